What follows belongs to an exercise in optimizing a design on an open flow for small area and a short achievable clock period; a production flow would make more cautious choices. RTL that was checked went through simulation tests only; none was proved equivalent to the original. Order is by start time. A run may have started before the one above it ended, and the first run may already hold edits. The series may have gaps, and a smaller design here may also do less where the tests do not look. Function not checked in runs 1 and 2: the RTL went through the layout flow alone. No activity file was given, so power comes from the tool's default toggle rates.

$ cat run.sh
#!/bin/bash
# synth_recipe.tcl (not shown) runs the flow's synth.tcl, then flattens the netlist and writes it again
# the make line also repeats each setting of config.mk as NAME=value (left out here)
make -C /OpenROAD-flow-scripts/flow DESIGN_CONFIG=/design/flow/config.mk WORK_HOME=/design/flow/orfs CLKGATE_MAP_FILE= SYNTH_SCRIPT=/design/flow/synth_recipe.tcl finish
$ cat config.mk
export PLATFORM = sky130hd
export DESIGN_NAME = top
export DESIGN_NICKNAME = top
export VERILOG_FILES = /design/flow/design.v
export SDC_FILE = /design/flow/constraint.sdc
export NUM_CORES = 4
export LEC_CHECK = 0
export CAP_MARGIN = 30
export CORE_MARGIN = 2
export CORE_UTILIZATION = 40
export SLEW_MARGIN = 20
$ cat constraint.sdc
create_clock -name core_clock -period 12.0 [get_ports {clk}]
set_input_delay 2.4000 -clock core_clock [delete_from_list [all_inputs] [get_ports {clk}]]
set_output_delay 2.4000 -clock core_clock [all_outputs]
set_load 0.01 [all_outputs]
$ cat design.v
module IFU(
    input wire clk,
    input wire rst,
    input wire mret_taken,  
    input wire [31:0] mret_target,  
    input wire ecall_taken,
    input wire [31:0] ecall_target,
    input wire branch_taken,
    input wire [31:0] branch_target,
    output reg [31:0] pc,
    output reg [31:0] snpc,  
    input wire [31:0] inst_in,  
    output reg [31:0] inst  
);
    reg [31:0] dnpc;  
    always @(*) begin
        snpc = pc + 32'd4;
    end
    always @(*) begin
        dnpc = mret_taken ? mret_target :   
                    ecall_taken ? ecall_target : 
                    branch_taken ? branch_target : 
                    snpc;
    end
    always @(*) begin
        inst = inst_in;
    end
    always @(posedge clk) begin
        if (!rst) begin
            pc <= 32'h80000000;
        end 
        else begin
            pc <= dnpc;
        end
    end
endmodule
module IDU(
    input wire [31:0] inst,
    input wire [31:0] pc,
    input wire rst,
    output wire [4:0] rs1_addr,
    output wire [4:0] rs2_addr,
    output wire [4:0] rd_addr,
    output reg [31:0] imm,
    output reg [3:0] alu_op,
    output reg mem_read,
    output reg mem_write,
    output reg reg_write,
    output reg alu_src,
    output reg mem_to_reg,
    output reg branch,
    output reg jal_en,
    output reg jalr_en,
    output reg ebreak_en,  
    output reg ecall_en,   
    output reg mret_en,    
    output wire [2:0] funct3,
    output reg auipc_flag,
    output reg is_csr_op
);
    wire [6:0] opcode;
    wire [6:0] funct7;
    assign opcode = inst[6:0];
    assign funct3 = inst[14:12];
    assign funct7 = inst[31:25];
    assign rs1_addr = inst[19:15] & 5'hF;  
    assign rs2_addr = inst[24:20] & 5'hF;
    assign rd_addr = inst[11:7] & 5'hF;
    always @(*) begin
        alu_op = 4'b0000;
        mem_read = 1'b0;
        mem_write = 1'b0;
        reg_write = 1'b0;
        alu_src = 1'b0;
        auipc_flag = 1'b0;
        ecall_en = 1'b0;
        ebreak_en = 1'b0;  
        mret_en = 1'b0;
        mem_to_reg = 1'b0;
        branch = 1'b0;
        jal_en = 1'b0;
        jalr_en = 1'b0;
        imm = 32'h0;
        is_csr_op = 1'b0;
        case (opcode)
            7'b0110011: begin  
                reg_write = 1'b1;
                alu_src = 1'b0;
                case (funct3)
                    3'b000: alu_op = (funct7 == 7'b0000000) ? 4'b0000 : 4'b0001;  
                    3'b001: alu_op = 4'b0010;  
                    3'b010: alu_op = 4'b0011;  
                    3'b011: alu_op = 4'b0100;  
                    3'b100: alu_op = 4'b0101;  
                    3'b101: alu_op = (funct7 == 7'b0000000) ? 4'b0110 : 4'b0111;  
                    3'b110: alu_op = 4'b1000;  
                    3'b111: alu_op = 4'b1001;  
                    default: begin
                end
                endcase
            end
            7'b0010011: begin  
                reg_write = 1'b1;
                alu_src = 1'b1;
                imm = {{20{inst[31]}}, inst[31:20]};
                case (funct3)
                    3'b000: alu_op = 4'b0000;  
                    3'b001: alu_op = 4'b0010;  
                    3'b010: alu_op = 4'b0011;  
                    3'b011: alu_op = (imm == 32'h0) ? 4'b1011 : 4'b0100;  
                    3'b100: alu_op = 4'b0101;  
                    3'b101: alu_op = (funct7 == 7'b0000000) ? 4'b0110 : 4'b0111;  
                    3'b110: alu_op = 4'b1000;  
                    3'b111: alu_op = 4'b1001;  
                    default: begin
                end
                endcase
            end
            7'b0000011: begin  
                reg_write = 1'b1;
                alu_src = 1'b1;
                mem_read = 1'b1;
                mem_to_reg = 1'b1;
                alu_op = 4'b0000;  
                imm = {{20{inst[31]}}, inst[31:20]};
            end
            7'b0100011: begin  
                alu_src = 1'b1;
                mem_write = 1'b1;
                alu_op = 4'b0000;  
                imm = {{20{inst[31]}}, inst[31:25], inst[11:7]};
            end
            7'b1100011: begin  
                branch = 1'b1;
                alu_src = 1'b0;
                case (funct3)
                    3'b000: alu_op = 4'b1010;  
                    3'b001: alu_op = 4'b1011;  
                    3'b100: alu_op = 4'b1100;  
                    3'b101: alu_op = 4'b1101;  
                    3'b110: alu_op = 4'b1110;  
                    3'b111: alu_op = 4'b1111;  
                default: begin
                end
                endcase
                imm = {{20{inst[31]}}, inst[7], inst[30:25], inst[11:8], 1'b0};
            end
            7'b1101111: begin  
                reg_write = 1'b1;
                jal_en = 1'b1;
                alu_src = 1'b1;
                alu_op = 4'b0000;
                imm = {{12{inst[31]}}, inst[19:12], inst[20], inst[30:21], 1'b0};
            end
            7'b1100111: begin  
                reg_write = 1'b1;
                jalr_en = 1'b1;
                alu_src = 1'b1;
                alu_op = 4'b0000;
                imm = {{20{inst[31]}}, inst[31:20]};
            end
            7'b0110111: begin  
                reg_write = 1'b1;
                alu_op = 4'b1010;  
                alu_src = 1'b1;
                imm = {inst[31:12], 12'b0};
            end
            7'b0010111: begin  
                reg_write = 1'b1;
                alu_op = 4'b0000;
                auipc_flag = 1'b1;  
                alu_src = 1'b1;
                imm = {inst[31:12], 12'b0};
            end
            7'b1110011: begin  
                if (funct3 == 3'b000) begin
                    case (inst[31:20])
                        12'b000000000000: begin  
                            ecall_en = 1'b1;  
                        end
                        12'b000000000001: begin  
                            ebreak_en = 1'b1;  
                        end
                        12'b001100000010: begin  
                            mret_en = 1'b1;  
                        end
                        default: begin
                        end
                    endcase
                end
                else if (funct3 == 3'b001) begin  
                    reg_write = 1'b1;
                    is_csr_op = 1'b1;
                    alu_op = 4'b1100;  
                    imm = {{20{1'b0}}, inst[31:20]};
                end 
                else if (funct3 == 3'b010) begin  
                    reg_write = 1'b1;
                    is_csr_op = (rs1_addr != 5'h0) ? 1'b1 : 1'b0;  
                    alu_op = 4'b1100;  
                    imm = {{20{1'b0}}, inst[31:20]};
                end 
                else begin
                end
            end
            default: begin
                if(!rst)begin
                end
            end
        endcase
    end
endmodule
module REG(
    input wire clk,
    input wire rst,
    input wire [4:0] rs1_addr,
    input wire [4:0] rs2_addr,
    input wire [4:0] rd_addr,
    input wire [31:0] rd_data,
    input wire rd_wen,   
    output reg [31:0] rs1_data,
    output reg [31:0] rs2_data
);
  reg [31:0] registers [0:31];
  integer i;
  always @(*) begin
      if (!rst) begin
          rs1_data = 32'h0;
          rs2_data = 32'h0;
      end else begin
          rs1_data = (rs1_addr == 5'h0) ? 32'h0 : registers[rs1_addr];
          rs2_data = (rs2_addr == 5'h0) ? 32'h0 : registers[rs2_addr];
      end
  end
  always @(posedge clk) begin
      if (!rst) begin
          for (i = 0; i < 16; i = i + 1) begin
              registers[i] <= 32'h0;
          end
      end else if (rd_wen && rd_addr != 5'h0) begin
          registers[rd_addr] <= rd_data;
      end
  end
endmodule
module EXU(
    input wire clk,
    input wire rst,
    input wire [3:0] alu_op,
    input wire ebreak_en,  
    input wire ecall_en,   
    input wire mret_en,    
    input wire [31:0] rs1_data,
    input wire [31:0] rs2_data,
    input wire [31:0] imm,
    input wire alu_src,
    input wire is_csr_op,
    input wire [31:0] pc,
    input wire branch,
    input wire jal_en,
    input wire jalr_en,
    input wire auipc_flag,
    output reg [31:0] alu_result,
    output reg ecall_taken,          
    output reg [31:0] ecall_target,   
    output reg mret_taken,        
    output reg [31:0] mret_target,  
    output wire branch_taken,
    output wire [31:0] branch_target
);
    wire [31:0] operand_a;
    wire [31:0] operand_b;
    wire [31:0] csr_read_data;
    reg [31:0] mstatus;
    reg [31:0] mepc;
    reg [31:0] mcause;
    reg [31:0] mtvec;
    assign csr_read_data = (imm == 32'h300) ? mstatus :
                          (imm == 32'h341) ? mepc :
                          (imm == 32'h342) ? mcause :
                          (imm == 32'h305) ? mtvec : 32'h0;
    assign operand_a = (jal_en | auipc_flag ) ? pc : rs1_data;
    assign operand_b = alu_src ? imm : rs2_data;   
    assign branch_target = (jal_en | jalr_en) ? 
                        (alu_op == 4'b0000 && alu_src && jal_en) ? (pc + imm) :     
                        (rs1_data + imm) & 32'hFFFFFFFE :                 
                        (pc + imm);        
    reg branch_cond;
    always @(*) begin
        case (alu_op)
            4'b1010: branch_cond = (rs1_data == rs2_data);      
            4'b1011: branch_cond = (rs1_data != rs2_data);      
            4'b1100: branch_cond = ($signed(rs1_data) < $signed(rs2_data));  
            4'b1101: branch_cond = ($signed(rs1_data) >= $signed(rs2_data));  
            4'b1110: branch_cond = (rs1_data < rs2_data);       
            4'b1111: branch_cond = (rs1_data >= rs2_data);      
            default: branch_cond = 1'b0;
        endcase
    end
    assign branch_taken = (branch && branch_cond) || (jal_en | jalr_en);
    always @(*) begin
        case (alu_op)
            4'b0000: alu_result = operand_a + operand_b;   
            4'b0001: alu_result = operand_a - operand_b;       
            4'b0010: alu_result = operand_a << operand_b[4:0];  
            4'b0011: alu_result = {31'b0, $signed(operand_a) < $signed(operand_b)};  
            4'b0100: alu_result = {31'b0, operand_a < operand_b};  
            4'b0101: alu_result = operand_a ^ operand_b;       
            4'b0110: alu_result = operand_a >> operand_b[4:0];  
            4'b0111: alu_result = $signed(operand_a) >>> operand_b[4:0];  
            4'b1000: alu_result = operand_a | operand_b;       
            4'b1001: alu_result = operand_a & operand_b;       
            4'b1010: alu_result = operand_b;                   
            4'b1011: alu_result = {31'b0, operand_a == 0};  
            4'b1100: alu_result = csr_read_data;
            default: alu_result = 32'h0;
        endcase
    end
    always @(*) begin
        mret_taken = 1'b0;
        mret_target = 32'h0;
        if (mret_en) begin
            mret_taken = 1'b1;
            mret_target = mepc;   
        end
    end
    always @(*) begin
        ecall_taken = 1'b0;
        ecall_target = 32'h0;
        if (ecall_en) begin
            ecall_taken = 1'b1;
            ecall_target = mtvec;  
        end
    end
    always @(posedge clk) begin
        if (!rst) begin
            mstatus <= 32'h1800;
            mepc <= 32'h0;
            mcause <= 32'h0;
            mtvec <= 32'h80000004;   
        end
        else if (ecall_en) begin
            mepc <= pc;             
            mcause <= 32'd11;       
        end
        else if (is_csr_op) begin
            case (imm)
                32'h300: mstatus <= rs1_data;  
                32'h341: mepc <= rs1_data;     
                32'h342: mcause <= rs1_data;   
                32'h305: mtvec <= rs1_data;    
                default: ;  
            endcase
        end
    end
endmodule
module LSU(
    input wire mem_read,
    input wire mem_write,
    input wire [2:0] funct3, 
    input wire [31:0] addr,
    input wire [31:0] store_data,
    output reg [31:0] load_data,
    input wire [31:0] ram_rdata,    
    output wire ram_re,
    output reg [1:0] ram_size,      
    output wire ram_we,
    output wire [31:0] ram_addr,
    output wire [31:0] ram_wdata
);
    assign ram_re = mem_read;
    assign ram_we = mem_write;
    assign ram_addr = addr;
    assign ram_wdata = store_data;
    reg [31:0] temp_data;
    always @(*) begin
        temp_data = ram_rdata;
        ram_size = 2'd2;
        if (mem_read) begin
            case (funct3)
                3'b000: begin   
                    ram_size = 2'd0;
                    load_data = {{24{temp_data[7]}}, temp_data[7:0]};
                end
                3'b100: begin   
                    ram_size = 2'd0;
                    load_data = temp_data;
                end
                3'b001: begin   
                    ram_size = 2'd1;
                    load_data = {{16{temp_data[15]}}, temp_data[15:0]};
                end
                3'b101: begin   
                    ram_size = 2'd1;
                    load_data = temp_data;
                end
                3'b010: begin   
                    load_data = temp_data;
                end
                default: load_data = temp_data;  
            endcase
        end 
        else if (mem_write) begin
            load_data = 32'h0;  
            case (funct3) 
                3'b000: ram_size = 2'd0;  
                3'b001: ram_size = 2'd1;  
                3'b010: ram_size = 2'd2;  
                default: ram_size = 2'd2;  
            endcase
        end
        else begin
            load_data = 32'h0;
        end
    end
endmodule
module WBU(
    input wire [31:0] alu_result,
    input wire [31:0] load_data,
    input wire [31:0] snpc,      
    input wire mem_to_reg,
    input wire jal_en,
    input wire jalr_en,
    output reg [31:0] wb_data
);
    always @(*) begin
        if (jal_en || jalr_en) begin
            wb_data = snpc;      
        end else if (mem_to_reg) begin
            wb_data = load_data;  
        end else begin
            wb_data = alu_result;  
        end
    end
endmodule
module top(
    input wire clk,
    input wire rst,
    output wire [31:0] pc,
    input  wire [31:0] inst,
    output wire ram_we,
    output wire ram_re,
    output wire [1:0] ram_size,
    output wire [31:0] ram_addr,
    output wire [31:0] ram_wdata,
    input  wire [31:0] ram_rdata,
    output wire ebreak
);
    wire [31:0] inst_out;
    wire [31:0] snpc;   
    wire [4:0] rs1_addr, rs2_addr, rd_addr;
    wire [31:0] rs1_data, rs2_data, wb_data;
    wire reg_write;
    wire [31:0] imm;
    wire [3:0] alu_op;
    wire mem_read, mem_write, alu_src, mem_to_reg, branch, jal_en, jalr_en, ebreak_en, ecall_en, mret_en, auipc_flag, is_csr_op;
    wire [31:0] alu_result;
    wire branch_taken;
    wire [31:0] branch_target;
    wire ecall_taken;
    wire [31:0] ecall_target;
    wire mret_taken;
    wire [31:0] mret_target;
    wire [31:0] load_data;
    wire [2:0] funct3;
    IFU ifu(
        .clk(clk),
        .rst(rst),
        .mret_taken(mret_taken),
        .mret_target(mret_target),
        .ecall_taken(ecall_taken),
        .ecall_target(ecall_target),
        .branch_taken(branch_taken),
        .branch_target(branch_target),
        .pc(pc),
        .snpc(snpc),
        .inst_in(inst),
        .inst(inst_out)
    );
    IDU idu(
        .pc(pc),
        .rst(rst),
        .inst(inst_out),
        .rs1_addr(rs1_addr),
        .rs2_addr(rs2_addr),
        .rd_addr(rd_addr),
        .imm(imm),
        .alu_op(alu_op),
        .ebreak_en(ebreak_en),
        .ecall_en(ecall_en),
        .mret_en(mret_en),
        .mem_read(mem_read),
        .mem_write(mem_write),
        .reg_write(reg_write),
        .alu_src(alu_src),
        .mem_to_reg(mem_to_reg),
        .funct3(funct3),
        .branch(branch),
        .jal_en(jal_en),
        .jalr_en(jalr_en),
        .auipc_flag(auipc_flag),
        .is_csr_op(is_csr_op)
    );
    REG reg_file(
        .clk(clk),
        .rst(rst),
        .rs1_addr(rs1_addr),
        .rs2_addr(rs2_addr),
        .rd_addr(rd_addr),
        .rd_data(wb_data),
        .rd_wen(reg_write),
        .rs1_data(rs1_data),
        .rs2_data(rs2_data)
    );
    EXU exu(
        .clk(clk),
        .rst(rst),
        .alu_op(alu_op),
        .rs1_data(rs1_data),
        .rs2_data(rs2_data),
        .imm(imm),
        .alu_src(alu_src),
        .pc(pc),
        .branch(branch),
        .jal_en(jal_en),
        .jalr_en(jalr_en),
        .ebreak_en(ebreak_en),
        .ecall_en(ecall_en),
        .mret_en(mret_en),
        .mret_taken(mret_taken),
        .mret_target(mret_target),
        .ecall_taken(ecall_taken),
        .ecall_target(ecall_target),
        .auipc_flag(auipc_flag),
        .is_csr_op(is_csr_op),
        .alu_result(alu_result),
        .branch_taken(branch_taken),
        .branch_target(branch_target)
    );
    LSU lsu(
        .mem_read(mem_read),
        .mem_write(mem_write),
        .addr(alu_result),
        .funct3(funct3),
        .store_data(rs2_data),
        .load_data(load_data),
        .ram_rdata(ram_rdata),
        .ram_re(ram_re),
        .ram_size(ram_size),
        .ram_we(ram_we),
        .ram_addr(ram_addr),
        .ram_wdata(ram_wdata)
    );
    WBU wbu(
        .alu_result(alu_result),
        .load_data(load_data),
        .snpc(snpc),            
        .mem_to_reg(mem_to_reg),
        .jal_en(jal_en),
        .jalr_en(jalr_en),
        .wb_data(wb_data)
    );
    assign ebreak = ebreak_en;
endmodule
==> impl_metrics.csv, run 1 <==
group,metric,value,unit
logic_synthesis,synth_cell_types,124,
power,p_leak,22.50,nW
setup_path,r2r_slack,4.49,ns
detailed_routing,via_per_inst,7.151,
timing,slew_headroom,0.1782,
detailed_routing,wl_per_cell,43.44,µm
floorplanning,start_util,0.4020,
floorplanning,row_count,132,
cts,cts_sinks,672,
timing,whs,0.4580,ns
run,drv_cap,0,
cts,clock_latency,0.68,ns
logic_synthesis,seq_area_frac_synth,0.3573,
timing,post-route-min-period,11.64,ns
setup_path,cp_max_fo,15,
timing,clock.fmax,0.08590,GHz
floorplanning,dieHeight,364.5,µm
global_routing,grt_use_total,0.4849,
timing,maxSlewViolCount,0,
global_routing,first_global_vias,49417,
detailed_routing,drc,0,
global_routing,antenna_found_initial,39,
cts,cts_buffer_depth,3,
place,dp_hpwl,245.4,mm
logic_synthesis,yosys-top-cells-count,"nor2_1 (618), edfxtp_1 (512), nand2_1 (507)",
cts,tritoncts,"built",
detailed_routing,drt_iter0_markers,9170,
cts,hold_buffers,0,
setup_path,crit_chain,"clkdlybuf4s50_1 -> nor2_1 -> o211ai_1 -> a21o_1 -> buf_4 -> mux2i_1 -> inv_1 -> ha_1 -> buf_4 -> nand4_1 -> nor3_1 -> o2111ai_1 -> a31oi_1 -> xnor2_1 -> nor2_1 -> a211oi_1 -> nand4_1 -> or2_1 -> clkdlybuf4s50_1",
timing,tns,0,ns
run_status,status,"no timing/DRC/antenna violations",
timing,rsz0062_at_grt,"no",
floorplanning,core_area,0.1293,mm²
detailed_routing,detail-route-antenna-nets,0,
timing,finalHoldViolations,0,
cts,postCtsSetupBuffers,0,
setup_path,crit_type,"input pin to primary output",
cells_and_area,drive_gt1_frac,0.1898,
setup_path,end_kind,"primary output",
setup_path,cp-start-kind,"input pin",
timing,fin_crit_sh,0.9701,
cts,cts_max_level,3,
logic_synthesis,netlist_top_cells_area,"edfxtp_1 (30%), mux4_2 (9.5%), dfxtp_1 (6.2%)",
timing,worst_slew_pin_slew,1.233,ns
place,place.gp.congestion,1.144,
global_routing,grt_max_degree,66,
logic_synthesis,synth_edf_count,512,
setup_path,worst_ep_arrival_time,9.24,ns
cts,cts_root_buffer,"clkbuf_16",
logic_synthesis,netlist_area,0.05199,mm²
hold_path,hold_path.class,"flip-flop to flip-flop",
cells_and_area,fillers,12468,
cts,cts_buffers,69,
floorplanning,dieArea,0.1329,mm²
setup_path,cp.buffers_inverters,5,
place,numPortBuffers,166,
logic_synthesis,yosysMostFrequentCell,"nor2_1",
logic_synthesis,synth-seq-cells,672,
global_routing,overflow,0,
floorplanning,die_w,364.5,µm
logic_synthesis,synth_top_cell_by_area,"edfxtp_1",
logic_synthesis,synth.avg_cell_area,9.582,µm²
timing,setup_viol,0,
setup_path,critPathMaxStageDelay,0.93,ns
cells_and_area,area_delta_synth_final,15.18,%
cts,cts.repair.resized,0,
detailed_routing,route.vias.total,53869,
setup_path,cp.required,9.60,ns
cts,clk_pin_slew,0.07,ns
floorplanning,ios,167,
logic_synthesis,synth_warnings,6,
detailed_routing,drt-pass1-iter-count,8,
cells_and_area,nets,5983,
setup_path,cpLargestDelayFamily,"buffers and inverters",
logic_synthesis,async_flop_share,0,
logic_synthesis,yosys_most_used_dff,"edfxtp_1",
setup_path,slowest_stage,"clkdlybuf4s50_1",
power,vdd_drop_max,0.1291,mV
detailed_routing,wirelength,327.2,mm
global_routing,grt_pass1_wl,437.8,mm
logic_synthesis,synth_top_area_frac,0.2957,
power,p_per_area,118.7,mW/mm²
logic_synthesis,syn-instance-count,5426,
timing,final.setup_skew,0.03869,ns
## cells in the final DEF (no fill, tap or decap), drive strengths merged, types with 35 or more instances in the layout
cell type and instances:
nor3 145, a22oi 98, nand3 186, nor2 630
a211oi 87, o22ai 41, dfxtp 160, xor2 38
o21ai 242, nand2b 35, nand4 73, and3 42
o22a 50, inv 176, a221o 35, and2 37
nand2 510, mux4 227, clkdlybuf4s50 158, o211ai 111
mux2 43, buf 457, nor2b 72, ha 200
a31oi 44, a21oi 428, edfxtp 512, mux2i 154
a21o 62, clkbuf 93, xnor2 65
## logic make-up (layout without fill, tap and decap cells)
group	count (synthesis)	count (layout)	synth area share
muxes	424	424	0.1413
adders and majority gates	204	204	0.04967
and+or+nand+nor	1874	1874	0.1708
other	1	58	0.00007213
DFF	672	672	0.3573
AOI/OAI and AO/OA	1542	1542	0.2076
xor gates and xnor gates	103	103	0.01750
buffers and inverters	606	914	0.05569
## per-layer routing
metal	share of wire	vias up	global-route usage	wire [µm]
met5	0.00050	-	0	164
met4	0.10	24	0.3942	33300
met3	0.13	1219	0.1606	41020
met2	0.42	4620	0.7142	138500
met1	0.35	26772	0.5769	114300
li1	-	21234	-	-
## worst register-to-register path, cell delays in order (launching register included)
cell       delay, ns
edfxtp_1        0.38
mux4_2          0.49
mux4_2          0.58
nand2_1         0.23
buf_4           0.22
ha_1            0.27
a211oi_1        0.26
nand2_1         0.09
o311ai_0        0.74
a31oi_1         0.41
nor3_2          0.77
mux2i_1         0.27
mux2i_1         0.09
o2bb2ai_1       0.81
nand2b_2        0.81
buf_4           0.32
o211ai_1        0.12
o21ai_0         0.26
a31oi_1         0.23
## through the flow
| step | power [W] | setup WS [ns] | utilization | cells | instance area, µm² |
|---|---|---|---|---|---|
| after detailed placement | 0.004812 | 0.6493 | 0.4443 | 7372 | 57450 |
| after CTS | 0.006968 | 0.6342 | 0.4615 | 7495 | 59680 |
| final | 0.007108 | 0.3585 | 0.4631 | 7533 | 59880 |
| after global placement | 0.004811 | 0.5566 | 0.4427 | 7356 | 57250 |
| after global routing | 0.007197 | 0.1492 | 0.4626 | 7507 | 59820 |
| after floorplan | 0.003750 | 1.971 | - | 5457 | 52110 |
## sequential cells by signal (all words and copies together) (netlist names)
signal and flops:
exu.mstatus 32, reg_file.registers 512, exu.mcause 32, ifu.pc 32, exu.mtvec 32, exu.mepc 32
## path summary, 6_finish.rpt
path / from / end / depth (start not counted)
setup / recovery: inst[6] / ram_addr[25] / 19
hold / removal: exu.mcause[26] / exu.mcause[26] / 2
setup reg to reg: reg_file.registers[7][7] / ifu.pc[23] / 18
hold reg to reg: exu.mcause[26] / exu.mcause[26] / 2
## cell type report
| class | instances | area [µm²] | share of cell area |
|---|---|---|---|
| clock inverter | 34 | 327.8 | 0.005474 |
| sequential | 672 | 18580 | 0.3102 |
| inverter | 172 | 648.1 | 0.01082 |
| tap | 1742 | 2180 | 0.03640 |
| antenna | 26 | 65.06 | 0.001087 |
| timing repair buffer | 619 | 5205 | 0.08692 |
| multi-input combinational | 4179 | 30970 | 0.5172 |
| clock buffer | 89 | 1907 | 0.03184 |
## power by group
group          internal, W  switching, W
Combinational     0.000699       0.00160
Clock              0.00122      0.000985
Sequential         0.00256     0.0000434
==> run 2, diff against run 1 <==
==> design.v (replaced) <==
module top(
    input  wire        clk,
    input  wire        rst,       
    output wire [31:0] pc,
    input  wire [31:0] inst,
    output wire        ram_we,
    output wire        ram_re,
    output wire [1:0]  ram_size,
    output wire [31:0] ram_addr,
    output wire [31:0] ram_wdata,
    input  wire [31:0] ram_rdata,
    output wire        ebreak
);
    wire b2 = inst[2], b3 = inst[3], b4 = inst[4], b5 = inst[5], b6 = inst[6];
    wire [2:0] f3 = inst[14:12];
    wire [3:0] rs1a = inst[18:15];
    wire [3:0] rs2a = inst[23:20];
    wire [3:0] rda  = inst[10:7];
    wire is_load   = ~b6 & ~b5 & ~b4;
    wire is_store  = ~b6 &  b5 & ~b4;
    wire is_op     = b5;                 
    wire is_lui    = ~b6 &  b5 &  b4 &  b2;
    wire is_branch =  b6 & ~b4 & ~b2;
    wire is_jal    =  b6 &  b3;
    wire is_jalr   =  b6 & ~b3 &  b2;
    wire is_sys    =  b6 &  b4;
    wire sys0      = is_sys & ~f3[0] & ~f3[1];
    wire is_ecall  = sys0 & ~inst[20] & ~inst[21];
    wire is_mret   = sys0 & inst[21];
    wire is_ebreak = sys0 & inst[20];
    wire csr_wen   = is_sys & (f3[0] | (f3[1] & (rs1a != 4'd0)));
    wire rd_wen = (rda != 4'd0) &
                  ((~b6 & (b4 | ~b5)) | (b6 & b2) | (is_sys & (f3[0] | f3[1])));
    wire [31:0] imm_i = {{20{inst[31]}}, inst[31:20]};
    wire [31:0] imm_m = {{20{inst[31]}}, inst[31:25], (b5 & ~b2) ? inst[11:7] : inst[24:20]};
    wire [31:0] imm_b = {{20{inst[31]}}, inst[7], inst[30:25], inst[11:8], 1'b0};
    wire [31:0] imm_j = {{12{inst[31]}}, inst[19:12], inst[20], inst[30:21], 1'b0};
    wire [31:0] imm_u = {inst[31:12], 12'b0};
    reg [31:0] pc_r;
    reg [31:0] mstatus, mepc, mcause, mtvec;
    assign pc = pc_r;
    wire [31:0] wb_data;
    wire [31:0] wd = rst ? wb_data : 32'd0;
    wire [31:0] rfv [0:15];
    assign rfv[0] = 32'd0;
    genvar gi;
    generate
        for (gi = 1; gi < 16; gi = gi + 1) begin : g_rf
            reg [31:0] r;
            always @(posedge clk)
                if (~rst | (rd_wen & (rda == gi))) r <= wd;
            assign rfv[gi] = r;
        end
    endgenerate
    wire [31:0] rs1 = rfv[rs1a];
    wire [31:0] rs2 = rfv[rs2a];
    wire [31:0] agu = rs1 + imm_m;
    assign ram_addr  = agu;
    assign ram_wdata = rs2;
    assign ram_re    = is_load;
    assign ram_we    = is_store;
    assign ram_size  = f3[1:0];
    assign ebreak    = is_ebreak;
    wire [31:0] opb = is_op ? rs2 : imm_i;
    wire sub = b6 | (~f3[2] & f3[1]) | (is_op & inst[30] & ~f3[2] & ~f3[1] & ~f3[0]);
    wire [31:0] opbx = opb ^ {32{sub}};
    wire [33:0] sum34 = {1'b0, rs1, 1'b1} + {1'b0, opbx, sub};
    wire [31:0] sum = sum34[32:1];
    wire cout = sum34[33];
    wire ltu = ~cout;
    wire lt  = (rs1[31] ^ opb[31]) ? rs1[31] : sum[31];
    wire eq  = (rs1 == opb);
    wire sltu_r = ltu | (~is_op & eq & (inst[31:20] == 12'd0));
    wire [4:0] shamt = opb[4:0];
    wire [31:0] rs1_rev;
    wire [31:0] shr_rev;
    generate
        for (gi = 0; gi < 32; gi = gi + 1) begin : g_rev
            assign rs1_rev[gi] = rs1[31-gi];
            assign shr_rev[gi] = shr[31-gi];
        end
    endgenerate
    wire [31:0] shin = f3[2] ? rs1 : rs1_rev;
    wire fill = f3[2] & inst[30] & rs1[31];
    wire [63:0] shx = {{32{fill}}, shin} >> shamt;
    wire [31:0] shr = shx[31:0];
    reg [31:0] alu;
    always @(*) begin
        case (f3)
            3'b000: alu = sum;
            3'b001: alu = shr_rev;
            3'b010: alu = {31'd0, lt};
            3'b011: alu = {31'd0, sltu_r};
            3'b100: alu = rs1 ^ opb;
            3'b101: alu = shr;
            3'b110: alu = rs1 | opb;
            default: alu = rs1 & opb;
        endcase
    end
    wire [11:0] csra = inst[31:20];
    wire sel_mstatus = csra == 12'h300;
    wire sel_mepc    = csra == 12'h341;
    wire sel_mcause  = csra == 12'h342;
    wire sel_mtvec   = csra == 12'h305;
    wire [31:0] csr_rdata = ({32{sel_mstatus}} & mstatus) | ({32{sel_mepc}} & mepc) |
                            ({32{sel_mcause}} & mcause) | ({32{sel_mtvec}} & mtvec);
    always @(posedge clk) begin
        if (~rst) begin
            mstatus <= 32'h1800;
            mepc    <= 32'h0;
            mcause  <= 32'h0;
            mtvec   <= 32'h80000004;
        end else if (is_ecall) begin
            mepc   <= pc_r;
            mcause <= 32'd11;
        end else if (csr_wen) begin
            if (sel_mstatus) mstatus <= rs1;
            if (sel_mepc)    mepc    <= rs1;
            if (sel_mcause)  mcause  <= rs1;
            if (sel_mtvec)   mtvec   <= rs1;
        end
    end
    wire [31:0] pc4   = {pc_r[31:2] + 30'd1, pc_r[1:0]};
    wire [31:0] pcimm = b6 ? (b3 ? imm_j : imm_b) : imm_u;
    wire [31:0] pcadd = (is_lui ? 32'd0 : pc_r) + pcimm;
    wire cond  = (f3[2] ? (f3[1] ? ltu : lt) : eq) ^ f3[0];
    wire taken = is_jal | (is_branch & cond);
    wire [31:0] npc = is_mret  ? mepc :
                      is_ecall ? mtvec :
                      is_jalr  ? {agu[31:1], 1'b0} :
                      taken    ? pcadd : pc4;
    always @(posedge clk)
        if (~rst) pc_r <= 32'h80000000;
        else      pc_r <= npc;
    wire [31:0] ld = {(f3[2] | f3[1]) ? ram_rdata[31:16] : {16{f3[0] ? ram_rdata[15] : ram_rdata[7]}},
                      (f3[2] | f3[1] | f3[0]) ? ram_rdata[15:8] : {8{ram_rdata[7]}},
                      ram_rdata[7:0]};
    assign wb_data = b6 ? (b2 ? pc4 : csr_rdata) :
                     ~b4 ? ld :
                     b2 ? pcadd : alu;
endmodule
==> run 2 against run 1 <==
  * Die area fell by 19%
  * Non-clock buffer count fell by 210
  * Critical endpoint is now ram_addr[31]
  * Utilization rose by 0.45 points
  * Still clean
  * Wire length fell by 32%
  * Highest routed layer unchanged
==> impl_metrics.csv, run 2 <==
group,metric,value,unit
logic_synthesis,netlist_top_cells_area,"edfxtp_1 (34%), dfxtp_1 (7.7%), ha_1 (4.7%)",
cells_and_area,multi_input_area,0.02251,mm²
power,intPower,0.004839,W
logic_synthesis,synth_top_cell_by_area,"edfxtp_1",
timing,finalHoldViolations,0,
detailed_routing,met2_length,86.49,mm
timing,maxSlewViolCount,0,
cts,cts_buffers,74,
logic_synthesis,synth_edf_count,480,
power,clockPowerShare,0.305,
cells_and_area,final_cells,5873,
cts,cts.repair.resized,0,
logic_synthesis,syn-instance-count,4260,
global_routing,grt_pass1_wl,304.4,mm
setup_path,slowest_stage,"nand2b_1",
place,numPortBuffers,164,
floorplanning,dieArea,0.1071,mm²
detailed_routing,drt_iter0_markers,8378,
logic_synthesis,netlist_area,0.04180,mm²
detailed_routing,detail-route-antenna-nets,0,
setup_path,critPathLaunch,"inst[16]",
cells_and_area,largest_reg_flops,480,
logic_synthesis,synth_warnings,1,
cts,cts_sinks,640,
power,power_frac_comb,0.342,
floorplanning,row_count,118,
timing,setup_viol,0,
timing,clock.fmax,0.09044,GHz
detailed_routing,wl_per_cell,38.04,µm
floorplanning,die_w,327.3,µm
timing,final.setup_skew,0.06113,ns
floorplanning,start_util,0.4033,
cts,cts_root_buffer,"clkbuf_16",
cts,tritoncts,"built",
setup_path,cp-start-kind,"input pin",
floorplanning,dieHeight,327.3,µm
power,total_power,0.007782,W
place,dp_hpwl,159.1,mm
logic_synthesis,synth-seq-cells,640,
place,place.gp.congestion,1.120,
floorplanning,core_area,0.1036,mm²
logic_synthesis,yosys_most_used_dff,"edfxtp_1",
logic_synthesis,synth_top_area_frac,0.3448,
setup_path,worst_ep_arrival_time,8.66,ns
global_routing,antenna_found_initial,20,
setup_path,r2r_start,"g_rf[4].r[4]",
global_routing,overflow,0,
power,p_per_area,160.6,mW/mm²
hold_path,hp-start,"mepc[11]",
cts,cts_max_level,3,
cts,clk_pin_slew,0.06,ns
timing,tns,0,ns
setup_path,crit_type,"input pin to primary output",
global_routing,first_global_vias,37954,
floorplanning,ios,167,
cts,postCtsSetupBuffers,0,
cells_and_area,fin_util,0.4676,
cells_and_area,nets,4643,
detailed_routing,route.met3.wl,36.72,mm
detailed_routing,drt-pass1-iter-count,8,
logic_synthesis,synth_cell_types,115,
timing,rsz0062_at_grt,"no",
detailed_routing,route.vias.total,42042,
detailed_routing,routed.top_layer,"met5",
cts,hold_buffers,0,
power,swShare,0.3782,
logic_synthesis,async_flop_share,0,
setup_path,cp_max_fo,39,
setup_path,end_kind,"primary output",
logic_synthesis,yosys-top-cells-count,"edfxtp_1 (480), nor2_1 (371), nand2_1 (275)",
timing,worst_slew_pin_slew,1.273,ns
detailed_routing,m1WireLength,82.29,mm
power,p_leak,18.05,nW
global_routing,grt_use_total,0.4030,
setup_path,crit_chain,"buf_4 -> buf_4 -> nand2b_1 -> o22ai_1 -> nor4_4 -> inv_1 -> ha_1 -> or3_1 -> a2111oi_0 -> a22o_1 -> o21ai_0 -> a2111oi_0 -> nor2_1 -> a21oi_1 -> o21ai_0 -> a21oi_1 -> xnor2_1 -> clkdlybuf4s50_1",
timing,fin_crit_sh,0.9214,
cells_and_area,area_delta_synth_final,15.93,%
logic_synthesis,yosysMostFrequentCell,"edfxtp_1",
setup_path,critPathMaxStageDelay,0.74,ns
cells_and_area,final_cell_mix,"edfxtp_1 (480), nor2_1 (360), nand2_1 (274), a22oi_1 (245), buf_4 (238)",
power,seqPwrFrac,0.352,
detailed_routing,via_per_inst,7.159,
detailed_routing,drc,0,
run_status,status,"no timing/DRC/antenna violations",
cts,cts_buffer_depth,3,
cells_and_area,layout_commonest_cell,"edfxtp_1",
cells_and_area,drive_gt1_frac,0.1293,
detailed_routing,wirelength,223.4,mm
cells_and_area,fillers,9786,
power,vdd_drop_max,0.1264,mV
run,drv_cap,0,
timing,slew_headroom,0.1514,
global_routing,grt_max_degree,54,
place,dp_cells,5714,
power,switchingPower,0.002944,W
cells_and_area,regArea,0.01762,mm²
setup_path,cp.required,9.60,ns
logic_synthesis,synth.avg_cell_area,9.813,µm²
hold_path,hold_path.class,"flip-flop to flip-flop",
logic_synthesis,seq_area_frac_synth,0.4214,
cts,clock_latency,0.66,ns
timing,post-route-min-period,11.06,ns
cells_and_area,regMostFlops,"g_rf.r",
==> run 2: cell count changes after synthesis, sizes merged, moves of 103 or more <==
cell,delta
a21oi,-218
a22oi,+147
mux4,-194
nand2,-234
nor2,-256
nor3,-103
==> run 2: path summary, 6_finish.rpt <==
kind	endpoint	cells past startpoint	slack (ns)
setup reg to reg	g_rf[3].r[20]	20	5.27
setup / recovery	ram_addr[31]	18	0.94
hold reg to reg	pc_r[11]	2	0.48
hold / removal	pc_r[11]	2	0.48
==> run 2: power groups by stage <==
stage / clock (W) / combinational, W / sequential (W)
after detailed placement: 0 / 0.00249 / 0.00278
after global routing: 0.00246 / 0.00270 / 0.00275
after global placement: 0 / 0.00249 / 0.00278
final: 0.00237 / 0.00266 / 0.00274
after floorplan: 0 / 0.00134 / 0.00273
after CTS: 0.00237 / 0.00251 / 0.00273
==> run 2: layer usage <==
| metal | global-route usage | vias up |
|---|---|---|
| li1 | - | 16889 |
| met1 | 0.5390 | 20217 |
| met2 | 0.5480 | 4058 |
| met3 | 0.1489 | 866 |
| met4 | 0.2474 | 12 |
| met5 | 0 | - |
==> run 2: area by class of cell <==
class,count,share of cell area
Timing Repair Buffer,409,0.07196
Antenna cell,15,0.0007746
Multi-Input combinational cell,3143,0.4646
Clock inverter,49,0.01208
Inverter,149,0.01154
Sequential cell,640,0.3635
Clock buffer,88,0.03994
Tap cell,1380,0.03563
==> run 2: kinds of logic (layout without fill, tap and decap cells) <==
logic type               after synthesis  in the layout  synth area share
AO/OA/AOI/OAI                       1454           1454            0.2507
AND/OR/NAND/NOR                     1189           1189            0.1414
flip-flops                           640            640            0.4214
buffers and inverters                477            695           0.04894
multiplexers                         194            194           0.05866
adder cells (fa/ha/maj)              160            160           0.04825
XOR/XNOR                             146            146           0.03059
other                                  0             15                 0
==> run 2: metrics by stage <==
stage,area [µm²],setup WS (ns),hold WS [ns]
global placement,45710,1.266,0.4585
floorplan,41800,3.304,0.4395
CTS,48350,1.328,0.4783
global route,48430,0.7356,0.4928
detailed placement,45830,1.346,0.4696
finish,48460,0.9429,0.4813
==> run 2: critical path: cells and delay by family <==
family | cells | cell delay [ns]
and+or+nand+nor | 4 | 1.99
xor gates and xnor gates | 1 | 0.19
buffers and inverters | 4 | 1.52
adders and majority gates | 1 | 0.32
AOI/OAI and AO/OA | 8 | 2.18
==> run 3, diff against run 2 <==
==> design.v (replaced) <==
module top(
    input  wire        clk,
    input  wire        rst,       
    output wire [31:0] pc,
    input  wire [31:0] inst,
    output wire        ram_we,
    output wire        ram_re,
    output wire [1:0]  ram_size,
    output wire [31:0] ram_addr,
    output wire [31:0] ram_wdata,
    input  wire [31:0] ram_rdata,
    output wire        ebreak
);
    wire b2 = inst[2], b3 = inst[3], b4 = inst[4], b5 = inst[5], b6 = inst[6];
    wire [2:0] f3 = inst[14:12];
    wire [3:0] rs1a = inst[18:15];
    wire [3:0] rs2a = inst[23:20];
    wire [3:0] rda  = inst[10:7];
    wire is_load   = ~b6 & ~b5 & ~b4;
    wire is_store  = ~b6 &  b5 & ~b4;
    wire is_lui    = ~b6 &  b5 &  b4 &  b2;
    wire is_branch =  b6 & ~b4 & ~b2;
    wire is_jal    =  b6 &  b3;
    wire is_jalr   =  b6 & ~b3 &  b2;
    wire is_sys    =  b6 &  b4;
    wire sys0      = is_sys & ~f3[0] & ~f3[1];
    wire is_ecall  = sys0 & ~inst[20] & ~inst[21];
    wire is_mret   = sys0 & inst[21];
    wire is_ebreak = sys0 & inst[20];
    wire csr_wen   = is_sys & (f3[0] | (f3[1] & (rs1a != 4'd0)));
    wire rd_wen = (rda != 4'd0) &
                  ((~b6 & (b4 | ~b5)) | (b6 & b2) | (is_sys & (f3[0] | f3[1])));
    reg [31:0] pc_r;
    reg [31:0] mstatus, mepc, mcause, mtvec;
    assign pc = pc_r;
    wire [31:0] wb_data;
    wire [31:0] wd = rst ? wb_data : 32'd0;
    wire [511:0] rf_all;
    assign rf_all[31:0] = 32'd0;
    genvar gi;
    generate
        for (gi = 1; gi < 16; gi = gi + 1) begin : g_rf
            reg [31:0] r;
            always @(posedge clk)
                if (~rst | (rd_wen & (rda == gi))) r <= wd;
            assign rf_all[gi*32 +: 32] = r;
        end
    endgenerate
    wire [31:0] rs1, rs2;
    wire [15:0] oh2;
    generate
        for (gi = 0; gi < 16; gi = gi + 1) begin : g_dec
            assign oh2[gi] = (rs2a == gi);
        end
    endgenerate
    rf_read_mux u_rd1(.rf(rf_all), .sel(rs1a), .q(rs1));
    rf_read u_rd2(.rf(rf_all), .oh(oh2), .q(rs2));
    wire [11:0] imm_m = {inst[31:25], (b5 & ~b2) ? inst[11:7] : inst[24:20]};
    agu_add u_agu(.a(rs1), .imm(imm_m), .s(ram_addr));
    assign ram_wdata = rs2;
    assign ram_re    = is_load;
    assign ram_we    = is_store;
    assign ram_size  = f3[1:0];
    assign ebreak    = is_ebreak;
    wire [31:0] alu;
    wire lt, ltu, eq;
    alu u_alu(.a(rs1), .rs2(rs2), .inst(inst), .y(alu), .lt(lt), .ltu(ltu), .eq(eq));
    wire [11:0] csra = inst[31:20];
    wire sel_mstatus = csra == 12'h300;
    wire sel_mepc    = csra == 12'h341;
    wire sel_mcause  = csra == 12'h342;
    wire sel_mtvec   = csra == 12'h305;
    wire [31:0] csr_rdata = ({32{sel_mstatus}} & mstatus) | ({32{sel_mepc}} & mepc) |
                            ({32{sel_mcause}} & mcause) | ({32{sel_mtvec}} & mtvec);
    always @(posedge clk) begin
        if (~rst) begin
            mstatus <= 32'h1800;
            mepc    <= 32'h0;
            mcause  <= 32'h0;
            mtvec   <= 32'h80000004;
        end else if (is_ecall) begin
            mepc   <= pc_r;
            mcause <= 32'd11;
        end else if (csr_wen) begin
            if (sel_mstatus) mstatus <= rs1;
            if (sel_mepc)    mepc    <= rs1;
            if (sel_mcause)  mcause  <= rs1;
            if (sel_mtvec)   mtvec   <= rs1;
        end
    end
    wire [31:0] pc4, pcadd;
    pc_add u_pca(.pc(pc_r), .inst(inst), .pc4(pc4), .pcadd(pcadd));
    wire cond  = (f3[2] ? (f3[1] ? ltu : lt) : eq) ^ f3[0];
    wire taken = is_jal | (is_branch & cond);
    wire [31:0] npc = is_mret  ? mepc :
                      is_ecall ? mtvec :
                      is_jalr  ? {ram_addr[31:1], 1'b0} :
                      taken    ? pcadd : pc4;
    always @(posedge clk)
        if (~rst) pc_r <= 32'h80000000;
        else      pc_r <= npc;
    wire [31:0] ld = {(f3[2] | f3[1]) ? ram_rdata[31:16] : {16{f3[0] ? ram_rdata[15] : ram_rdata[7]}},
                      (f3[2] | f3[1] | f3[0]) ? ram_rdata[15:8] : {8{ram_rdata[7]}},
                      ram_rdata[7:0]};
    assign wb_data = b6 ? (b2 ? pc4 : csr_rdata) :
                     ~b4 ? ld :
                     b2 ? pcadd : alu;
endmodule
module rf_read_mux(
    input  wire [511:0] rf,
    input  wire [3:0]   sel,
    output wire [31:0]  q
);
    assign q = rf[sel*32 +: 32];
endmodule
module rf_read(
    input  wire [511:0] rf,
    input  wire [15:0]  oh,
    output reg  [31:0]  q
);
    integer k;
    always @(*) begin
        q = 32'd0;
        for (k = 1; k < 16; k = k + 1)
            q = q | ({32{oh[k]}} & rf[k*32 +: 32]);
    end
endmodule
module pc_add(
    input  wire [31:0] pc,
    input  wire [31:0] inst,
    output wire [31:0] pc4,
    output wire [31:0] pcadd
);
    wire b2 = inst[2], b3 = inst[3], b4 = inst[4], b5 = inst[5], b6 = inst[6];
    wire [31:0] imm_b = {{20{inst[31]}}, inst[7], inst[30:25], inst[11:8], 1'b0};
    wire [31:0] imm_j = {{12{inst[31]}}, inst[19:12], inst[20], inst[30:21], 1'b0};
    wire [31:0] imm_u = {inst[31:12], 12'b0};
    wire is_lui = ~b6 & b5 & b4 & b2;
    wire [31:0] pcimm = b6 ? (b3 ? imm_j : imm_b) : imm_u;
    assign pcadd = (is_lui ? 32'd0 : pc) + pcimm;
    assign pc4 = {pc[31:2] + 30'd1, pc[1:0]};
endmodule
module alu(
    input  wire [31:0] a,
    input  wire [31:0] rs2,
    input  wire [31:0] inst,
    output reg  [31:0] y,
    output wire        lt,
    output wire        ltu,
    output wire        eq
);
    wire [2:0] f3 = inst[14:12];
    wire is_op = inst[5];
    wire b6 = inst[6];
    wire [31:0] imm_i = {{20{inst[31]}}, inst[31:20]};
    wire [31:0] opb = is_op ? rs2 : imm_i;
    wire sub = b6 | (~f3[2] & f3[1]) | (is_op & inst[30] & ~f3[2] & ~f3[1] & ~f3[0]);
    wire [31:0] bx = opb ^ {32{sub}};
    wire [31:0] p = a ^ bx;
    wire [31:0] g = a & bx;
    wire [31:0] G [0:5];
    wire [31:0] P [0:5];
    assign G[0] = {g[31:1], g[0] | (p[0] & sub)};
    assign P[0] = p;
    genvar l, i;
    generate
        for (l = 0; l < 5; l = l + 1) begin : lv
            for (i = 0; i < 32; i = i + 1) begin : b
                if (i & (1 << l)) begin : x
                    localparam integer j = (i & ~((1 << l) - 1)) - 1;   
                    assign G[l+1][i] = G[l][i] | (P[l][i] & G[l][j]);
                    assign P[l+1][i] = P[l][i] & P[l][j];
                end else begin : y
                    assign G[l+1][i] = G[l][i];
                    assign P[l+1][i] = P[l][i];
                end
            end
        end
    endgenerate
    wire [32:0] c = {G[5], sub};
    wire [31:0] sum = p ^ c[31:0];
    assign ltu = ~c[32];
    assign lt  = (a[31] ^ opb[31]) ? a[31] : sum[31];
    assign eq  = &p;
    wire sltu_r = ltu | (~is_op & eq & (inst[31:20] == 12'd0));
    wire [4:0] shamt = opb[4:0];
    wire [31:0] a_rev, shr_rev, shr;
    genvar gi;
    generate
        for (gi = 0; gi < 32; gi = gi + 1) begin : g_rev
            assign a_rev[gi]   = a[31-gi];
            assign shr_rev[gi] = shr[31-gi];
        end
    endgenerate
    wire [31:0] shin = f3[2] ? a : a_rev;
    wire fill = f3[2] & inst[30] & a[31];
    wire [63:0] shx = {{32{fill}}, shin} >> shamt;
    assign shr = shx[31:0];
    always @(*) begin
        case (f3)
            3'b000: y = sum;
            3'b001: y = shr_rev;
            3'b010: y = {31'd0, lt};
            3'b011: y = {31'd0, sltu_r};
            3'b100: y = p;
            3'b101: y = shr;
            3'b110: y = p | g;
            default: y = g;
        endcase
    end
endmodule
module agu_add(
    input  wire [31:0] a,
    input  wire [11:0] imm,
    output wire [31:0] s
);
    wire [11:0] g0 = a[11:0] & imm;
    wire [11:0] p0 = a[11:0] ^ imm;
    wire [11:0] g1, p1, g2, p2, g3, p3, g4;
    genvar i;
    generate
        for (i = 0; i < 12; i = i + 1) begin : l1
            if (i >= 1) begin : x
                assign g1[i] = g0[i] | (p0[i] & g0[i-1]);
                assign p1[i] = p0[i] & p0[i-1];
            end else begin : y
                assign g1[i] = g0[i];
                assign p1[i] = p0[i];
            end
        end
        for (i = 0; i < 12; i = i + 1) begin : l2
            if (i >= 2) begin : x
                assign g2[i] = g1[i] | (p1[i] & g1[i-2]);
                assign p2[i] = p1[i] & p1[i-2];
            end else begin : y
                assign g2[i] = g1[i];
                assign p2[i] = p1[i];
            end
        end
        for (i = 0; i < 12; i = i + 1) begin : l3
            if (i >= 4) begin : x
                assign g3[i] = g2[i] | (p2[i] & g2[i-4]);
                assign p3[i] = p2[i] & p2[i-4];
            end else begin : y
                assign g3[i] = g2[i];
                assign p3[i] = p2[i];
            end
        end
        for (i = 0; i < 12; i = i + 1) begin : l4
            if (i >= 8) begin : x
                assign g4[i] = g3[i] | (p3[i] & g3[i-8]);
            end else begin : y
                assign g4[i] = g3[i];
            end
        end
    endgenerate
    assign s[0] = p0[0];
    assign s[11:1] = p0[11:1] ^ g4[10:0];
    wire c12 = g4[11];
    wire sg = imm[11];
    wire [19:0] ah = a[31:12];
    wire [19:0] all1, all0;    
    assign all1[0] = 1'b1;
    assign all0[0] = 1'b1;
    generate
        for (i = 1; i < 20; i = i + 1) begin : hp
            assign all1[i] = &ah[i-1:0];
            assign all0[i] = ~|ah[i-1:0];
        end
    endgenerate
    wire [19:0] inc = ah ^ all1;
    wire [19:0] dec = ah ^ all0;
    assign s[31:12] = (sg == c12) ? ah : (c12 ? inc : dec);
endmodule
--- a/config.mk
+++ b/config.mk
@@ -7,5 +7,9 @@
 export LEC_CHECK = 0
 export CAP_MARGIN = 30
 export CORE_MARGIN = 2
-export CORE_UTILIZATION = 40
+export CORE_UTILIZATION = 60
+export CTS_BUF_LIST = sky130_fd_sc_hd__clkbuf_8
+export SETUP_SLACK_MARGIN = 4
 export SLEW_MARGIN = 20
+export SYNTH_HIERARCHICAL = 1
+export SYNTH_MINIMUM_KEEP_SIZE = 0
==> run 3 against run 2 <==
  * Via count fell by 8.4%
  * First-iteration DRC count shrank 11%
  * Register-to-register slack gained 0.78 ns
  * Clock skew down 0.010 ns
  * Global-route usage is 8.2 points higher
  * Synthesized cell count is 9.9% lower
  * Utilization is 24 points higher
  * Critical path depth is 2 higher
  * Cell area is 2.1% lower
  * Sequential power down 1%
  * Flip-flop and latch count unchanged
  * Clock-buffer cell count increased by 19
  * Critical path type unchanged
  * Largest power group unchanged
  * Highest routed layer unchanged
==> impl_metrics.csv, run 3 <==
group,metric,value,unit
floorplanning,dieHeight,263.6,µm
detailed_routing,m1WireLength,57.25,mm
setup_path,cp_max_fo,6,
timing,post-route-min-period,8.281,ns
logic_synthesis,synth_warnings,9,
detailed_routing,detail-route-antenna-nets,0,
setup_path,cp.required,9.60,ns
cells_and_area,regMostFlops,"g_rf.r",
timing,final.setup_skew,0.05112,ns
logic_synthesis,synth.avg_cell_area,10.54,µm²
timing,finalHoldViolations,0,
floorplanning,core_area,0.06692,mm²
setup_path,worst_r2r_path_depth,18,
place,place.gp.congestion,1.055,
cells_and_area,drive_gt1_frac,0.1970,
setup_path,r2r_start,"g_rf[4].r[1]",
setup_path,end_kind,"primary output",
setup_path,crit_type,"input pin to primary output",
global_routing,antenna_found_initial,14,
detailed_routing,via_per_inst,7.648,
hold_path,hp-start,"mcause[12]",
cts,cts_buffer_depth,3,
global_routing,grt_use_total,0.4852,
timing,rsz0062_at_grt,"yes",
run,drv_cap,0,
detailed_routing,drt-pass1-iter-count,10,
detailed_routing,wl_per_cell,34.43,µm
floorplanning,start_util,0.6043,
timing,maxSlewViolCount,0,
cts,hold_buffers,0,
cells_and_area,nets,4253,
timing,slew_headroom,0.2947,
timing,fin_crit_sh,0.6901,
place,numPortBuffers,164,
global_routing,grt_max_degree,67,
cts,cts_max_level,3,
cells_and_area,final_cell_mix,"edfxtp_1 (480), nand2_1 (366), a21oi_1 (363), a22oi_1 (210), buf_4 (199)",
run_status,status,"no timing/DRC/antenna violations",
setup_path,slowest_stage,"mux4_2",
cells_and_area,fin_util,0.7091,
hold_path,hold_path.class,"flip-flop to flip-flop",
power,p_per_area,147.1,mW/mm²
detailed_routing,wirelength,173.4,mm
floorplanning,die_w,263.6,µm
hold_path,worstHoldEndpoint,"mcause[12]",
setup_path,crit-reg2reg-capture,"g_rf[14].r[22]",
setup_path,cp-start-kind,"input pin",
detailed_routing,route.met3.wl,30.85,mm
floorplanning,row_count,95,
setup_path,critPathMaxStageDelay,0.42,ns
setup_path,r2r_slack,6.05,ns
global_routing,first_global_vias,36689,
logic_synthesis,syn-instance-count,3838,
cells_and_area,final_cells,5037,
cells_and_area,largest_reg_flops,480,
logic_synthesis,netlist_area,0.04044,mm²
place,dp_cells,4732,
cells_and_area,area_delta_synth_final,17.34,%
cells_and_area,fillers,4626,
floorplanning,dieArea,0.06949,mm²
timing,clock.fmax,0.1208,GHz
detailed_routing,met2_length,72.39,mm
detailed_routing,drc,0,
power,vdd_drop_max,0.1357,mV
detailed_routing,routed.top_layer,"met5",
global_routing,overflow,0,
cells_and_area,layout_commonest_cell,"edfxtp_1",
power,p_leak,17.40,nW
global_routing,grt_pass1_wl,246.8,mm
cts,tritoncts,"built",
detailed_routing,drt_iter0_markers,7453,
setup_path,worst_ep_arrival_time,5.88,ns
timing,tns,0,ns
cts,clk_pin_slew,0.06,ns
cts,clock_latency,0.76,ns
place,dp_hpwl,112.4,mm
cts,cts_sinks,640,
cts,cts_root_buffer,"clkbuf_8",
setup_path,crit_top_cell,"buf_4",
timing,worst_slew_pin_slew,1.052,ns
hold_path,whs_path_depth,2,
cts,cts_buffers,101,
power,total_power,0.006978,W
setup_path,crit_chain,"clkbuf_16 -> buf_4 -> buf_6 -> buf_4 -> mux4_2 -> a22oi_2 -> nand2_2 -> buf_12 -> ha_4 -> o211ai_1 -> o211ai_1 -> buf_4 -> buf_4 -> buf_6 -> a31o_4 -> buf_6 -> nand4b_1 -> nand2_1 -> xor2_2 -> buf_2",
floorplanning,ios,167,
timing,setup_viol,0,
detailed_routing,route.vias.total,38522,
## run 3: cell type report
type	count	area (µm²)	share of cell area
Clock inverter	81	625.6	0.01318
Inverter	106	397.9	0.008385
Clock buffer	107	1473	0.03103
Antenna cell	6	15.01	0.0003164
Sequential cell	640	17620	0.3712
Multi-Input combinational cell	2820	22390	0.4717
Tap cell	873	1092	0.02302
Timing Repair Buffer	404	3847	0.08108
## run 3: worst max-delay path by stage
stage,start,to,slack [ns],depth (start not counted)
2_1_floorplan,inst[21],pc_r[11],3.93,26
3_3_place_gp,inst[23],pc_r[18],1.43,25
3_5_place_dp,inst[23],pc_r[29],1.13,25
4_1_cts,inst[15],ram_addr[30],3.74,15
5_1_grt,inst[15],ram_addr[27],3.67,14
6_report,inst[15],ram_addr[14],3.72,20
## run 3: stage by stage
stage               hold WS [ns]  worst slack, ns  area, µm²
finish                    0.4576            3.719      47450
global route              0.4706            3.668      47440
global placement          0.4421            1.427      43150
detailed placement        0.4490            1.134      43250
CTS                       0.4570            3.744      46520
floorplan                 0.4360            3.930      40580
## run 3: where the power goes
group / total, W / leakage (nW) / internal (W) / switching [W]
registers: 0.00270 / 6.24 / 0.00258 / 0.000117
clock network: 0.00197 / 1.18 / 0.00101 / 0.000953
logic: 0.00231 / 9.98 / 0.000872 / 0.00144
## run 3: what timing repair did
item                       4_1_cts  5_1_grt
gates cloned                    11        2
pin swaps                       45       44
buffers inserted                48       43
resized for setup              246      102
setup endpoints to repair      575      339
## run 3: worst max-delay path: cells and delay by family
kind	cells	cell delay [ns]
fa+ha+maj	1	0.28
xor+xnor	1	0.30
compound gates	4	0.72
mux	1	0.42
buf+inv	10	1.41
simple gates	3	0.31
## run 3: routing by layer
layer,GRT usage,up-vias
met2,0.6984,3968
met1,0.6222,18165
met4,0.2934,14
met5,0,-
met3,0.1839,911
li1,-,15464
==> run 4, diff against run 3 <==
==> flow/run.sh (new file) <==
#!/bin/bash
# The standard layout, except that the port buffers inserted before global
# placement are the smallest buffer; timing repair resizes those that need it.
set -euo pipefail
export BUFFER_PORTS_ARGS="-buffer_cell sky130_fd_sc_hd__buf_1"
bash standard.sh > standard_flow.log 2>&1
==> standard.sh (new file) <==
#!/bin/bash
# synth_recipe.tcl (not shown) runs the flow's synth.tcl, then flattens the netlist and writes it again
# the make line also repeats each setting of config.mk as NAME=value (left out here)
make -C /OpenROAD-flow-scripts/flow DESIGN_CONFIG=/design/flow/config.mk WORK_HOME=/design/flow/orfs CLKGATE_MAP_FILE= SYNTH_SCRIPT=/design/flow/synth_recipe.tcl "${@:-finish}"
--- a/config.mk
+++ b/config.mk
@@ -9,6 +9,8 @@
 export CORE_MARGIN = 2
 export CORE_UTILIZATION = 60
 export CTS_BUF_LIST = sky130_fd_sc_hd__clkbuf_8
+export CTS_CLUSTER_DIAMETER = 50
+export CTS_CLUSTER_SIZE = 20
 export SETUP_SLACK_MARGIN = 4
 export SLEW_MARGIN = 20
 export SYNTH_HIERARCHICAL = 1
removed: run.sh
==> run 4 against run 3 <==
  * Still clean
  * Sequential share of layout area grew 1.1 points
  * Global-route usage grew 0.10 points
  * Via count shrank 0.79%
  * Worst setup slack lost 0.015 ns
  * Critical endpoint is now ram_addr[29]
==> impl_metrics.csv, run 4 <==
group,metric,value,unit
timing,slew_headroom,0.2763,
timing,maxSlewViolCount,0,
timing,post-route-min-period,8.295,ns
detailed_routing,detail-route-antenna-nets,0,
logic_synthesis,netlist_area,0.04044,mm²
timing,layout_setup_ws,3.705,ns
floorplanning,row_count,95,
cts,cts_buffers,67,
power,p_leak,16.65,nW
cts,clk_pin_slew,0.08,ns
place,numPortBuffers,164,
logic_synthesis,syn-instance-count,3838,
cells_and_area,final_cell_mix,"edfxtp_1 (480), nand2_1 (369), a21oi_1 (364), a22oi_1 (215), buf_4 (191)",
setup_path,cp-start-kind,"input pin",
detailed_routing,drt-pass1-iter-count,13,
global_routing,grt_max_degree,96,
global_routing,grt_use_total,0.4862,
place,post-place-ws,1.854,ns
global_routing,first_global_vias,36508,
floorplanning,core_area,0.06692,mm²
setup_path,cp_max_fo,12,
cts,cts_root_buffer,"clkbuf_8",
cts,cts_sinks,640,
timing,worst_slew_pin_slew,1.083,ns
cts,tritoncts,"built",
setup_path,end_kind,"primary output",
cells_and_area,drive_gt1_frac,0.1912,
logic_synthesis,synth_warnings,9,
floorplanning,dieArea,0.06949,mm²
setup_path,cp.required,9.60,ns
detailed_routing,drt_iter0_markers,7413,
global_routing,antenna_found_initial,14,
timing,tns,0,ns
run_status,status,"no timing/DRC/antenna violations",
cells_and_area,largest_reg_flops,480,
cts,clock_latency,0.75,ns
floorplanning,dieHeight,263.6,µm
power,p_per_area,142.6,mW/mm²
power,total_power,0.006568,W
detailed_routing,wirelength,174.1,mm
hold_path,hold_path.class,"flip-flop to flip-flop",
floorplanning,die_w,263.6,µm
cells_and_area,area_delta_synth_final,13.90,%
cells_and_area,fillers,4927,
floorplanning,ios,167,
floorplanning,start_util,0.6043,
logic_synthesis,synth.avg_cell_area,10.54,µm²
cts,cts_max_level,3,
setup_path,worst_ep_arrival_time,5.90,ns
run,drv_cap,0,
timing,fin_crit_sh,0.6913,
detailed_routing,via_per_inst,7.680,
setup_path,r2r_slack,6.02,ns
detailed_routing,route.vias.total,38218,
cells_and_area,fin_util,0.6883,
detailed_routing,drc,0,
detailed_routing,wl_per_cell,34.99,µm
cells_and_area,layout_commonest_cell,"edfxtp_1",
power,vdd_drop_max,0.1500,mV
setup_path,crit_type,"input pin to primary output",
cts,cts_buffer_depth,3,
timing,final.setup_skew,0.07026,ns
global_routing,overflow,0,
timing,finalHoldViolations,0,
timing,whs,0.4598,ns
cells_and_area,regMostFlops,"g_rf.r",
place,dp_hpwl,112.0,mm
cells_and_area,nets,4221,
timing,rsz0062_at_grt,"yes",
timing,clock.fmax,0.1206,GHz
timing,setup_viol,0,
global_routing,grt_pass1_wl,246.7,mm
place,place.gp.congestion,1.040,
[run 4: worst max-delay path, stage by stage]
cell and delay (ns):
clkbuf_2 0.29, buf_12 0.26, nor2b_4 0.19, mux2_2 0.36
ha_4 0.17, fa_2 0.37, a211oi_2 0.25, o211ai_1 0.12
buf_4 0.18, a31o_4 0.30, and4bb_4 0.46, a32oi_2 0.10
xnor2_2 0.22, buf_2 0.17
[run 4: layout make-up]
class                      instances  area [µm²]  share of cell area
clock buffer                      67       922.1             0.02002
antenna                            8       20.02           0.0004346
tap                              873        1092             0.02372
inverter                         106       397.9            0.008638
multi-input combinational       2820       22290              0.4839
sequential                       640       17620              0.3825
clock inverter                    56       638.1             0.01385
timing repair buffer             406        3082             0.06691
[run 4: what timing repair did]
action / in CTS / in global routing
setup endpoints to repair: 452 / 295
pin swaps: 44 / 28
cloned: 12 / 4
setup buffers: 48 / 34
hold buffers: 0 / 0
resized for setup: 161 / 69
[run 4: power breakdown]
part	switching [W]	internal (W)
logic	0.00144	0.000797
clock network	0.000934	0.000702
registers	0.000114	0.00258
total	0.00249	0.00408
[run 4: final timing paths]
path / start / to / depth (start not counted)
worst min-delay path: mcause[24] / mcause[24] / 2
worst max-delay path: inst[5] / ram_addr[29] / 14
worst max register to register: g_rf[3].r[0] / g_rf[12].r[22] / 20
worst min register to register: mcause[24] / mcause[24] / 2
[run 4: routing by layer]
metal	vias to the layer above	GRT usage	wire length, µm
met1	18081	0.6289	58490
met2	3848	0.6986	72500
met4	16	0.3012	13140
li1	15400	-	-
met3	873	0.1734	29880
met5	-	0.001386	118
[run 4: per-stage QoR]
stage / cell area (µm²) / cells
final: 46060 / 4976
after global placement: 42240 / 4734
after floorplan: 40580 / 3869
after CTS: 45300 / 4926
after detailed placement: 42370 / 4743
after global routing: 46040 / 4970
==> run 5, diff against run 4 <==
--- a/design.v
+++ b/design.v
@@ -34,7 +34,7 @@
     reg [31:0] mstatus, mepc, mcause, mtvec;
     assign pc = pc_r;
     wire [31:0] wb_data;
-    wire [31:0] wd = rst ? wb_data : 32'd0;
+    wire [31:0] wd = wb_data;    
     wire [511:0] rf_all;
     assign rf_all[31:0] = 32'd0;
     genvar gi;
@@ -62,16 +62,15 @@
     assign ram_we    = is_store;
     assign ram_size  = f3[1:0];
     assign ebreak    = is_ebreak;
-    wire [31:0] alu;
-    wire lt, ltu, eq;
-    alu u_alu(.a(rs1), .rs2(rs2), .inst(inst), .y(alu), .lt(lt), .ltu(ltu), .eq(eq));
+    wire [31:0] a_sum, a_shr, a_p, a_g;
+    wire lt, ltu, eq, sltu_r;
+    alu u_alu(.a(rs1), .rs2(rs2), .inst(inst), .sum(a_sum), .shr(a_shr), .p(a_p), .g(a_g),
+              .lt(lt), .ltu(ltu), .sltu_r(sltu_r), .eq(eq));
     wire [11:0] csra = inst[31:20];
     wire sel_mstatus = csra == 12'h300;
     wire sel_mepc    = csra == 12'h341;
     wire sel_mcause  = csra == 12'h342;
     wire sel_mtvec   = csra == 12'h305;
-    wire [31:0] csr_rdata = ({32{sel_mstatus}} & mstatus) | ({32{sel_mepc}} & mepc) |
-                            ({32{sel_mcause}} & mcause) | ({32{sel_mtvec}} & mtvec);
     always @(posedge clk) begin
         if (~rst) begin
             mstatus <= 32'h1800;
@@ -102,9 +101,15 @@
     wire [31:0] ld = {(f3[2] | f3[1]) ? ram_rdata[31:16] : {16{f3[0] ? ram_rdata[15] : ram_rdata[7]}},
                       (f3[2] | f3[1] | f3[0]) ? ram_rdata[15:8] : {8{ram_rdata[7]}},
                       ram_rdata[7:0]};
-    assign wb_data = b6 ? (b2 ? pc4 : csr_rdata) :
-                     ~b4 ? ld :
-                     b2 ? pcadd : alu;
+    wire is_alu = ~b6 & b4 & ~b2;
+    wire [7:0] f3d = 8'd1 << f3;
+    wire is_csr = b6 & ~b2;
+    wire [14:0] wsel = {15{rst}} & {is_csr & sel_mtvec, is_csr & sel_mcause, is_csr & sel_mepc,
+                                    is_csr & sel_mstatus, ~b6 & ~b4, ~b6 & b4 & b2, b6 & b2,
+                                    {8{is_alu}} & f3d};
+    wb_sel u_wb(.sel(wsel), .sum(a_sum), .shr(a_shr), .p(a_p), .g(a_g), .lt(lt), .sltu_r(sltu_r),
+                .pc4(pc4), .pcadd(pcadd), .ld(ld), .mstatus(mstatus), .mepc(mepc),
+                .mcause(mcause), .mtvec(mtvec), .y(wb_data));
 endmodule
 module rf_read_mux(
     input  wire [511:0] rf,
@@ -144,9 +149,13 @@
     input  wire [31:0] a,
     input  wire [31:0] rs2,
     input  wire [31:0] inst,
-    output reg  [31:0] y,
+    output wire [31:0] sum,
+    output wire [31:0] shr,
+    output wire [31:0] p,
+    output wire [31:0] g,
     output wire        lt,
     output wire        ltu,
+    output wire        sltu_r,
     output wire        eq
 );
     wire [2:0] f3 = inst[14:12];
@@ -156,8 +165,8 @@
     wire [31:0] opb = is_op ? rs2 : imm_i;
     wire sub = b6 | (~f3[2] & f3[1]) | (is_op & inst[30] & ~f3[2] & ~f3[1] & ~f3[0]);
     wire [31:0] bx = opb ^ {32{sub}};
-    wire [31:0] p = a ^ bx;
-    wire [31:0] g = a & bx;
+    assign p = a ^ bx;
+    assign g = a & bx;
     wire [31:0] G [0:5];
     wire [31:0] P [0:5];
     assign G[0] = {g[31:1], g[0] | (p[0] & sub)};
@@ -178,36 +187,54 @@
         end
     endgenerate
     wire [32:0] c = {G[5], sub};
-    wire [31:0] sum = p ^ c[31:0];
+    assign sum = p ^ c[31:0];
     assign ltu = ~c[32];
     assign lt  = (a[31] ^ opb[31]) ? a[31] : sum[31];
     assign eq  = &p;
-    wire sltu_r = ltu | (~is_op & eq & (inst[31:20] == 12'd0));
+    assign sltu_r = ltu | (~is_op & eq & (inst[31:20] == 12'd0));
     wire [4:0] shamt = opb[4:0];
-    wire [31:0] a_rev, shr_rev, shr;
-    genvar gi;
-    generate
-        for (gi = 0; gi < 32; gi = gi + 1) begin : g_rev
-            assign a_rev[gi]   = a[31-gi];
-            assign shr_rev[gi] = shr[31-gi];
+    wire [31:0] a_rev;
+    generate
+        for (i = 0; i < 32; i = i + 1) begin : g_rev
+            assign a_rev[i] = a[31-i];
         end
     endgenerate
     wire [31:0] shin = f3[2] ? a : a_rev;
     wire fill = f3[2] & inst[30] & a[31];
     wire [63:0] shx = {{32{fill}}, shin} >> shamt;
     assign shr = shx[31:0];
-    always @(*) begin
-        case (f3)
-            3'b000: y = sum;
-            3'b001: y = shr_rev;
-            3'b010: y = {31'd0, lt};
-            3'b011: y = {31'd0, sltu_r};
-            3'b100: y = p;
-            3'b101: y = shr;
-            3'b110: y = p | g;
-            default: y = g;
-        endcase
-    end
+endmodule
+module wb_sel(
+    input  wire [14:0] sel,
+    input  wire [31:0] sum,
+    input  wire [31:0] shr,
+    input  wire [31:0] p,
+    input  wire [31:0] g,
+    input  wire        lt,
+    input  wire        sltu_r,
+    input  wire [31:0] pc4,
+    input  wire [31:0] pcadd,
+    input  wire [31:0] ld,
+    input  wire [31:0] mstatus,
+    input  wire [31:0] mepc,
+    input  wire [31:0] mcause,
+    input  wire [31:0] mtvec,
+    output wire [31:0] y
+);
+    wire [31:0] shl;
+    genvar i;
+    generate
+        for (i = 0; i < 32; i = i + 1) begin : g_rev
+            assign shl[i] = shr[31-i];
+        end
+    endgenerate
+    assign y = ({32{sel[0]}} & sum) | ({32{sel[1]}} & shl) |
+               {31'd0, (sel[2] & lt) | (sel[3] & sltu_r)} |
+               ({32{sel[4]}} & p) | ({32{sel[5]}} & shr) |
+               ({32{sel[6]}} & (p | g)) | ({32{sel[7]}} & g) |
+               ({32{sel[8]}} & pc4) | ({32{sel[9]}} & pcadd) | ({32{sel[10]}} & ld) |
+               ({32{sel[11]}} & mstatus) | ({32{sel[12]}} & mepc) |
+               ({32{sel[13]}} & mcause) | ({32{sel[14]}} & mtvec);
 endmodule
 module agu_add(
     input  wire [31:0] a,
@@ -220,7 +247,10 @@
     genvar i;
     generate
         for (i = 0; i < 12; i = i + 1) begin : l1
-            if (i >= 1) begin : x
+            if (i == 1) begin : z
+                assign g1[i] = g0[i] | ((p0[i] & a[0]) & imm[0]);
+                assign p1[i] = p0[i] & p0[i-1];
+            end else if (i >= 1) begin : x
                 assign g1[i] = g0[i] | (p0[i] & g0[i-1]);
                 assign p1[i] = p0[i] & p0[i-1];
             end else begin : y
--- a/config.mk
+++ b/config.mk
@@ -7,7 +7,7 @@
 export LEC_CHECK = 0
 export CAP_MARGIN = 30
 export CORE_MARGIN = 2
-export CORE_UTILIZATION = 60
+export CORE_UTILIZATION = 50
 export CTS_BUF_LIST = sky130_fd_sc_hd__clkbuf_8
 export CTS_CLUSTER_DIAMETER = 50
 export CTS_CLUSTER_SIZE = 20
==> run 5 against run 4 <==
  * Combinational power fell by 9.8%
  * Maximum frequency rose by 0.43%
  * Critical path depth rose by 4
  * Non-clock buffer count fell by 4
  * Largest power group unchanged
  * Utilization fell by 11 points
  * Synthesized cell count fell by 9.6%
  * Total power fell by 2.9%
  * Die area rose by 16%
  * Still clean on timing, DRC and antenna
  * Clock-buffer cell count rose by 6
  * Wire length fell by 5.9%
  * Synthesized area fell by 2.9%
  * Sequential power barely moved
  * Critical path type unchanged
==> impl_metrics.csv, run 5 <==
group,metric,value,unit
run_status,status,"no timing/DRC/antenna violations",
cts,cts_sinks,640,
power,vdd_drop_max,0.1129,mV
setup_path,cp.buffers_inverters,9,
setup_path,end_kind,"primary output",
cts,hold_buffers,0,
setup_path,worst_r2r_path_depth,15,
setup_path,crit-reg2reg-capture,"g_rf[10].r[27]",
detailed_routing,drc,0,
place,post-place-ws,1.787,ns
cells_and_area,area_delta_synth_final,14.86,%
setup_path,cp_max_fo,5,
timing,maxSlewViolCount,0,
cells_and_area,fillers,6566,
global_routing,grt_max_degree,69,
floorplanning,die_w,284.2,µm
timing,final.setup_skew,0.09747,ns
detailed_routing,wirelength,163.8,mm
cells_and_area,final_cell_mix,"edfxtp_1 (480), a22oi_1 (241), mux2i_1 (228), nand2_1 (210), a21oi_1 (193)",
setup_path,crit_top_cell,"buf_6",
timing,slew_headroom,0.3132,
setup_path,critPathMaxStageDelay,0.50,ns
setup_path,crit_chain,"clkbuf_16 -> buf_12 -> buf_6 -> buf_16 -> buf_6 -> mux4_2 -> a22oi_2 -> nand2_1 -> buf_12 -> or4_4 -> nor4b_4 -> nand3b_1 -> buf_4 -> nor3_4 -> buf_6 -> a32oi_4 -> xnor2_2 -> buf_2",
setup_path,r2r_start,"g_rf[4].r[4]",
floorplanning,dieHeight,284.2,µm
cells_and_area,regMostFlops,"g_rf.r",
hold_path,worstHoldEndpoint,"mcause[18]",
setup_path,slowest_stage,"mux4_2",
cells_and_area,regArea,0.01762,mm²
place,place_area,0.04110,mm²
place,place.gp.congestion,1.005,
timing,post-route-min-period,8.260,ns
place,dp_hpwl,105.3,mm
floorplanning,ios,167,
global_routing,grt_use_total,0.3933,
detailed_routing,detail-route-antenna-nets,0,
run,drv_cap,0,
cells_and_area,nets,3831,
cells_and_area,drive_gt1_frac,0.2046,
floorplanning,core_area,0.07759,mm²
detailed_routing,route.vias.total,34370,
setup_path,worst_ep_arrival_time,5.86,ns
detailed_routing,wl_per_cell,34.19,µm
timing,worst_slew_pin_slew,1.028,ns
cts,cts_buffer_depth,3,
cells_and_area,largest_reg_flops,480,
cts,tritoncts,"built",
cells_and_area,fin_area,0.04509,mm²
floorplanning,start_util,0.5060,
floorplanning,dieArea,0.08078,mm²
hold_path,hold_path.class,"flip-flop to flip-flop",
global_routing,overflow,0,
hold_path,hp-start,"mcause[18]",
logic_synthesis,synth_warnings,9,
timing,finalHoldViolations,0,
setup_path,cp.required,9.60,ns
power,p_leak,16.89,nW
setup_path,crit_type,"input pin to primary output",
cts,clock_latency,0.75,ns
detailed_routing,drt-pass1-iter-count,9,
place,dp_cells,4523,
power,total_power,0.006380,W
timing,setup_viol,0,
cts,cts_max_level,3,
cells_and_area,layout_commonest_cell,"edfxtp_1",
floorplanning,row_count,102,
hold_path,whs_path_depth,2,
global_routing,grt_pass1_wl,231.6,mm
timing,clock.fmax,0.1211,GHz
detailed_routing,via_per_inst,7.175,
cells_and_area,final_cells,4790,
logic_synthesis,syn-instance-count,3469,
place,numPortBuffers,164,
cts,cts_root_buffer,"clkbuf_8",
global_routing,antenna_found_initial,5,
cells_and_area,multi_input_area,0.02119,mm²
timing,layout_setup_ws,3.740,ns
logic_synthesis,synth.avg_cell_area,11.32,µm²
setup_path,cp-start-kind,"input pin",
logic_synthesis,netlist_area,0.03926,mm²
timing,fin_crit_sh,0.6883,
detailed_routing,drt_iter0_markers,5217,
global_routing,first_global_vias,32994,
cts,cts_buffers,72,
setup_path,r2r_slack,6.41,ns
timing,tns,0,ns
cts,clk_pin_slew,0.05,ns
setup_path,cpLargestDelayFamily,"buffers and inverters",
timing,rsz0062_at_grt,"yes",
power,p_per_area,141.5,mW/mm²
==> run 5: cell types whose count changed in the layout (fill, tap and decap cells not counted), moves of 46 or more <==
cell / change
nand2_1: -159
mux2i_1: +120
a21oi_1: -171
inv_1: -56
a22o_1: +52
nand4_1: +46
==> run 5: what timing repair did <==
action | CTS | global route
setup endpoints to repair | 499 | 323
buffers inserted | 77 | 33
cloned | 10 | 2
gates resized for setup | 169 | 66
pin swaps | 54 | 47
==> run 5: final cells by class <==
| cell class | instances | share of cell area |
|---|---|---|
| inverters | 44 | 0.003746 |
| clock inverters | 60 | 0.01326 |
| multi-input cells | 2524 | 0.4700 |
| repair buffers | 402 | 0.07084 |
| well taps | 1040 | 0.02886 |
| clock buffers | 73 | 0.02228 |
| diodes | 7 | 0.0003885 |
| flip-flops and latches | 640 | 0.3907 |
==> run 5: tightest hold or removal path: cells and delay by family, from the launching register on <==
kind	cells	cell delay (ns)
simple gates	1	0.05
flops	1	0.30
compound gates	1	0.05
==> run 5: how the worst max path moves through the flow <==
stage	start	slack [ns]	to	depth (start not counted)
finish	inst[15]	3.74	ram_addr[23]	18
CTS	inst[15]	3.80	ram_addr[23]	15
detailed placement	inst[20]	1.79	pc_r[26]	22
global placement	inst[20]	1.95	pc_r[27]	21
floorplan	inst[15]	4.10	ram_addr[27]	12
global route	inst[15]	3.69	ram_addr[23]	18
==> run 5: layer usage <==
layer / GRT usage / share of wire
met5: 0 / 0.000092
met4: 0.2109 / 0.058
met3: 0.09374 / 0.13
met2: 0.6038 / 0.45
met1: 0.5166 / 0.37
==> run 5: where the power goes <==
group | switching [W] | internal [W]
clock | 0.000957 | 0.000701
combinational | 0.00130 | 0.000722
sequential | 0.000110 | 0.00259
total | 0.00236 | 0.00402
==> run 5: stage by stage <==
stage | utilization | hold WS, ns
final | 0.5811 | 0.4507
after global placement | 0.5278 | 0.4375
after floorplan | - | 0.4319
after CTS | 0.5725 | 0.4515
after detailed placement | 0.5297 | 0.4447
after global routing | 0.5811 | 0.4648
==> run 6, diff against run 5 <==
--- a/design.v
+++ b/design.v
@@ -241,64 +241,133 @@
     input  wire [11:0] imm,
     output wire [31:0] s
 );
-    wire [11:0] g0 = a[11:0] & imm;
-    wire [11:0] p0 = a[11:0] ^ imm;
-    wire [11:0] g1, p1, g2, p2, g3, p3, g4;
     genvar i;
+    wire [11:0] gn, tn, hs;           
+    wire [11:0] g1, t1;               
+    wire [11:0] g2n, t2n;             
+    wire [11:0] g3, t3;               
+    wire [11:0] g4n;                  
     generate
-        for (i = 0; i < 12; i = i + 1) begin : l1
-            if (i == 1) begin : z
-                assign g1[i] = g0[i] | ((p0[i] & a[0]) & imm[0]);
-                assign p1[i] = p0[i] & p0[i-1];
-            end else if (i >= 1) begin : x
-                assign g1[i] = g0[i] | (p0[i] & g0[i-1]);
-                assign p1[i] = p0[i] & p0[i-1];
+        for (i = 0; i < 12; i = i + 1) begin : lo0
+            hm_nand2 u_g(.a(a[i]), .b(imm[i]), .y(gn[i]));
+            hm_nor2  u_t(.a(a[i]), .b(imm[i]), .y(tn[i]));
+            hm_xor2  u_h(.a(a[i]), .b(imm[i]), .y(hs[i]));
+        end
+        for (i = 0; i < 12; i = i + 1) begin : lo1
+            if (i >= 1) begin : x
+                hm_oai21 u_g(.a1(tn[i]), .a2(gn[i-1]), .b1(gn[i]), .y(g1[i]));
+                hm_nor2  u_t(.a(tn[i]), .b(tn[i-1]), .y(t1[i]));
             end else begin : y
-                assign g1[i] = g0[i];
-                assign p1[i] = p0[i];
+                hm_inv u_g(.a(gn[i]), .y(g1[i]));
+                hm_inv u_t(.a(tn[i]), .y(t1[i]));
             end
         end
-        for (i = 0; i < 12; i = i + 1) begin : l2
+        for (i = 0; i < 12; i = i + 1) begin : lo2
             if (i >= 2) begin : x
-                assign g2[i] = g1[i] | (p1[i] & g1[i-2]);
-                assign p2[i] = p1[i] & p1[i-2];
+                hm_aoi21 u_g(.a1(t1[i]), .a2(g1[i-2]), .b1(g1[i]), .y(g2n[i]));
+                hm_nand2 u_t(.a(t1[i]), .b(t1[i-2]), .y(t2n[i]));
             end else begin : y
-                assign g2[i] = g1[i];
-                assign p2[i] = p1[i];
+                hm_inv u_g(.a(g1[i]), .y(g2n[i]));
+                hm_inv u_t(.a(t1[i]), .y(t2n[i]));
             end
         end
-        for (i = 0; i < 12; i = i + 1) begin : l3
+        for (i = 0; i < 12; i = i + 1) begin : lo3
             if (i >= 4) begin : x
-                assign g3[i] = g2[i] | (p2[i] & g2[i-4]);
-                assign p3[i] = p2[i] & p2[i-4];
+                hm_oai21 u_g(.a1(t2n[i]), .a2(g2n[i-4]), .b1(g2n[i]), .y(g3[i]));
+                hm_nor2  u_t(.a(t2n[i]), .b(t2n[i-4]), .y(t3[i]));
             end else begin : y
-                assign g3[i] = g2[i];
-                assign p3[i] = p2[i];
+                hm_inv u_g(.a(g2n[i]), .y(g3[i]));
+                hm_inv u_t(.a(t2n[i]), .y(t3[i]));
             end
         end
-        for (i = 0; i < 12; i = i + 1) begin : l4
+        for (i = 0; i < 12; i = i + 1) begin : lo4
             if (i >= 8) begin : x
-                assign g4[i] = g3[i] | (p3[i] & g3[i-8]);
+                hm_aoi21 u_g(.a1(t3[i]), .a2(g3[i-8]), .b1(g3[i]), .y(g4n[i]));
             end else begin : y
-                assign g4[i] = g3[i];
+                hm_inv u_g(.a(g3[i]), .y(g4n[i]));
             end
         end
     endgenerate
-    assign s[0] = p0[0];
-    assign s[11:1] = p0[11:1] ^ g4[10:0];
-    wire c12 = g4[11];
+    assign s[0] = hs[0];
+    generate
+        for (i = 1; i < 12; i = i + 1) begin : los
+            hm_xnor2 u_s(.a(hs[i]), .b(g4n[i-1]), .y(s[i]));
+        end
+    endgenerate
+    wire c12n = g4n[11];
     wire sg = imm[11];
     wire [19:0] ah = a[31:12];
-    wire [19:0] all1, all0;    
-    assign all1[0] = 1'b1;
-    assign all0[0] = 1'b1;
+    wire [19:0] a1n, z1, a2, z2n, a3n, z3, a4, z4n, a5n, z5;
+    generate
+        for (i = 0; i < 20; i = i + 1) begin : hp1
+            if (i >= 1) begin : x
+                hm_nand2 u_a(.a(ah[i]), .b(ah[i-1]), .y(a1n[i]));
+                hm_nor2  u_z(.a(ah[i]), .b(ah[i-1]), .y(z1[i]));
+            end else begin : y
+                hm_inv u_a(.a(ah[i]), .y(a1n[i]));
+                hm_inv u_z(.a(ah[i]), .y(z1[i]));
+            end
+        end
+        for (i = 0; i < 20; i = i + 1) begin : hp2
+            if (i >= 2) begin : x
+                hm_nor2  u_a(.a(a1n[i]), .b(a1n[i-2]), .y(a2[i]));
+                hm_nand2 u_z(.a(z1[i]), .b(z1[i-2]), .y(z2n[i]));
+            end else begin : y
+                hm_inv u_a(.a(a1n[i]), .y(a2[i]));
+                hm_inv u_z(.a(z1[i]), .y(z2n[i]));
+            end
+        end
+        for (i = 0; i < 20; i = i + 1) begin : hp3
+            if (i >= 4) begin : x
+                hm_nand2 u_a(.a(a2[i]), .b(a2[i-4]), .y(a3n[i]));
+                hm_nor2  u_z(.a(z2n[i]), .b(z2n[i-4]), .y(z3[i]));
+            end else begin : y
+                hm_inv u_a(.a(a2[i]), .y(a3n[i]));
+                hm_inv u_z(.a(z2n[i]), .y(z3[i]));
+            end
+        end
+        for (i = 0; i < 20; i = i + 1) begin : hp4
+            if (i >= 8) begin : x
+                hm_nor2  u_a(.a(a3n[i]), .b(a3n[i-8]), .y(a4[i]));
+                hm_nand2 u_z(.a(z3[i]), .b(z3[i-8]), .y(z4n[i]));
+            end else begin : y
+                hm_inv u_a(.a(a3n[i]), .y(a4[i]));
+                hm_inv u_z(.a(z3[i]), .y(z4n[i]));
+            end
+        end
+        for (i = 0; i < 20; i = i + 1) begin : hp5
+            if (i >= 16) begin : x
+                hm_nand2 u_a(.a(a4[i]), .b(a4[i-16]), .y(a5n[i]));
+                hm_nor2  u_z(.a(z4n[i]), .b(z4n[i-16]), .y(z5[i]));
+            end else begin : y
+                hm_inv u_a(.a(a4[i]), .y(a5n[i]));
+                hm_inv u_z(.a(z4n[i]), .y(z5[i]));
+            end
+        end
+    endgenerate
+    wire sgn;
+    hm_inv u_sgn(.a(sg), .y(sgn));
+    wire [19:0] f1, f0n, x1, x0;
     generate
-        for (i = 1; i < 20; i = i + 1) begin : hp
-            assign all1[i] = &ah[i-1:0];
-            assign all0[i] = ~|ah[i-1:0];
+        for (i = 0; i < 20; i = i + 1) begin : hs_
+            if (i >= 1) begin : x
+                hm_nor2  u_f1(.a(sg), .b(a5n[i-1]), .y(f1[i]));
+                hm_nand2 u_f0(.a(sg), .b(z5[i-1]), .y(f0n[i]));
+            end else begin : y
+                assign f1[i] = sgn;
+                hm_inv u_f0(.a(sg), .y(f0n[i]));
+            end
+            hm_xor2  u_x1(.a(ah[i]), .b(f1[i]), .y(x1[i]));
+            hm_xnor2 u_x0(.a(ah[i]), .b(f0n[i]), .y(x0[i]));
+            hm_mux2  u_m(.a0(x1[i]), .a1(x0[i]), .s(c12n), .y(s[12+i]));
         end
     endgenerate
-    wire [19:0] inc = ah ^ all1;
-    wire [19:0] dec = ah ^ all0;
-    assign s[31:12] = (sg == c12) ? ah : (c12 ? inc : dec);
 endmodule
+module hm_inv  (input wire a, output wire y); assign y = ~a; endmodule
+module hm_nand2(input wire a, input wire b, output wire y); assign y = ~(a & b); endmodule
+module hm_nor2 (input wire a, input wire b, output wire y); assign y = ~(a | b); endmodule
+module hm_xor2 (input wire a, input wire b, output wire y); assign y = a ^ b; endmodule
+module hm_xnor2(input wire a, input wire b, output wire y); assign y = ~(a ^ b); endmodule
+module hm_oai21(input wire a1, input wire a2, input wire b1, output wire y); assign y = ~((a1 | a2) & b1); endmodule
+module hm_aoi21(input wire a1, input wire a2, input wire b1, output wire y); assign y = ~((a1 & a2) | b1); endmodule
+module hm_mux2 (input wire a0, input wire a1, input wire s, output wire y); assign y = s ? a1 : a0; endmodule
--- a/config.mk
+++ b/config.mk
@@ -11,7 +11,7 @@
 export CTS_BUF_LIST = sky130_fd_sc_hd__clkbuf_8
 export CTS_CLUSTER_DIAMETER = 50
 export CTS_CLUSTER_SIZE = 20
-export SETUP_SLACK_MARGIN = 4
+export SETUP_SLACK_MARGIN = 4.5
 export SLEW_MARGIN = 20
 export SYNTH_HIERARCHICAL = 1
 export SYNTH_MINIMUM_KEEP_SIZE = 0
==> run 6 against run 5 <==
  * Critical endpoint is now ram_addr[29]
  * Flip-flop and latch count unchanged
  * First-iteration DRC count down 3.6%
  * Worst setup slack better by 0.66 ns
  * Register-to-register slack better by 0.30 ns
  * Largest cell class unchanged
  * Die area up 1.8%
  * Via count up 4.8%
  * Cell count up 6.6%
  * Maximum frequency up 8.7%
  * Synthesized cell count up 6.3%
==> impl_metrics.csv, run 6 <==
group,metric,value,unit
cts,cts_max_level,3,
timing,fin_crit_sh,0.6331,
run_status,status,"no timing/DRC/antenna violations",
detailed_routing,via_per_inst,7.053,
global_routing,grt_pass1_wl,241.1,mm
timing,final.setup_skew,0.07378,ns
cts,cts_buffer_depth,3,
timing,finalHoldViolations,0,
setup_path,cp.required,9.60,ns
logic_synthesis,synth_warnings,9,
floorplanning,start_util,0.5053,
timing,layout_setup_ws,4.403,ns
cells_and_area,layout_commonest_cell,"edfxtp_1",
timing,worst_slew_pin_slew,1.028,ns
timing,setup_viol,0,
place,numPortBuffers,164,
place,post-place-ws,1.891,ns
setup_path,crit_chain,"clkbuf_16 -> buf_12 -> mux4_2 -> a22oi_2 -> nand2_4 -> nor2_4 -> nor2_2 -> a21oi_2 -> o21ai_2 -> a21oi_4 -> buf_12 -> buf_6 -> buf_16 -> mux2_4 -> buf_2",
detailed_routing,wirelength,173.5,mm
cells_and_area,regMostFlops,"g_rf.r",
global_routing,overflow,0,
timing,maxSlewViolCount,0,
hold_path,hold_path.class,"flip-flop to flip-flop",
timing,slew_headroom,0.3130,
cts,cts_root_buffer,"clkbuf_8",
floorplanning,die_w,286.8,µm
place,place.gp.congestion,0.9800,
detailed_routing,route.vias.total,36006,
cells_and_area,area_delta_synth_final,17.69,%
logic_synthesis,netlist_area,0.03998,mm²
global_routing,first_global_vias,34469,
cts,cts_buffers,73,
place,dp_cells,4759,
place,dp_hpwl,107.8,mm
cts,clock_latency,0.74,ns
global_routing,grt_use_total,0.4070,
cts,tritoncts,"built",
logic_synthesis,syn-instance-count,3689,
floorplanning,dieHeight,286.8,µm
cts,cts_sinks,640,
setup_path,cp_max_fo,22,
floorplanning,core_area,0.07913,mm²
cells_and_area,nets,4133,
setup_path,crit_type,"input pin to primary output",
setup_path,worst_ep_arrival_time,5.20,ns
cells_and_area,final_cells,5105,
timing,clock.fmax,0.1316,GHz
cells_and_area,final_cell_mix,"edfxtp_1 (480), nand2_1 (299), a22oi_1 (232), mux2i_1 (223), buf_4 (221)",
setup_path,slowest_stage,"mux4_2",
detailed_routing,detail-route-antenna-nets,0,
setup_path,end_kind,"primary output",
detailed_routing,drt_iter0_markers,5030,
global_routing,grt_max_degree,69,
power,vdd_drop_max,0.1172,mV
timing,tns,0,ns
cts,hold_buffers,0,
detailed_routing,drc,0,
timing,post-route-min-period,7.597,ns
cells_and_area,drive_gt1_frac,0.2240,
timing,rsz0062_at_grt,"yes",
cells_and_area,largest_reg_flops,480,
setup_path,critPathMaxStageDelay,0.36,ns
global_routing,antenna_found_initial,3,
detailed_routing,drt-pass1-iter-count,6,
logic_synthesis,synth.avg_cell_area,10.84,µm²
run,drv_cap,0,
setup_path,cp-start-kind,"input pin",
power,p_leak,17.90,nW
detailed_routing,wl_per_cell,33.98,µm
floorplanning,ios,167,
setup_path,crit_top_cell,"buf_12",
floorplanning,dieArea,0.08225,mm²
power,p_per_area,142.6,mW/mm²
floorplanning,row_count,103,
cts,clk_pin_slew,0.07,ns
==> run 6: report_power, final <==
group,switching (W),internal [W],leakage (nW)
registers,0.000115,0.00260,6.25
logic,0.00142,0.000868,10.8
clock network,0.000951,0.000760,0.827
==> run 6: per-layer routing <==
| layer | global-route usage | vias up | part of all wire |
|---|---|---|---|
| met1 | 0.5360 | 17657 | 0.36 |
| li1 | - | 14999 | - |
| met2 | 0.6151 | 2731 | 0.44 |
| met5 | 0 | - | 0.000086 |
| met3 | 0.09119 | 617 | 0.13 |
| met4 | 0.2471 | 2 | 0.069 |
==> run 6: critical path, delay by kind of cell <==
family / cells / cell delay [ns]
buf+inv: 6 / 1.05
mux: 2 / 0.67
compound gates: 4 / 0.66
simple gates: 3 / 0.35
==> run 6: metrics by stage <==
step                power (W)  hold slack (ns)  area, µm²  utilization
finish               0.006710           0.4540      47060       0.5947
global route         0.006894           0.4738      47050       0.5947
CTS                  0.006532           0.4544      46070       0.5823
detailed placement   0.004620           0.4446      41900       0.5295
global placement     0.004591           0.4378      41780       0.5280
floorplan            0.003932           0.4319      40170            -
==> run 6: worst paths after layout <==
check | startpoint | to | slack, ns | cells after the start
worst max-delay path | inst[16] | ram_addr[29] | 4.40 | 15
worst min register to register | mcause[20] | mcause[20] | 0.45 | 2
worst min-delay path | mcause[20] | mcause[20] | 0.45 | 2
worst max register to register | g_rf[4].r[3] | pc_r[21] | 6.71 | 19
==> run 6: layout make-up <==
cell class	count	area, µm²
Clock buffer	73	1005
Sequential cell	640	17620
Clock inverter	57	651.9
Antenna cell	2	5.005
Multi-Input combinational cell	2683	21780
Inverter	119	452.9
Timing Repair Buffer	481	4234
Fill cell	6597	32070
Tap cell	1050	1314
==> run 6: what timing repair did <==
action                                  4_1_cts  5_1_grt
endpoints found under the setup margin      574      263
endpoints found under the hold margin         0        0
gates cloned                                 24        4
buffers inserted                            126       57
gates resized for setup                     247      102
pin swaps                                    61       47
==> run 7, diff against run 6 <==
--- a/config.mk
+++ b/config.mk
@@ -9,8 +9,8 @@
 export CORE_MARGIN = 2
 export CORE_UTILIZATION = 50
 export CTS_BUF_LIST = sky130_fd_sc_hd__clkbuf_8
-export CTS_CLUSTER_DIAMETER = 50
-export CTS_CLUSTER_SIZE = 20
+export CTS_CLUSTER_DIAMETER = 40
+export CTS_CLUSTER_SIZE = 16
 export SETUP_SLACK_MARGIN = 4.5
 export SLEW_MARGIN = 20
 export SYNTH_HIERARCHICAL = 1
==> run 7 against run 6 <==
  * Still clean
  * Clock skew rose by 0.0062 ns
  * Sequential share of layout area increased by 0.18 points
  * Combinational power down 3%
  * Critical path depth did not move
  * Non-clock buffer count decreased by 22
  * Wire length fell by 0.89%
  * Cell count up 0.25%
  * Worst setup slack worse by 0.040 ns
  * Synthesized area is the same
  * Cell area decreased by 0.48%
  * Largest power group unchanged
==> impl_metrics.csv, run 7 <==
group,metric,value,unit
timing,worst_slew_pin_slew,1.041,ns
cells_and_area,regArea,0.01762,mm²
setup_path,worst_ep_arrival_time,5.24,ns
detailed_routing,drt-pass1-iter-count,6,
cells_and_area,area_delta_synth_final,17.13,%
hold_path,whs_path_depth,2,
run_status,status,"no timing/DRC/antenna violations",
cts,cts_buffer_depth,3,
global_routing,first_global_vias,34016,
global_routing,overflow,0,
hold_path,hold_path.class,"flip-flop to flip-flop",
timing,fin_crit_sh,0.6364,
timing,setup_viol,0,
power,vdd_drop_max,0.1513,mV
detailed_routing,drt_iter0_markers,5350,
cts,clock_latency,0.75,ns
timing,rsz0062_at_grt,"yes",
cells_and_area,layout_commonest_cell,"edfxtp_1",
cells_and_area,multi_input_area,0.02173,mm²
setup_path,crit_type,"input pin to primary output",
timing,maxSlewViolCount,0,
global_routing,antenna_found_initial,4,
place,dp_hpwl,107.8,mm
timing,post-route-min-period,7.636,ns
timing,whs,0.4518,ns
setup_path,cp_max_fo,6,
detailed_routing,detail-route-antenna-nets,0,
setup_path,cp.required,9.60,ns
place,place.gp.congestion,0.9800,
floorplanning,core_area,0.07913,mm²
floorplanning,dieHeight,286.8,µm
logic_synthesis,synth_warnings,9,
setup_path,end_kind,"primary output",
detailed_routing,wirelength,171.9,mm
detailed_routing,via_per_inst,7.008,
cells_and_area,largest_reg_flops,480,
setup_path,cp-start-kind,"input pin",
cts,cts_max_level,3,
cells_and_area,nets,4129,
logic_synthesis,syn-instance-count,3689,
detailed_routing,wl_per_cell,33.60,µm
run,drv_cap,0,
floorplanning,row_count,103,
cells_and_area,fillers,6682,
cts,hold_buffers,0,
cells_and_area,final_cell_mix,"edfxtp_1 (480), nand2_1 (295), a22oi_1 (233), mux2i_1 (223), buf_4 (222)",
timing,final.setup_skew,0.08000,ns
cts,cts_buffers,91,
global_routing,grt_pass1_wl,237.4,mm
floorplanning,start_util,0.5053,
setup_path,r2r_slack,6.75,ns
timing,slew_headroom,0.3045,
detailed_routing,route.vias.total,35865,
floorplanning,dieArea,0.08225,mm²
detailed_routing,drc,0,
global_routing,grt_max_degree,69,
timing,tns,0,ns
cells_and_area,drive_gt1_frac,0.2209,
global_routing,grt_use_total,0.4004,
timing,finalHoldViolations,0,
cts,tritoncts,"built",
timing,clock.fmax,0.1310,GHz
floorplanning,die_w,286.8,µm
logic_synthesis,synth.avg_cell_area,10.84,µm²
setup_path,worst_r2r_path_depth,19,
power,p_per_area,145.7,mW/mm²
logic_synthesis,netlist_area,0.03998,mm²
cts,cts_sinks,640,
cts,clk_pin_slew,0.06,ns
cells_and_area,regMostFlops,"g_rf.r",
place,numPortBuffers,164,
power,p_leak,17.83,nW
cts,cts_root_buffer,"clkbuf_8",
floorplanning,ios,167,
-- run 7: worst max-delay path: stages --
cell and delay [ns]:
clkbuf_16 0.14, buf_12 0.15, buf_16 0.16, mux4_2 0.51, a22oi_2 0.24, nand2_4 0.14, nor2_4 0.16, o21ai_4 0.07
a21oi_2 0.18, inv_2 0.07, a21oi_4 0.14, buf_12 0.16, buf_16 0.16, mux2_4 0.35, buf_6 0.13
-- run 7: report_power, final --
| part | switching (W) | internal (W) |
|---|---|---|
| Combinational | 0.00140 | 0.000826 |
| Clock | 0.000969 | 0.000915 |
| Sequential | 0.000116 | 0.00260 |
| Total | 0.00249 | 0.00434 |
-- run 7: final cells by class --
class / count / share of cell area
antenna: 3 / 0.0001603
clock buffer: 92 / 0.02704
clock inverter: 72 / 0.01480
inverter: 119 / 0.009618
multi-input combinational: 2683 / 0.4641
sequential: 640 / 0.3762
tap: 1050 / 0.02805
timing repair buffer: 459 / 0.08007
-- run 7: final timing paths --
path / from / to
max: inst[15] / ram_addr[18]
min reg2reg: mcause[15] / mcause[15]
min: mcause[15] / mcause[15]
max reg2reg: g_rf[4].r[25] / pc_r[7]
-- run 7: per-layer routing --
layer	global-route usage	share of wire	up-vias
met4	0.2273	0.058	0
met3	0.09389	0.13	509
met5	0	0	-
met2	0.6075	0.44	2796
met1	0.5288	0.37	17549
li1	-	-	15011
-- run 7: repair_timing --
item                                   4_1_cts  5_1_grt
setup buffers                               69       96
pin swaps                                   34       52
gates resized for setup                    101      202
setup endpoints to repair                  574      416
gates cloned                                13       11
endpoints found under the hold margin        0        0
-- run 7: metrics by stage --
step	cell area (µm²)	worst slack [ns]	util	total power (W)	instances
2_1_floorplan	40170	4.525	-	0.003932	3720
3_3_place_gp	41780	1.937	0.5280	0.004591	4753
3_5_place_dp	41900	1.891	0.5295	0.004620	4759
4_1_cts	45080	4.291	0.5697	0.006570	5005
5_1_grt	46830	4.311	0.5918	0.007034	5116
6_report	46830	4.364	0.5919	0.006825	5118
==> run 8, diff against run 7 <==
--- a/design.v
+++ b/design.v
@@ -295,6 +295,8 @@
         end
     endgenerate
     wire c12n = g4n[11];
+    wire c12p;
+    hm_inv u_c12p(.a(c12n), .y(c12p));
     wire sg = imm[11];
     wire [19:0] ah = a[31:12];
     wire [19:0] a1n, z1, a2, z2n, a3n, z3, a4, z4n, a5n, z5;
@@ -359,7 +361,10 @@
             end
             hm_xor2  u_x1(.a(ah[i]), .b(f1[i]), .y(x1[i]));
             hm_xnor2 u_x0(.a(ah[i]), .b(f0n[i]), .y(x0[i]));
-            hm_mux2  u_m(.a0(x1[i]), .a1(x0[i]), .s(c12n), .y(s[12+i]));
+            wire n1, n0;
+            hm_nand2 u_n1(.a(c12p), .b(x1[i]), .y(n1));
+            hm_nand2 u_n0(.a(c12n), .b(x0[i]), .y(n0));
+            hm_nand2 u_o (.a(n1), .b(n0), .y(s[12+i]));
         end
     endgenerate
 endmodule
==> run 8 against run 7 <==
  * Still clean
  * Clock power up 4%
  * Hold slack worse by 0.0020 ns
  * Non-clock buffer count down 3
  * Clock-buffer cell count up 8
  * Via count up 1.4%
  * Global-route usage up 0.30 points
  * Register-to-register slack worse by 0.05 ns
  * Die area down 0.18%
  * Utilization up 0.31 points
  * Cell area up 0.36%
  * Largest power group unchanged
==> impl_metrics.csv, run 8 <==
group,metric,value,unit
place,dp_cells,4811,
global_routing,overflow,0,
timing,maxSlewViolCount,0,
detailed_routing,drt_iter0_markers,5238,
detailed_routing,detail-route-antenna-nets,0,
place,place.gp.congestion,1.020,
timing,post-route-min-period,7.550,ns
floorplanning,dieArea,0.08210,mm²
floorplanning,die_w,286.5,µm
timing,finalHoldViolations,0,
cells_and_area,fillers,6604,
power,swShare,0.3644,
power,p_per_area,145.8,mW/mm²
hold_path,hold_path.class,"flip-flop to flip-flop",
timing,final.setup_skew,0.06594,ns
setup_path,end_kind,"primary output",
timing,layout_setup_ws,4.450,ns
power,intPower,0.004356,W
cts,cts_buffer_depth,3,
detailed_routing,drc,0,
cts,cts_root_buffer,"clkbuf_8",
power,seqPwrFrac,0.396,
cts,clock_latency,0.75,ns
timing,setup_viol,0,
setup_path,cp.required,9.60,ns
detailed_routing,drt-pass1-iter-count,6,
power,p_leak,17.95,nW
cells_and_area,final_cells,5174,
cells_and_area,largest_reg_flops,480,
global_routing,grt_use_total,0.4034,
timing,worst_slew_pin_slew,1.155,ns
cells_and_area,drive_gt1_frac,0.2210,
detailed_routing,via_per_inst,7.027,
setup_path,crit_type,"input pin to primary output",
setup_path,worst_ep_arrival_time,5.15,ns
power,vdd_drop_max,0.1334,mV
run,drv_cap,0,
power,switchingPower,0.002497,W
run_status,status,"no timing/DRC/antenna violations",
cts,hold_buffers,0,
cells_and_area,final_cell_mix,"edfxtp_1 (480), nand2_1 (345), a22oi_1 (238), mux2i_1 (223), buf_4 (223)",
detailed_routing,route.vias.total,36360,
timing,slew_headroom,0.2217,
global_routing,grt_pass1_wl,240.1,mm
place,post-place-ws,1.964,ns
cells_and_area,multi_input_area,0.02168,mm²
detailed_routing,wirelength,171.3,mm
cts,cts_buffers,96,
logic_synthesis,synth_warnings,9,
cells_and_area,layout_commonest_cell,"edfxtp_1",
detailed_routing,wl_per_cell,33.10,µm
timing,rsz0062_at_grt,"yes",
logic_synthesis,synth.avg_cell_area,10.70,µm²
logic_synthesis,netlist_area,0.03991,mm²
floorplanning,dieHeight,286.5,µm
timing,tns,0,ns
cts,cts_sinks,640,
floorplanning,row_count,103,
cells_and_area,area_delta_synth_final,17.76,%
cts,tritoncts,"built",
cells_and_area,regMostFlops,"g_rf.r",
cts,cts_max_level,3,
timing,fin_crit_sh,0.6292,
place,dp_hpwl,109.1,mm
power,power_frac_comb,0.318,
global_routing,grt_max_degree,70,
cells_and_area,nets,4178,
place,numPortBuffers,164,
floorplanning,core_area,0.07900,mm²
floorplanning,ios,167,
cts,clk_pin_slew,0.06,ns
setup_path,cp-start-kind,"input pin",
power,clockPowerShare,0.286,
global_routing,antenna_found_initial,5,
setup_path,cp_max_fo,9,
cells_and_area,regArea,0.01762,mm²
timing,clock.fmax,0.1324,GHz
logic_synthesis,syn-instance-count,3730,
floorplanning,start_util,0.5052,
global_routing,first_global_vias,34533,
[run 8: stage by stage]
stage / hold WS (ns) / utilization / area, µm² / power (W)
after floorplan: 0.4319 / - / 40040 / 0.003906
after global placement: 0.4374 / 0.5288 / 41770 / 0.004554
after detailed placement: 0.4432 / 0.5311 / 41960 / 0.004591
after CTS: 0.4517 / 0.5794 / 45770 / 0.006660
after global routing: 0.4681 / 0.5950 / 47000 / 0.007052
final: 0.4498 / 0.5950 / 47000 / 0.006853
[run 8: cell type report]
class / instances / share of cell area
antenna: 1 / 0.00005324
clock buffer: 100 / 0.02928
clock inverter: 78 / 0.01523
inverter: 120 / 0.009743
multi-input combinational: 2727 / 0.4613
sequential: 640 / 0.3748
tap: 1050 / 0.02795
timing repair buffer: 456 / 0.08133
timing repair inverter: 2 / 0.0003194
[run 8: worst max-delay path, cell delays in order]
cell and delay [ns]:
clkbuf_16 0.22, buf_16 0.16, mux4_2 0.50, a22oi_1 0.19, nand2_1 0.13, buf_12 0.17
nor2_4 0.11, nor2_2 0.07, a21oi_2 0.17, inv_2 0.08, a21oi_4 0.14, buf_12 0.17
buf_12 0.12, clkinvlp_4 0.16, nand2_1 0.11, nand2_1 0.08, buf_1 0.14
[run 8: timing repair]
item | 4_1_cts | 5_1_grt
endpoints found under the setup margin | 576 | 262
setup buffers | 89 | 67
pin swaps | 29 | 48
gates cloned | 20 | 5
gates resized for setup | 157 | 179
[run 8: power groups by stage]
stage	registers [W]	clock network, W	logic [W]
5_1_grt	0.00273	0.00206	0.00226
2_1_floorplan	0.00272	0	0.00119
3_5_place_dp	0.00276	0	0.00183
3_3_place_gp	0.00275	0	0.00181
4_1_cts	0.00271	0.00198	0.00198
6_report	0.00271	0.00196	0.00218
[run 8: final timing paths]
kind	startpoint	endpoint	slack, ns	depth (start not counted)
worst max-delay path	inst[15]	ram_addr[31]	4.45	17
worst min-delay path	mcause[28]	mcause[28]	0.45	2
worst max register to register	g_rf[4].r[15]	pc_r[22]	6.70	21
worst min register to register	mcause[28]	mcause[28]	0.45	2
[run 8: layer usage]
layer  GRT usage  routed length, µm
met1      0.5190              61940
met2      0.6254              76980
met3     0.08378              20740
met4      0.2503              11600
met5           0                  0

==> port drivers added, routing unchanged <==
Ports are ideal in the flow. The routed layouts listed here were re-timed in OpenROAD. Step 1: set_driving_cell puts a clkbuf_16 on clk and a buf_2 on each other input, an assumption about the parent block. Step 2, shift: input delay + t, output delay - t, t = (earliest + latest rising clock arrival at the registers) / 2. This alone moves slack from input paths to output paths. Slacks: no drivers / after step 1 / after step 2; pairs: no drivers / after step 1.
| run | shift t [ns] | setup slack, ns | worst register clock-pin slew, ns | cell pins on the clock port's net |
|---|---|---|---|---|
| run 1 | 0.734 | 0.359 / 0.165 / 0.165 | 0.07 / 0.07 | 1 |
| run 2 | 0.708 | 0.943 / 0.922 / 0.922 | 0.07 / 0.07 | 1 |
| run 3 | 0.805 | 3.719 / 3.302 / 3.070 | 0.07 / 0.07 | 1 |
| run 4 | 0.775 | 3.705 / 3.283 / 3.185 | 0.12 / 0.12 | 1 |
| run 5 | 0.763 | 3.740 / 3.372 / 3.347 | 0.11 / 0.11 | 1 |
| run 6 | 0.776 | 4.403 / 4.021 / 3.731 | 0.12 / 0.12 | 1 |
| run 7 | 0.771 | 4.364 / 3.971 / 3.720 | 0.09 / 0.09 | 1 |
| run 8 | 0.783 | 4.450 / 4.098 / 3.794 | 0.09 / 0.09 | 1 |
After both steps setup and hold are still met in every run listed. The setup slack of run 6, which loses most, moves by -0.382 ns with the drivers and by -0.672 ns with both steps.
